Context: an optimization exercise on an open-source flow, tuned for small area. The choices shown serve that exercise and are no tape-out recipe.
Function was checked by simulation only, so behaviour that the tests miss may differ from the original.
The runs stand in the order in which they began. Some may have run side by side, so a run need not build on the results above it, and the first need not be the original design.
The series may have gaps, and a smaller design here may also do less where the tests do not look.
Power is estimated from default activity; no workload was simulated. No driver is modelled on the clock port, so clocking that relies on it looks cheaper here than on a real chip.

<file path="config.mk">
export PLATFORM = sky130hd
export DESIGN_NAME = ping_pong_buffer
export DESIGN_NICKNAME = ping_pong_buffer
export VERILOG_FILES = /design/flow/design.v
export SDC_FILE = /design/flow/constraint.sdc
export NUM_CORES = 4
export LEC_CHECK = 0
export CAP_MARGIN = 20
export CORE_MARGIN = 2
export CORE_UTILIZATION = 40
export SLEW_MARGIN = 20
</file>
<file path="constraint.sdc">
create_clock -name core_clock -period 5.0 [get_ports {clk}]
set_input_delay 1.0000 -clock core_clock [delete_from_list [all_inputs] [get_ports {clk}]]
set_output_delay 1.0000 -clock core_clock [all_outputs]
set_load 0.01 [all_outputs]
</file>
<file path="run.sh">
#!/bin/bash
# synth_recipe.tcl (not shown) runs the flow's synth.tcl, then flattens the netlist and writes it again
# the make line also repeats each setting of config.mk as NAME=value (left out here)
make -C /OpenROAD-flow-scripts/flow DESIGN_CONFIG=/design/flow/config.mk WORK_HOME=/design/flow/orfs CLKGATE_MAP_FILE= SYNTH_SCRIPT=/design/flow/synth_recipe.tcl finish
</file>
<file path="design.v">
module ping_pong_buffer #(
    parameter int DATA_WIDTH = 16,
    parameter int BUFFER_SIZE = 32
) (
    input  logic                  clk,
    input  logic                  rst,
    input  logic                  write_en,
    input  logic [DATA_WIDTH-1:0] write_data,
    output logic                  write_full,
    input  logic                  read_en,
    output logic [DATA_WIDTH-1:0] read_data,
    output logic                  read_empty,
    output logic                  current_write_buffer,
    output logic                  current_read_buffer
);
    logic [DATA_WIDTH-1:0] buffer_a [0:BUFFER_SIZE-1];
    logic [DATA_WIDTH-1:0] buffer_b [0:BUFFER_SIZE-1];
    logic write_buffer;                         
    logic read_buffer;                          
    logic [$clog2(BUFFER_SIZE)-1:0] write_ptr;  
    logic [$clog2(BUFFER_SIZE)-1:0] read_ptr;   
    logic buffer_ready [1:0];                   
    assign current_write_buffer = write_buffer;
    assign current_read_buffer  = read_buffer;
    always_ff @(posedge clk or posedge rst) begin
        if (rst) begin
            write_buffer       <= 0;
            read_buffer        <= 0;
            write_ptr          <= 0;
            read_ptr           <= 0;
            buffer_ready[0]    <= 0;
            buffer_ready[1]    <= 0;
            write_full         <= 0;
            read_empty         <= 1;
            read_data          <= 0;
        end else begin
            if (write_en && !write_full) begin
                if (write_buffer == 0)
                    buffer_a[write_ptr] <= write_data;
                else
                    buffer_b[write_ptr] <= write_data;
                write_ptr <= write_ptr + 1;
                if (write_ptr == BUFFER_SIZE - 1) begin
                    buffer_ready[write_buffer] <= 1;  
                    write_full <= (buffer_ready[~write_buffer]);  
                    if (!buffer_ready[~write_buffer]) begin
                        write_buffer <= ~write_buffer;
                        write_ptr    <= 0;
                    end
                end
            end else if (write_full) begin
                if (!buffer_ready[~write_buffer]) begin
                    write_full   <= 0;
                    write_buffer <= ~write_buffer;
                    write_ptr    <= 0;
                end
            end
            if (read_en && !read_empty) begin
                if (read_buffer == 0)
                    read_data <= buffer_a[read_ptr];
                else
                    read_data <= buffer_b[read_ptr];
                read_ptr <= read_ptr + 1;
                if (read_ptr == BUFFER_SIZE - 1) begin
                    buffer_ready[read_buffer] <= 0;  
                    read_empty <= (buffer_ready[~read_buffer] == 0);  
                    if (buffer_ready[~read_buffer]) begin
                        read_buffer <= ~read_buffer;
                        read_ptr    <= 0;
                    end
                end
            end else if (read_empty) begin
                if (buffer_ready[read_buffer]) begin
                    read_empty <= 0;
                    read_ptr   <= 0;
                end else if (buffer_ready[~read_buffer]) begin
                    read_empty  <= 0;
                    read_buffer <= ~read_buffer;
                    read_ptr    <= 0;
                end
            end
        end
    end
endmodule
</file>
==> impl_metrics.env, run 1 <==
export IMPL_status="complete, no violations"
export IMPL_cts_tree="done"
export IMPL_stdcell_count=3638
export IMPL_cp_data_required_time_ns=5.59
export IMPL_grt_pass1_wl_microns=187000
export IMPL_wl_per_cell_microns=37.6
export IMPL_syn_area_sq_um=39000
export IMPL_max_cap_violations=0
export IMPL_gp_congestion=0.956
export IMPL_clock_latency_ns=0.68
export IMPL_synthDominantCellAreaShare_pct=78.9
export IMPL_final_hold_viol_count=0
export IMPL_avgSynthCellArea_sq_um=18.4
export IMPL_ys_seq_area_share_pct=80.9
export IMPL_synthCells=2124
export IMPL_drtPass1Iterations=6
export IMPL_power_density_nw_per_um2=480
export IMPL_cp_start_kind="flip-flop"
export IMPL_grt_max_degree=65
export IMPL_leakagePower_nw=14.1
export IMPL_crit_type="flip-flop to flip-flop"
export IMPL_hold_slack_ns=0.546
export IMPL_detail_route_antenna_nets=0
export IMPL_cts_root_buf="clkbuf_16"
export IMPL_layout_common_cells="1024 x edfxtp_1, 159 x a22oi_1, 145 x buf_4, 134 x a221oi_1, 130 x a22o_1"
export IMPL_yosys_warnings=4
export IMPL_setup_viol=0
export IMPL_route_detailed_drc=0
export IMPL_hold_path_class="primary input to flip-flop"
export IMPL_antenna_found_initial=9
export IMPL_htreeDepth=3
export IMPL_finalCriticalPeriod_ns=4.25
export IMPL_synth_ff_type="edfxtp_1"
export IMPL_grt_pass1_vias=22700
export IMPL_drv_slew=0
export IMPL_multiInputGateArea_sq_um=7030
export IMPL_mostFrequentLayoutCell="edfxtp_1"
export IMPL_rows=114
export IMPL_total_power_mw=21.6
export IMPL_seq_area_sq_um=31600
export IMPL_worstMarginPinSlew_ns=1.22
export IMPL_num_vias=24000
export IMPL_wl_met1_microns=49800
export IMPL_fin_nets=2313
export IMPL_layout_setup_ws_ns=0.751
export IMPL_rsz0062_at_grt="no"
export IMPL_n_fill_cell=7998
export IMPL_dr_max_layer_used="met5"
export IMPL_route_met3_wl_microns=18400
export IMPL_synthesis_nets=2156
export IMPL_dp_cells=3456
export IMPL_irDropWorstVdd_mv=0.249
export IMPL_grt_usage_pct=27.2
export IMPL_die_w_microns=316
export IMPL_placed_cell_area_sq_um=41800
export IMPL_max_freq_ghz=0.235
export IMPL_fin_skew_ns=0.0233
export IMPL_path_clk_slew_ns=0.06
export IMPL_clock_sinks=1056
export IMPL_dieArea_sq_um=100000
export IMPL_dpl_hpwl_microns=81800
export IMPL_first_iter_violations=4678
export IMPL_post_cts_buffers=0
export IMPL_final_area_sq_um=44900
export IMPL_crit_arrival_ns=4.84
export IMPL_period_share_pct=85.0
export IMPL_cp_max_fo=15
export IMPL_post_place_ws_ns=1.08
export IMPL_routed_wl_microns=137000
export IMPL_grt_overflow=0
export IMPL_yosys_top_cells_area="edfxtp_1 79%, a22oi_1 3.1%, a221oi_1 3.0%, a22o_1 2.9%, dfrtp_1 2.0%"
export IMPL_drive_gt1_share_pct=17.4
export IMPL_fin_util_pct=46.5
export IMPL_synth_area_leader_cell="edfxtp_1"
export IMPL_setup_tns_ns=0
export IMPL_ctsResizeCount=0
export IMPL_synthToLayoutAreaGrowth_pct=15.3
export IMPL_r2r_start="read_ptr[1]$_DFFE_PP0P_"
export IMPL_viasPerCell=6.60
export IMPL_fp_coreArea_sq_um=96600
export IMPL_cts_hold_fix_buffers=0
export IMPL_ys_ff_latch=1056
export IMPL_die_height_microns=316
export IMPL_cts_buffer_depth=3
export IMPL_synth_edf_count=1024
export IMPL_worstHoldStart="write_data[10]"
export IMPL_async_flop_share_pct=3.03
export IMPL_startpoint="read_ptr[1]$_DFFE_PP0P_"
export IMPL_relSlewSlack_pct=18.5
export IMPL_initial_core_util_pct=40.4
export IMPL_cts_buffers=99
export IMPL_ys_types=68
export IMPL_io_pins=40
export IMPL_crit_path_end_kind="flip-flop"
export IMPL_port_buffer_count=39
export IMPL_met2WireLength_microns=61400
==> sequential cells by signal, indices dropped and copies added, names as in the netlist, 2 cells and up <==
signal,cells
read_data,16
write_ptr,5
buffer_b,512
buffer_a,512
read_ptr,5
buffer_ready,2
==> cell families (layout without fill, tap and decap cells) <==
group / after synthesis / after routing / synth area share (%)
other: 0 / 5 / 0
buffers and inverters: 147 / 380 / 1.77
and+or+nand+nor: 312 / 312 / 4.32
muxes: 16 / 16 / 0.440
adders and majority gates: 12 / 12 / 0.385
DFF: 1056 / 1056 / 80.9
AOI/OAI and AO/OA: 581 / 581 / 12.1
==> synth_stat cells (6+ instances only) <==
| master | instances |
|---|---|
| a32oi_1 | 8 |
| a222oi_1 | 33 |
| buf_6 | 8 |
| nand4_1 | 57 |
| a22oi_1 | 159 |
| dfrtp_1 | 31 |
| o21ai_0 | 23 |
| mux2i_1 | 7 |
| nand3_1 | 28 |
| and4b_1 | 10 |
| clkbuf_1 | 64 |
| inv_1 | 10 |
| edfxtp_1 | 1024 |
| nor3_1 | 7 |
| or4_1 | 10 |
| nand2_1 | 54 |
| o211ai_1 | 9 |
| a221oi_1 | 134 |
| a31oi_1 | 12 |
| and2_1 | 6 |
| mux2_2 | 9 |
| buf_1 | 11 |
| buf_2 | 48 |
| nor2_1 | 92 |
| a21oi_1 | 23 |
| a22o_1 | 130 |
| ha_1 | 12 |
| nor4bb_1 | 7 |
| nor2b_1 | 9 |
==> layout make-up <==
| type | count | share of cell area, % |
|---|---|---|
| diodes | 5 | 0.0278 |
| clock buffers | 129 | 5.92 |
| clock inverters | 48 | 1.07 |
| inverters | 11 | 0.0919 |
| multi-input cells | 921 | 15.6 |
| flip-flops and latches | 1056 | 70.2 |
| well taps | 1276 | 3.55 |
| repair buffers | 192 | 3.48 |
==> where the power goes <==
part | leakage [nW] | switching (mW) | internal, mW
logic | 2.91 | 2.72 | 1.18
clock network | 1.55 | 3.29 | 4.14
registers | 9.59 | 0.312 | 9.94
total | 14.1 | 6.32 | 15.3
==> layer usage <==
layer	up-vias	global-route usage [%]
met5	-	0
met4	12	12.8
met3	388	6.49
met2	1931	41.6
met1	12300	37.0
li1	9331	-
==> final timing paths <==
check	to	depth (start not counted)	slack, ns
min	buffer_a[19][10]$_DFFE_PP_	1	0.55
max reg2reg	read_data[2]$_DFFE_PP0P_	10	0.75
min reg2reg	read_data[3]$_DFFE_PP0P_	2	0.57
min in group asynchronous	write_ptr[4]$_DFFE_PP0P_	3	0.94
max	read_data[2]$_DFFE_PP0P_	10	0.75
max in group asynchronous	read_ptr[2]$_DFFE_PP0P_	3	3.70
==> worst max-delay path, stage by stage (launching register included) <==
cell      delay (ns)
dfrtp_1         0.44
inv_1           0.10
ha_1            0.78
nand2b_1        0.59
nor3_4          0.80
buf_4           0.31
a221oi_1        0.11
nand4_1         0.28
or4_1           0.20
o211ai_1        0.27
a31oi_1         0.27
==> run 2: changes to the inputs <==
==> design.v (replaced) <==
module ping_pong_buffer #(
    parameter int DATA_WIDTH = 16,
    parameter int BUFFER_SIZE = 32
) (
    input  logic                  clk,
    input  logic                  rst,
    input  logic                  write_en,
    input  logic [DATA_WIDTH-1:0] write_data,
    output logic                  write_full,
    input  logic                  read_en,
    output logic [DATA_WIDTH-1:0] read_data,
    output logic                  read_empty,
    output logic                  current_write_buffer,
    output logic                  current_read_buffer
);
    localparam int AW = $clog2(BUFFER_SIZE);
    localparam int W  = DATA_WIDTH;
    localparam int N  = BUFFER_SIZE;
    logic          write_buffer;
    logic          read_buffer;
    logic [AW-1:0] write_ptr;
    logic [AW-1:0] read_ptr;
    logic [1:0]    buffer_ready;
    logic          ph;
    assign current_write_buffer = write_buffer;
    assign current_read_buffer  = read_buffer;
    wire wr = write_en && !write_full;
    wire rd = read_en && !read_empty;
    logic [N*W-1:0] bank0, bank1;
    logic [1:0]     sh, sh_n;
    logic [W-1:0]   wd;
    wire [W-1:0] src0 = sh[0] ? bank0[(N-2)*W +: W] : bank0[(N-1)*W +: W];
    wire [W-1:0] src1 = sh[1] ? bank1[(N-2)*W +: W] : bank1[(N-1)*W +: W];
    wire [W-1:0] src  = read_buffer ? src1 : src0;
    always_ff @(posedge clk or posedge rst) begin
        if (rst) begin
            write_buffer <= 0;
            read_buffer  <= 0;
            write_ptr    <= 0;
            read_ptr     <= 0;
            buffer_ready <= 2'b00;
            write_full   <= 0;
            read_empty   <= 1;
            read_data    <= 0;
            ph           <= 0;
        end else begin
            ph <= !ph;
            if (wr) begin
                write_ptr <= write_ptr + 1'b1;
                if (write_ptr == AW'(N - 1)) begin
                    buffer_ready[write_buffer] <= 1;
                    write_full <= buffer_ready[!write_buffer];
                    if (!buffer_ready[!write_buffer]) begin
                        write_buffer <= !write_buffer;
                        write_ptr    <= 0;
                    end
                end
            end else if (write_full) begin
                if (!buffer_ready[!write_buffer]) begin
                    write_full   <= 0;
                    write_buffer <= !write_buffer;
                    write_ptr    <= 0;
                end
            end
            if (rd) begin
                read_data <= src ^ {W{ph}};
                read_ptr  <= read_ptr + 1'b1;
                if (read_ptr == AW'(N - 1)) begin
                    buffer_ready[read_buffer] <= 0;
                    read_empty <= !buffer_ready[!read_buffer];
                    if (buffer_ready[!read_buffer]) begin
                        read_buffer <= !read_buffer;
                        read_ptr    <= 0;
                    end
                end
            end else if (read_empty) begin
                if (buffer_ready[read_buffer]) begin
                    read_empty <= 0;
                    read_ptr   <= 0;
                end else if (buffer_ready[!read_buffer]) begin
                    read_empty  <= 0;
                    read_buffer <= !read_buffer;
                    read_ptr    <= 0;
                end
            end
        end
    end
    always_ff @(posedge clk) begin
        sh[0]   <=  ((wr && !write_buffer) || (rd && !read_buffer));
        sh[1]   <=  ((wr &&  write_buffer) || (rd &&  read_buffer));
        sh_n[0] <= !((wr && !write_buffer) || (rd && !read_buffer));
        sh_n[1] <= !((wr &&  write_buffer) || (rd &&  read_buffer));
        wd      <= write_data ^ {W{!ph}};
    end
    always_ff @(posedge clk) begin
        bank0[0 +: W] <= ~(({W{sh_n[0]}} | wd) & ({W{sh[0]}} | bank0[0 +: W]));
        bank1[0 +: W] <= ~(({W{sh_n[1]}} | wd) & ({W{sh[1]}} | bank1[0 +: W]));
        for (int i = 1; i < N; i++) begin
            bank0[i*W +: W] <= ~(({W{sh_n[0]}} | bank0[(i-1)*W +: W]) & ({W{sh[0]}} | bank0[i*W +: W]));
            bank1[i*W +: W] <= ~(({W{sh_n[1]}} | bank1[(i-1)*W +: W]) & ({W{sh[1]}} | bank1[i*W +: W]));
        end
    end
endmodule
==> run 2 against run 1 <==
  * Still clean
  * Critical path depth is 9 lower
  * Register-to-register slack improved by 2.0 ns
  * Clock-buffer cell count is 26 higher
  * Total power increased by 11%
  * Routed wire length down 61%
  * Cell count decreased by 3.6%
  * Sequential share of layout area fell by 8.0 points
  * Worst setup slack better by 1.2 ns
  * Global-route usage fell by 14 points
  * Utilization shrank 0.48 points
  * Clock power is 2% higher
  * Clock skew down 0.011 ns
  * Largest cell class unchanged
==> impl_metrics.env, run 2 <==
export IMPL_cp_data_required_time_ns=4.00
export IMPL_relSlewSlack_pct=34.2
export IMPL_critPathBufInv=1
export IMPL_min_path_cells=1
export IMPL_synthDominantCellAreaShare_pct=68.2
export IMPL_viasPerCell=5.43
export IMPL_clock_latency_ns=0.64
export IMPL_yosys_warnings=1
export IMPL_ctsResizeCount=0
export IMPL_die_w_microns=281
export IMPL_synth_area_leader_cell="dfxtp_1"
export IMPL_worstHoldStart="bank0[19]$_DFF_P_"
export IMPL_htreeDepth=3
export IMPL_path_clk_slew_ns=0.06
export IMPL_cts_hold_fix_buffers=0
export IMPL_max_freq_ghz=0.332
export IMPL_post_cts_buffers=0
export IMPL_dp_cells=3322
export IMPL_routed_wl_microns=52700
export IMPL_r2r_end="read_data[0]$_DFFE_PP0P_"
export IMPL_grt_max_degree=211
export IMPL_cts_buffer_depth=3
export IMPL_grt_overflow=0
export IMPL_dpl_hpwl_microns=29600
export IMPL_grt_met1_usage_pct=17.7
export IMPL_grt_pass1_vias=18400
export IMPL_port_buffer_count=39
export IMPL_setup_tns_ns=0
export IMPL_gp_congestion=0.743
export IMPL_async_flop_share_pct=3.06
export IMPL_drive_gt1_share_pct=7.68
export IMPL_syn_area_sq_um=30600
export IMPL_synth_ff_type="dfxtp_1"
export IMPL_finalCriticalPeriod_ns=3.01
export IMPL_crit_type="flip-flop to output pin"
export IMPL_final_hold_viol_count=0
export IMPL_synthToLayoutAreaGrowth_pct=14.0
export IMPL_stdcell_count=3507
export IMPL_route_detailed_drc=0
export IMPL_cp_start_kind="flip-flop"
export IMPL_synth_edf_count=0
export IMPL_ys_seq_area_share_pct=70.9
export IMPL_antenna_found_initial=1
export IMPL_crit_path_end_kind="output pin"
export IMPL_power_density_nw_per_um2=688
export IMPL_clock_sinks=1077
export IMPL_synthesis_nets=2558
export IMPL_die_height_microns=281
export IMPL_cp_max_fo=15
export IMPL_crit_chain="clkdlybuf4s50_1"
export IMPL_top_regs="bank0 x512, bank1 x512"
export IMPL_startpoint="read_buffer$_DFFE_PP0P_"
export IMPL_rrSetupSlack_ns=2.80
export IMPL_period_share_pct=60.3
export IMPL_ys_types=46
export IMPL_max_cap_violations=0
export IMPL_worst_path_max_delay_cell="dfrtp_1"
export IMPL_yosys_top_cells_area="dfxtp_1 68%, o22ai_1 21%, dfrtp_1 2.6%, clkbuf_1 2.1%, mux2i_1 2.1%"
export IMPL_path_delay_family="flip-flops"
export IMPL_yosys_top_cells_count="1044 x dfxtp_1, 1026 x o22ai_1, 173 x clkbuf_1"
export IMPL_drtPass1Iterations=4
export IMPL_grt_met3_usage_pct=2.74
export IMPL_grt_pass1_wl_microns=89000
export IMPL_setup_viol=0
export IMPL_avgSynthCellArea_sq_um=12.1
export IMPL_rsz0062_at_grt="no"
export IMPL_wl_per_cell_microns=15.0
export IMPL_synthCells=2534
export IMPL_r2r_start="sh[0]$_DFF_P_"
export IMPL_mostFrequentLayoutCell="dfxtp_1"
export IMPL_worstMarginPinSlew_ns=0.986
export IMPL_fin_nets=2470
export IMPL_initial_core_util_pct=40.4
export IMPL_grt_busiest_layer="met2"
export IMPL_crit_arrival_ns=2.01
export IMPL_hold_path_class="flip-flop to flip-flop"
export IMPL_layout_common_cells="1040 x dfxtp_1, 1026 x o22ai_1, 102 x clkbuf_16, 64 x mux2i_1, 39 x clkdlybuf4s50_1"
export IMPL_whs_endpoint="bank0[35]$_DFF_P_"
export IMPL_ys_ff_latch=1077
export IMPL_fp_coreArea_sq_um=75800
export IMPL_detail_route_antenna_nets=0
export IMPL_cts_root_buf="clkbuf_16"
export IMPL_cts_tree="done"
export IMPL_grt_usage_pct=13.2
export IMPL_rows=101
export IMPL_fin_util_pct=46.1
export IMPL_status="complete, no violations"
export IMPL_cts_buffers=99
export IMPL_use_met2_pct=21.1
export IMPL_io_pins=40
export IMPL_dieArea_sq_um=78800
export IMPL_cpPeakStageDelay_ns=0.72
export IMPL_r2r_cells=4
export IMPL_irDropWorstVdd_mv=0.289
export IMPL_fin_skew_ns=0.0120
export IMPL_num_vias=19000
export IMPL_yosysMostFrequentCell="dfxtp_1"
export IMPL_leakagePower_nw=13.2
export IMPL_first_iter_violations=930
export IMPL_drv_slew=0
-- run 2: changes by cell type in the layout (fill, tap and decap cells not counted), sizes merged, moves of 137 or more --
cell,before,now
buf,169,20
edfxtp,1024,0
a22oi,159,2
dfxtp,0,1044
o22ai,1,1026
a221oi,137,0
-- run 2: how the worst max path moves through the flow --
stage,end,cells after the start
after global placement,read_data[0]$_DFFE_PP0P_,4
after detailed placement,read_data[0]$_DFFE_PP0P_,4
after global routing,current_read_buffer,1
after floorplan,read_data[0]$_DFFE_PP0P_,5
after CTS,current_read_buffer,1
final,current_read_buffer,1
-- run 2: cell families after synthesis --
group / count (synthesis) / share of synthesized area [%]
fa+ha+maj: 4 / 0.163
buf+inv: 256 / 3.39
flops: 1077 / 70.9
compound gates: 1054 / 21.6
simple gates: 59 / 1.18
mux: 67 / 2.21
xor+xnor: 17 / 0.486
-- run 2: cell type report --
class,instances,area [sq um]
inverters,8,30.0
repair buffers,59,686
clock inverters,27,382
diodes,2,5.00
multi-input cells,1201,7860
clock buffers,155,2990
well taps,978,1220
flip-flops and latches,1077,21700
fillers,6849,40900
-- run 2: through the flow --
step	power, mW	cell area, sq um	hold WS, ns	worst slack, ns
after floorplan	15.6	30600	0.423	3.18
after detailed placement	16.7	31500	0.433	2.01
after global placement	16.4	31500	0.429	2.14
final	24.0	34900	0.432	1.99
after CTS	24.3	34900	0.436	1.95
after global routing	25.4	34900	0.450	1.90
-- run 2: power breakdown --
part | total (mW) | switching [mW] | internal (mW)
clock network | 7.57 | 3.04 | 4.53
logic | 3.00 | 1.37 | 1.63
registers | 13.5 | 1.73 | 11.7
total | 24.0 | 6.15 | 17.9
-- run 2: per-layer routing --
layer | routed length, microns | up-vias | share of wire [%]
li1 | - | 9655 | -
met1 | 26000 | 9094 | 49
met2 | 23500 | 211 | 45
met3 | 2060 | 78 | 3.9
met4 | 1150 | 0 | 2.2
met5 | 0 | - | 0
==> run 3: changes to the inputs <==
--- a/design.v
+++ b/design.v
@@ -29,9 +29,14 @@
     logic [N*W-1:0] bank0, bank1;
     logic [1:0]     sh, sh_n;
     logic [W-1:0]   wd;
-    wire [W-1:0] src0 = sh[0] ? bank0[(N-2)*W +: W] : bank0[(N-1)*W +: W];
-    wire [W-1:0] src1 = sh[1] ? bank1[(N-2)*W +: W] : bank1[(N-1)*W +: W];
-    wire [W-1:0] src  = read_buffer ? src1 : src0;
+    logic [N*W-1:0] nxt0, nxt1;
+    assign nxt0[0 +: W] = ~(({W{sh_n[0]}} | wd) & ({W{sh[0]}} | bank0[0 +: W]));
+    assign nxt1[0 +: W] = ~(({W{sh_n[1]}} | wd) & ({W{sh[1]}} | bank1[0 +: W]));
+    for (genvar i = 1; i < N; i++) begin : g_stage
+        assign nxt0[i*W +: W] = ~(({W{sh_n[0]}} | bank0[(i-1)*W +: W]) & ({W{sh[0]}} | bank0[i*W +: W]));
+        assign nxt1[i*W +: W] = ~(({W{sh_n[1]}} | bank1[(i-1)*W +: W]) & ({W{sh[1]}} | bank1[i*W +: W]));
+    end
+    wire [W-1:0] src = read_buffer ? nxt1[(N-1)*W +: W] : nxt0[(N-1)*W +: W];
     always_ff @(posedge clk or posedge rst) begin
         if (rst) begin
             write_buffer <= 0;
@@ -63,7 +68,7 @@
                 end
             end
             if (rd) begin
-                read_data <= src ^ {W{ph}};
+                read_data <= src ^ {W{!ph}};
                 read_ptr  <= read_ptr + 1'b1;
                 if (read_ptr == AW'(N - 1)) begin
                     buffer_ready[read_buffer] <= 0;
@@ -93,11 +98,7 @@
         wd      <= write_data ^ {W{!ph}};
     end
     always_ff @(posedge clk) begin
-        bank0[0 +: W] <= ~(({W{sh_n[0]}} | wd) & ({W{sh[0]}} | bank0[0 +: W]));
-        bank1[0 +: W] <= ~(({W{sh_n[1]}} | wd) & ({W{sh[1]}} | bank1[0 +: W]));
-        for (int i = 1; i < N; i++) begin
-            bank0[i*W +: W] <= ~(({W{sh_n[0]}} | bank0[(i-1)*W +: W]) & ({W{sh[0]}} | bank0[i*W +: W]));
-            bank1[i*W +: W] <= ~(({W{sh_n[1]}} | bank1[(i-1)*W +: W]) & ({W{sh[1]}} | bank1[i*W +: W]));
-        end
+        bank0 <= nxt0;
+        bank1 <= nxt1;
     end
 endmodule
--- a/config.mk
+++ b/config.mk
@@ -7,5 +7,8 @@
 export LEC_CHECK = 0
 export CAP_MARGIN = 20
 export CORE_MARGIN = 2
-export CORE_UTILIZATION = 40
+export CORE_UTILIZATION = 60
+export CTS_BUF_LIST = sky130_fd_sc_hd__clkbuf_4
+export CTS_CLUSTER_DIAMETER = 40
+export CTS_CLUSTER_SIZE = 12
 export SLEW_MARGIN = 20
==> run 3 against run 2 <==
  * Largest cell class unchanged
  * Clock-buffer cell count shrank 27
  * Critical endpoint is now read_empty
  * First-iteration DRC count grew 1.3%
  * Sequential power is 11% higher
  * Largest power group unchanged
  * Global-route usage grew 5.1 points
  * Non-clock buffer count decreased by 1
  * Utilization grew 18 points
==> impl_metrics.env, run 3 <==
export IMPL_status="complete, no violations"
export IMPL_synth_area_leader_cell="dfxtp_1"
export IMPL_ys_seq_area_share_pct=71.4
export IMPL_antenna_found_initial=1
export IMPL_path_clk_slew_ns=0.12
export IMPL_switching_power_mw=6.89
export IMPL_yosysMostFrequentCell="dfxtp_1"
export IMPL_synthesis_nets=2531
export IMPL_fin_skew_ns=0.0455
export IMPL_htreeDepth=3
export IMPL_ctsResizeCount=0
export IMPL_rsz0062_at_grt="no"
export IMPL_path_delay_family="flip-flops"
export IMPL_cp_start_kind="flip-flop"
export IMPL_die_height_microns=229
export IMPL_fp_coreArea_sq_um=50100
export IMPL_die_w_microns=229
export IMPL_initial_core_util_pct=60.8
export IMPL_drv_slew=0
export IMPL_cp_max_fo=15
export IMPL_cp_data_required_time_ns=4.00
export IMPL_synth_ff_type="dfxtp_1"
export IMPL_crit_type="flip-flop to output pin"
export IMPL_top_regs="bank0 x512, bank1 x512"
export IMPL_grt_usage_pct=18.3
export IMPL_synthToLayoutAreaGrowth_pct=6.12
export IMPL_syn_area_sq_um=30400
export IMPL_n_fill_cell=4082
export IMPL_layout_common_cells="1040 x dfxtp_1, 1026 x o22ai_1, 128 x clkbuf_4, 39 x clkdlybuf4s50_1, 33 x mux2i_1"
export IMPL_wl_per_cell_microns=15.0
export IMPL_hold_slack_ns=0.426
export IMPL_rows=82
export IMPL_cts_root_buf="clkbuf_4"
export IMPL_port_buffer_count=39
export IMPL_ys_ff_latch=1077
export IMPL_multiInputGateArea_sq_um=7580
export IMPL_cts_buffers=115
export IMPL_crit_cells=1
export IMPL_dpl_hpwl_microns=26000
export IMPL_cpPeakStageDelay_ns=0.69
export IMPL_drtPass1Iterations=7
export IMPL_first_iter_violations=942
export IMPL_ys_types=47
export IMPL_final_hold_viol_count=0
export IMPL_cts_tree="done"
export IMPL_irDropWorstVdd_mv=0.364
export IMPL_fin_util_pct=64.5
export IMPL_relSlewSlack_pct=37.2
export IMPL_crit_path_end_kind="output pin"
export IMPL_route_detailed_drc=0
export IMPL_power_frac_clock_pct=18.3
export IMPL_p_int_mw=16.7
export IMPL_layout_setup_ws_ns=1.86
export IMPL_period_share_pct=62.8
export IMPL_mostFrequentLayoutCell="dfxtp_1"
export IMPL_total_power_mw=23.6
export IMPL_yosys_warnings=1
export IMPL_p_seq_share_pct=63.6
export IMPL_grt_overflow=0
export IMPL_grt_pass1_wl_microns=83800
export IMPL_max_cap_violations=0
export IMPL_routed_wl_microns=47600
export IMPL_synth_edf_count=0
export IMPL_critPathBufInv=1
export IMPL_async_flop_share_pct=3.06
export IMPL_viasPerCell=5.91
export IMPL_crit_chain="clkdlybuf4s50_1"
export IMPL_worstMarginPinSlew_ns=0.941
export IMPL_r2r_cells=2
export IMPL_yosys_top_cells_area="dfxtp_1 69%, o22ai_1 21%, dfrtp_1 2.6%, buf_2 1.8%, clkbuf_1 1.3%"
export IMPL_drive_gt1_share_pct=8.18
export IMPL_power_density_nw_per_um2=732
export IMPL_p_comb_share_pct=18.1
export IMPL_synthDominantCellAreaShare_pct=68.7
export IMPL_clock_sinks=1077
export IMPL_num_vias=18800
export IMPL_detail_route_antenna_nets=0
export IMPL_fin_nets=2461
export IMPL_crit_arrival_ns=2.14
export IMPL_grt_max_degree=185
export IMPL_grt_pass1_vias=18000
export IMPL_post_place_ws_ns=2.19
export IMPL_setup_viol=0
export IMPL_post_cts_buffers=0
export IMPL_p_sw_share_pct=29.1
export IMPL_finalCriticalPeriod_ns=3.14
export IMPL_io_pins=40
export IMPL_leakagePower_nw=12.2
export IMPL_max_freq_ghz=0.318
export IMPL_gp_congestion=0.745
export IMPL_dieArea_sq_um=52500
export IMPL_clock_latency_ns=0.88
export IMPL_avgSynthCellArea_sq_um=12.1
export IMPL_hold_path_class="flip-flop to flip-flop"
export IMPL_min_path_cells=1
export IMPL_cts_hold_fix_buffers=0
export IMPL_seq_area_sq_um=21700
export IMPL_synthCells=2507
export IMPL_worst_path_max_delay_cell="dfstp_2"
export IMPL_setup_tns_ns=0
export IMPL_cts_buffer_depth=3
export IMPL_yosys_top_cells_count="1044 x dfxtp_1, 1026 x o22ai_1, 108 x buf_2"
run 3: changes by cell type after synthesis, moves of 2 or more:
cell / delta
a211oi_1: +2
a21oi_1: +5
a22o_1: -2
a32o_1: +2
buf_1: -6
buf_2: +72
buf_4: -3
clkbuf_1: -66
mux2i_1: -31
run 3: cells by family (layout without fill, tap and decap cells):
group	count (synthesis)	in the layout	share of synthesized area [%]
AOI/OAI and AO/OA	1061	1061	21.9
xor gates and xnor gates	16	16	0.461
DFF	1077	1077	71.4
other	0	2	0
and+or+nand+nor	60	60	1.18
adders and majority gates	4	4	0.165
buffers and inverters	253	251	3.66
muxes	36	36	1.20
run 3: final timing paths:
path / end / slack, ns / from
max in group asynchronous: read_empty$_DFFE_PP1P_ / 4.14 / rst
hold / removal: bank1[476]$_DFF_P_ / 0.43 / bank1[460]$_DFF_P_
setup reg to reg: bank1[264]$_DFF_P_ / 2.86 / sh_n[1]$_DFF_P_
hold reg to reg: bank1[476]$_DFF_P_ / 0.43 / bank1[460]$_DFF_P_
min in group asynchronous: read_data[0]$_DFFE_PP0P_ / 0.53 / rst
setup / recovery: read_empty / 1.86 / read_empty$_DFFE_PP1P_
run 3: worst reg2reg max path, delay by kind of cell, from the launching register on:
family                 cells  cell delay [ns]
flip-flops                 1             0.86
AO/OA/AOI/OAI              1             0.27
buffers and inverters      1             0.85
run 3: area by class of cell:
cell class              instances  area share, %
diodes                          2         0.0155
clock buffers                 128           2.98
clock inverters                57           1.55
inverters                       8         0.0930
multi-input cells            1177           23.5
flip-flops and latches       1077           67.4
well taps                     672           2.60
repair buffers                 58           1.92
run 3: through the flow:
step                cell area [sq um]  instances
floorplan                       30400       2507
global placement                30800       2992
detailed placement              30800       2992
CTS                             32300       3177
global route                    32300       3179
finish                          32300       3179
run 3: metal layers:
layer,global-route usage [%],vias up,routed length [microns]
li1,-,9608,-
met1,24.9,8877,24000
met2,29.2,243,20900
met3,3.67,73,1790
met4,6.68,0,920
met5,0,-,0
run 3: power by group through the flow:
stage	clock (mW)	sequential, mW	combinational (mW)
5_1_grt	4.91	15.6	4.82
3_5_place_dp	0	15.3	4.29
6_report	4.32	15.0	4.28
3_3_place_gp	0	15.1	4.08
2_1_floorplan	0	14.5	3.79
4_1_cts	4.53	15.1	4.30
==> run 4: changes to the inputs <==
--- a/config.mk
+++ b/config.mk
@@ -8,7 +8,7 @@
 export CAP_MARGIN = 20
 export CORE_MARGIN = 2
 export CORE_UTILIZATION = 60
-export CTS_BUF_LIST = sky130_fd_sc_hd__clkbuf_4
-export CTS_CLUSTER_DIAMETER = 40
-export CTS_CLUSTER_SIZE = 12
+export CTS_BUF_LIST = sky130_fd_sc_hd__clkbuf_8
+export CTS_CLUSTER_DIAMETER = 50
+export CTS_CLUSTER_SIZE = 20
 export SLEW_MARGIN = 20
==> run 4 against run 3 <==
  * Clock skew down 0.022 ns
  * Clock power down 1%
  * Flip-flop and latch count unchanged
  * Non-clock buffer count unchanged
  * First-iteration DRC count up 1.9%
  * Area after synthesis unchanged
  * Routed wire length down 1.2%
  * Sequential power about the same
  * Utilization down 0.060 points
  * Critical path depth unchanged
  * Register-to-register slack better by 0.02 ns
  * Global-route usage down 0.34 points
==> impl_metrics.env, run 4 <==
export IMPL_fin_skew_ns=0.0232
export IMPL_drive_gt1_share_pct=6.04
export IMPL_mostFrequentLayoutCell="dfxtp_1"
export IMPL_cts_hold_fix_buffers=0
export IMPL_antenna_found_initial=0
export IMPL_fp_coreArea_sq_um=50100
export IMPL_cts_buffer_depth=3
export IMPL_worst_path_max_delay_cell="dfstp_2"
export IMPL_initial_core_util_pct=60.8
export IMPL_clock_sinks=1077
export IMPL_critPathBufInv=1
export IMPL_fin_util_pct=64.4
export IMPL_synthCells=2507
export IMPL_finalCriticalPeriod_ns=2.93
export IMPL_status="complete, no violations"
export IMPL_layout_setup_ws_ns=2.07
export IMPL_synth_compound_area_share_pct=21.9
export IMPL_drtPass1Iterations=4
export IMPL_r2r_cells=2
export IMPL_crit_arrival_ns=1.93
export IMPL_routed_wl_microns=47100
export IMPL_ys_types=47
export IMPL_cp_max_fo=15
export IMPL_synth_xor_area_share_pct=0.461
export IMPL_antenna_cells=0
export IMPL_layout_common_cells="1040 x dfxtp_1, 1026 x o22ai_1, 81 x clkbuf_8, 39 x clkdlybuf4s50_1, 33 x mux2i_1"
export IMPL_cp_start_kind="flip-flop"
export IMPL_hold_slack_ns=0.435
export IMPL_clock_latency_ns=0.67
export IMPL_first_iter_violations=960
export IMPL_ys_seq_area_share_pct=71.4
export IMPL_setup_viol=0
export IMPL_cts_buffers=72
export IMPL_post_place_ws_ns=2.19
export IMPL_cp_data_required_time_ns=4.00
export IMPL_final_hold_viol_count=0
export IMPL_synth_edf_count=0
export IMPL_syn_area_sq_um=30400
export IMPL_fin_nets=2418
export IMPL_top_regs="bank0 x512, bank1 x512"
export IMPL_leakagePower_nw=12.1
export IMPL_synthToLayoutAreaGrowth_pct=6.02
export IMPL_dpl_hpwl_microns=26000
export IMPL_io_pins=40
export IMPL_synthesis_nets=2531
export IMPL_crit_cells=1
export IMPL_muxShareOfSynthArea_pct=1.20
export IMPL_synthDominantCellAreaShare_pct=68.7
export IMPL_synth_fa_ha_area_share_pct=0.165
export IMPL_gp_congestion=0.745
export IMPL_yosys_top_cells_count="1044 x dfxtp_1, 1026 x o22ai_1, 108 x buf_2"
export IMPL_hold_path_class="flip-flop to flip-flop"
export IMPL_worstMarginPinSlew_ns=0.934
export IMPL_synth_top_family_by_area="compound AO/OA/AOI/OAI gates"
export IMPL_ys_ff_latch=1077
export IMPL_avgSynthCellArea_sq_um=12.1
export IMPL_async_flop_share_pct=3.06
export IMPL_grt_pass1_wl_microns=82200
export IMPL_synth_ff_type="dfxtp_1"
export IMPL_cts_root_buf="clkbuf_8"
export IMPL_detail_route_antenna_nets=0
export IMPL_crit_chain="clkdlybuf4s50_1"
export IMPL_grt_usage_pct=18.0
export IMPL_rsz0062_at_grt="no"
export IMPL_cts_tree="done"
export IMPL_rows=82
export IMPL_route_detailed_drc=0
export IMPL_synth_area_leader_cell="dfxtp_1"
export IMPL_max_freq_ghz=0.341
export IMPL_grt_pass1_vias=17500
export IMPL_num_vias=18500
export IMPL_n_fill_cell=4059
export IMPL_period_share_pct=58.6
export IMPL_viasPerCell=5.94
export IMPL_port_buffer_count=39
export IMPL_crit_path_end_kind="output pin"
export IMPL_grt_max_degree=185
export IMPL_htreeDepth=3
export IMPL_irDropWorstVdd_mv=0.403
export IMPL_crit_type="flip-flop to output pin"
export IMPL_post_cts_buffers=0
export IMPL_yosys_top_cells_area="dfxtp_1 69%, o22ai_1 21%, dfrtp_1 2.6%, buf_2 1.8%, clkbuf_1 1.3%"
export IMPL_synth_simple_area_share_pct=1.18
export IMPL_min_path_cells=1
export IMPL_die_height_microns=229
export IMPL_wl_per_cell_microns=15.1
export IMPL_path_delay_family="flip-flops"
export IMPL_setup_tns_ns=0
export IMPL_die_w_microns=229
export IMPL_grt_overflow=0
export IMPL_max_cap_violations=0
export IMPL_ctsResizeCount=0
export IMPL_yosys_warnings=1
export IMPL_cpPeakStageDelay_ns=0.69
export IMPL_power_density_nw_per_um2=731
export IMPL_drv_slew=0
export IMPL_path_clk_slew_ns=0.11
export IMPL_yosysMostFrequentCell="dfxtp_1"
export IMPL_dieArea_sq_um=52500
export IMPL_relSlewSlack_pct=37.8
-- run 4: changes by cell type in the layout (fill, tap and decap cells not counted), moves of 2 or more --
cell,previous run,this run
bufinv_16,8,2
clkbuf_4,128,0
clkbuf_8,0,81
clkinv_1,19,0
clkinv_2,13,4
clkinv_8,0,5
clkinvlp_4,4,7
diode_2,2,0
inv_1,8,15
inv_2,4,0
inv_6,4,6
-- run 4: final cells by class --
class,count,area [sq um],share of cell area (%)
inverters,8,30.0,0.0931
clock buffers,81,1110,3.46
flip-flops and latches,1077,21700,67.4
clock inverters,34,322,0.997
well taps,672,841,2.61
repair buffers,58,621,1.92
multi-input cells,1177,7580,23.5
-- run 4: path summary, 6_finish.rpt --
check	start	endpoint	slack, ns
setup / recovery	read_empty$_DFFE_PP1P_	read_empty	2.07
setup reg to reg	sh_n[1]$_DFF_P_	bank1[264]$_DFF_P_	2.88
hold reg to reg	bank1[185]$_DFF_P_	bank1[201]$_DFF_P_	0.43
max in group asynchronous	rst	read_empty$_DFFE_PP1P_	3.93
hold / removal	bank1[185]$_DFF_P_	bank1[201]$_DFF_P_	0.43
min in group asynchronous	rst	read_data[5]$_DFFE_PP0P_	0.73
-- run 4: stage by stage --
stage | cell area, sq um | total power [mW] | instances
floorplan | 30400 | 18.3 | 2507
global placement | 30800 | 19.2 | 2992
detailed placement | 30800 | 19.6 | 2992
CTS | 32200 | 23.8 | 3107
global route | 32200 | 25.2 | 3107
finish | 32200 | 23.6 | 3107
-- run 4: cell families (layout without fill, tap and decap cells) --
| family | count (synthesis) | after routing |
|---|---|---|
| adders and majority gates | 4 | 4 |
| DFF | 1077 | 1077 |
| buffers and inverters | 253 | 181 |
| and+or+nand+nor | 60 | 60 |
| AOI/OAI and AO/OA | 1061 | 1061 |
| muxes | 36 | 36 |
| xor gates and xnor gates | 16 | 16 |
-- run 4: routing by layer --
metal / up-vias / part of all wire [%] / track usage [%]
met2: 181 / 44 / 28.6
met5: - / 0 / 0
met1: 8757 / 51 / 25.1
li1: 9451 / - / -
met3: 77 / 2.9 / 3.50
met4: 0 / 2.3 / 5.38
-- run 4: power by group --
part           internal (mW)  switching (mW)
registers               12.8            2.24
clock network           1.66            2.61
logic                   2.27            2.01
total                   16.7            6.86
==> run 5: changes to the inputs <==
--- a/config.mk
+++ b/config.mk
@@ -8,7 +8,7 @@
 export CAP_MARGIN = 20
 export CORE_MARGIN = 2
 export CORE_UTILIZATION = 60
-export CTS_BUF_LIST = sky130_fd_sc_hd__clkbuf_8
-export CTS_CLUSTER_DIAMETER = 50
-export CTS_CLUSTER_SIZE = 20
+export CTS_BUF_LIST = sky130_fd_sc_hd__clkbuf_16
+export CTS_CLUSTER_DIAMETER = 100
+export CTS_CLUSTER_SIZE = 33
 export SLEW_MARGIN = 20
==> run 5 against run 4 <==
  * Still clean
  * Die area stayed put
  * Largest cell class unchanged
  * Routed wire length is 0.95% lower
  * Sequential power hardly changed
  * Combinational power hardly changed
  * Cell count is 2.3% lower
  * Non-clock buffer count stayed put
==> impl_metrics.env, run 5 <==
export IMPL_status="complete, no violations"
export IMPL_cts_buffer_depth=3
export IMPL_grt_pass1_wl_microns=81300
export IMPL_cts_root_buf="clkbuf_16"
export IMPL_leakagePower_nw=11.9
export IMPL_power_frac_clock_pct=16.5
export IMPL_cp_start_kind="flip-flop"
export IMPL_synth_ff_type="dfxtp_1"
export IMPL_ys_types=47
export IMPL_ctsResizeCount=0
export IMPL_crit_path_end_kind="output pin"
export IMPL_n_fill_cell=4066
export IMPL_worstHoldStart="bank0[277]$_DFF_P_"
export IMPL_grt_pass1_vias=17300
export IMPL_synthDominantCellAreaShare_pct=68.7
export IMPL_final_hold_viol_count=0
export IMPL_stdcell_count=3036
export IMPL_viasPerCell=6.02
export IMPL_p_int_mw=16.5
export IMPL_ys_seq_area_share_pct=71.4
export IMPL_power_density_nw_per_um2=726
export IMPL_crit_chain="clkdlybuf4s50_1"
export IMPL_synth_edf_count=0
export IMPL_hold_slack_ns=0.440
export IMPL_irDropWorstVdd_mv=0.509
export IMPL_post_cts_buffers=0
export IMPL_r2r_cells=2
export IMPL_cts_hold_fix_buffers=0
export IMPL_drive_gt1_share_pct=3.43
export IMPL_relSlewSlack_pct=37.5
export IMPL_fin_skew_ns=0.0157
export IMPL_whs_endpoint="bank0[293]$_DFF_P_"
export IMPL_grt_max_degree=185
export IMPL_p_sw_share_pct=28.5
export IMPL_cts_tree="done"
export IMPL_syn_area_sq_um=30400
export IMPL_yosys_warnings=1
export IMPL_layout_common_cells="1040 x dfxtp_1, 1026 x o22ai_1, 41 x clkbuf_16, 39 x clkdlybuf4s50_1, 33 x mux2i_1"
export IMPL_fp_coreArea_sq_um=50100
export IMPL_routed_wl_microns=46600
export IMPL_cpPeakStageDelay_ns=0.69
export IMPL_first_iter_violations=1072
export IMPL_rrSetupSlack_ns=2.87
export IMPL_worstMarginPinSlew_ns=0.938
export IMPL_yosysMostFrequentCell="dfxtp_1"
export IMPL_synthCells=2507
export IMPL_path_clk_slew_ns=0.11
export IMPL_dieArea_sq_um=52500
export IMPL_r2r_end="bank1[264]$_DFF_P_"
export IMPL_initial_core_util_pct=60.8
export IMPL_clock_sinks=1077
export IMPL_grt_overflow=0
export IMPL_io_pins=40
export IMPL_cts_buffers=38
export IMPL_period_share_pct=57.4
export IMPL_die_w_microns=229
export IMPL_max_cap_violations=0
export IMPL_crit_arrival_ns=1.87
export IMPL_min_path_cells=1
export IMPL_cp_data_required_time_ns=4.00
export IMPL_rows=82
export IMPL_fin_nets=2384
export IMPL_p_comb_share_pct=18.5
export IMPL_ys_ff_latch=1077
export IMPL_htreeDepth=2
export IMPL_startpoint="read_empty$_DFFE_PP1P_"
export IMPL_placed_cell_area_sq_um=30800
export IMPL_r2r_start="sh_n[1]$_DFF_P_"
export IMPL_cp_max_fo=15
export IMPL_async_flop_share_pct=3.06
export IMPL_avgSynthCellArea_sq_um=12.1
export IMPL_detail_route_antenna_nets=0
export IMPL_critPathBufInv=1
export IMPL_antenna_cells=0
export IMPL_yosys_top_cells_count="1044 x dfxtp_1, 1026 x o22ai_1, 108 x buf_2"
export IMPL_worst_path_max_delay_cell="dfstp_2"
export IMPL_rsz0062_at_grt="no"
export IMPL_drtPass1Iterations=4
export IMPL_setup_tns_ns=0
export IMPL_num_vias=18300
export IMPL_final_area_sq_um=31900
export IMPL_route_detailed_drc=0
export IMPL_switching_power_mw=6.58
export IMPL_dpl_hpwl_microns=26000
export IMPL_dp_cells=2992
export IMPL_port_buffer_count=39
export IMPL_p_seq_share_pct=65.0
export IMPL_synth_area_leader_cell="dfxtp_1"
export IMPL_grt_usage_pct=17.7
export IMPL_top_regs="bank0 x512, bank1 x512"
export IMPL_synthesis_nets=2531
export IMPL_gp_congestion=0.745
export IMPL_hold_path_class="flip-flop to flip-flop"
export IMPL_antenna_found_initial=0
export IMPL_drv_slew=0
export IMPL_crit_type="flip-flop to output pin"
export IMPL_max_freq_ghz=0.349
export IMPL_yosys_top_cells_area="dfxtp_1 69%, o22ai_1 21%, dfrtp_1 2.6%, buf_2 1.8%, clkbuf_1 1.3%"
export IMPL_mostFrequentLayoutCell="dfxtp_1"
export IMPL_post_place_ws_ns=2.19
export IMPL_finalCriticalPeriod_ns=2.87
export IMPL_die_height_microns=229
export IMPL_clock_latency_ns=0.60
export IMPL_layout_setup_ws_ns=2.13
export IMPL_wl_per_cell_microns=15.4
export IMPL_synthToLayoutAreaGrowth_pct=4.75
export IMPL_setup_viol=0
export IMPL_path_delay_family="flip-flops"
==> run 5: area by class of cell <==
| class | instances | area (sq um) | share of cell area (%) |
|---|---|---|---|
| clock buffers | 41 | 1030 | 3.22 |
| clock inverters | 3 | 23.8 | 0.0746 |
| inverters | 8 | 30.0 | 0.0943 |
| multi-input cells | 1177 | 7580 | 23.8 |
| flip-flops and latches | 1077 | 21700 | 68.2 |
| well taps | 672 | 841 | 2.64 |
| repair buffers | 58 | 621 | 1.95 |
==> run 5: kinds of logic (layout without fill, tap and decap cells) <==
logic type / after synthesis / count (layout) / share of synthesized area, %
buffers and inverters: 253 / 110 / 3.66
XOR/XNOR: 16 / 16 / 0.461
multiplexers: 36 / 36 / 1.20
flip-flops: 1077 / 1077 / 71.4
AND/OR/NAND/NOR: 60 / 60 / 1.18
adder cells (fa/ha/maj): 4 / 4 / 0.165
AO/OA/AOI/OAI: 1061 / 1061 / 21.9
==> run 5: power groups by stage <==
stage | clock network (mW) | logic (mW) | registers [mW]
after floorplan | 0 | 3.79 | 14.5
after global placement | 0 | 4.08 | 15.1
after detailed placement | 0 | 4.29 | 15.3
after CTS | 4.00 | 4.30 | 15.1
after global routing | 4.29 | 4.82 | 15.6
final | 3.82 | 4.28 | 15.0
==> run 5: worst max path at each step <==
stage          slack [ns]                       end  cells past startpoint
2_1_floorplan        3.08  write_ptr[0]$_DFFE_PP0P_                      4
3_3_place_gp         2.26  read_data[7]$_DFFE_PP0P_                      4
3_5_place_dp         2.19  read_data[1]$_DFFE_PP0P_                      4
4_1_cts              2.09                read_empty                      1
5_1_grt              2.04                read_empty                      1
6_report             2.13                read_empty                      1
==> run 5: stage by stage <==
stage	util, %	power, mW
floorplan	-	18.3
CTS	63.6	23.4
detailed placement	61.5	19.6
finish	63.6	23.1
global route	63.6	24.7
global placement	61.5	19.2
==> run 5: layer usage <==
layer | global-route usage (%) | routed length [microns]
met5 | 0 | 0
met4 | 3.90 | 743
met3 | 3.03 | 1310
met2 | 29.1 | 20500
met1 | 24.7 | 24000
==> run 6: changes to the inputs <==
--- a/config.mk
+++ b/config.mk
@@ -8,7 +8,7 @@
 export CAP_MARGIN = 20
 export CORE_MARGIN = 2
 export CORE_UTILIZATION = 60
-export CTS_BUF_LIST = sky130_fd_sc_hd__clkbuf_16
-export CTS_CLUSTER_DIAMETER = 100
-export CTS_CLUSTER_SIZE = 33
+export CTS_BUF_LIST = sky130_fd_sc_hd__clkbuf_8
+export CTS_CLUSTER_DIAMETER = 80
+export CTS_CLUSTER_SIZE = 18
 export SLEW_MARGIN = 20
==> run 6 against run 5 <==
  * Combinational power about the same
  * Clock-buffer cell count up 32
  * Sequential share of layout area unchanged
  * Clock power down 3%
  * Non-clock buffer count unchanged
  * Critical path depth unchanged
  * Register-to-register slack about the same
  * Cell count up 1.2%
  * Still clean on timing, DRC and antenna
  * Critical endpoint unchanged
  * Critical path type unchanged
==> impl_metrics.env, run 6 <==
export IMPL_layout_setup_ws_ns=2.07
export IMPL_synthCells=2507
export IMPL_rsz0062_at_grt="no"
export IMPL_switching_power_mw=6.64
export IMPL_yosys_top_cells_count="1044 x dfxtp_1, 1026 x o22ai_1, 108 x buf_2"
export IMPL_fin_skew_ns=0.0201
export IMPL_first_iter_violations=970
export IMPL_cp_start_kind="flip-flop"
export IMPL_synthesis_nets=2531
export IMPL_grt_max_degree=185
export IMPL_critPathBufInv=1
export IMPL_worstMarginPinSlew_ns=0.940
export IMPL_min_path_cells=1
export IMPL_detail_route_antenna_nets=0
export IMPL_startpoint="read_empty$_DFFE_PP1P_"
export IMPL_stdcell_count=3073
export IMPL_wl_per_cell_microns=15.3
export IMPL_dp_cells=2992
export IMPL_power_density_nw_per_um2=723
export IMPL_post_cts_buffers=0
export IMPL_io_pins=40
export IMPL_grt_usage_pct=18.0
export IMPL_drtPass1Iterations=5
export IMPL_max_freq_ghz=0.342
export IMPL_finalCriticalPeriod_ns=2.93
export IMPL_p_int_mw=16.4
export IMPL_mostFrequentLayoutCell="dfxtp_1"
export IMPL_leakagePower_nw=11.9
export IMPL_yosysMostFrequentCell="dfxtp_1"
export IMPL_placed_cell_area_sq_um=30800
export IMPL_rrSetupSlack_ns=2.86
export IMPL_synth_edf_count=0
export IMPL_hold_slack_ns=0.441
export IMPL_crit_arrival_ns=1.93
export IMPL_status="complete, no violations"
export IMPL_fin_nets=2415
export IMPL_gp_congestion=0.745
export IMPL_grt_pass1_wl_microns=82300
export IMPL_final_area_sq_um=31900
export IMPL_whs_endpoint="bank0[340]$_DFF_P_"
export IMPL_clock_latency_ns=0.66
export IMPL_cts_buffers=69
export IMPL_crit_path_end_kind="output pin"
export IMPL_period_share_pct=58.5
export IMPL_crit_type="flip-flop to output pin"
export IMPL_path_delay_family="flip-flops"
export IMPL_viasPerCell=6.01
export IMPL_p_seq_share_pct=65.3
export IMPL_crit_chain="clkdlybuf4s50_1"
export IMPL_yosys_warnings=1
export IMPL_max_cap_violations=0
export IMPL_grt_overflow=0
export IMPL_layout_common_cells="1040 x dfxtp_1, 1026 x o22ai_1, 73 x clkbuf_8, 39 x clkdlybuf4s50_1, 33 x mux2i_1"
export IMPL_drive_gt1_share_pct=4.83
export IMPL_dpl_hpwl_microns=26000
export IMPL_syn_area_sq_um=30400
export IMPL_top_regs="bank0 x512, bank1 x512"
export IMPL_cts_root_buf="clkbuf_8"
export IMPL_relSlewSlack_pct=37.4
export IMPL_worst_path_max_delay_cell="dfstp_2"
export IMPL_cts_tree="done"
export IMPL_ys_seq_area_share_pct=71.4
export IMPL_htreeDepth=3
export IMPL_hold_path_class="flip-flop to flip-flop"
export IMPL_ys_ff_latch=1077
export IMPL_final_hold_viol_count=0
export IMPL_post_place_ws_ns=2.19
export IMPL_power_frac_clock_pct=16.2
export IMPL_async_flop_share_pct=3.06
export IMPL_route_detailed_drc=0
export IMPL_initial_core_util_pct=60.8
export IMPL_grt_pass1_vias=17600
export IMPL_synth_area_leader_cell="dfxtp_1"
export IMPL_irDropWorstVdd_mv=0.396
export IMPL_die_height_microns=229
export IMPL_ctsResizeCount=0
export IMPL_r2r_start="sh_n[1]$_DFF_P_"
export IMPL_routed_wl_microns=47100
export IMPL_cts_hold_fix_buffers=0
export IMPL_p_comb_share_pct=18.6
export IMPL_setup_viol=0
export IMPL_cp_data_required_time_ns=4.00
export IMPL_r2r_end="bank1[264]$_DFF_P_"
export IMPL_p_sw_share_pct=28.8
export IMPL_avgSynthCellArea_sq_um=12.1
export IMPL_worstHoldStart="bank0[324]$_DFF_P_"
export IMPL_fin_util_pct=63.6
export IMPL_synthToLayoutAreaGrowth_pct=4.75
export IMPL_synth_ff_type="dfxtp_1"
export IMPL_n_fill_cell=4085
export IMPL_antenna_cells=0
export IMPL_num_vias=18500
export IMPL_cp_max_fo=15
export IMPL_fp_coreArea_sq_um=50100
export IMPL_dieArea_sq_um=52500
export IMPL_path_clk_slew_ns=0.11
export IMPL_die_w_microns=229
export IMPL_r2r_cells=2
export IMPL_ys_types=47
export IMPL_cts_buffer_depth=3
export IMPL_antenna_found_initial=0
export IMPL_port_buffer_count=39
export IMPL_synthDominantCellAreaShare_pct=68.7
export IMPL_rows=82
export IMPL_setup_tns_ns=0
export IMPL_total_power_mw=23.0
export IMPL_clock_sinks=1077
export IMPL_drv_slew=0
export IMPL_yosys_top_cells_area="dfxtp_1 69%, o22ai_1 21%, dfrtp_1 2.6%, buf_2 1.8%, clkbuf_1 1.3%"
export IMPL_cpPeakStageDelay_ns=0.69
run 6: changes by cell type in the layout (fill, tap and decap cells not counted), sizes merged:
cell      previous run  this run
inv                 10        14
clkinvlp             0         1
clkbuf              41        73
run 6: cell families after synthesis:
group | count (synthesis) | share of synthesized area (%)
adders and majority gates | 4 | 0.165
AOI/OAI and AO/OA | 1061 | 21.9
xor gates and xnor gates | 16 | 0.461
muxes | 36 | 1.20
DFF | 1077 | 71.4
and+or+nand+nor | 60 | 1.18
buffers and inverters | 253 | 3.66
run 6: layer usage:
metal | GRT usage, % | up-vias | part of all wire, %
met4 | 5.84 | 0 | 1.9
met5 | 0 | - | 0
met3 | 2.96 | 74 | 3.1
li1 | - | 9402 | -
met1 | 24.8 | 8790 | 51
met2 | 29.1 | 201 | 44
run 6: worst max path at each step:
stage,to,slack [ns],depth (start not counted)
floorplan,write_ptr[0]$_DFFE_PP0P_,3.08,4
detailed placement,read_data[1]$_DFFE_PP0P_,2.19,4
finish,read_empty,2.07,1
CTS,read_empty,2.01,1
global placement,read_data[7]$_DFFE_PP0P_,2.26,4
global route,read_empty,1.99,1
run 6: cell type report:
cell class	instances	area [sq um]	area share, %
clock inverters	8	45.0	0.141
multi-input cells	1177	7580	23.8
repair buffers	58	621	1.95
well taps	672	841	2.64
inverters	8	30.0	0.0943
flip-flops and latches	1077	21700	68.2
clock buffers	73	1000	3.15
run 6: power by group through the flow:
stage          logic (mW)  registers [mW]  clock network (mW)
2_1_floorplan        3.79            14.5                   0
3_3_place_gp         4.08            15.1                   0
3_5_place_dp         4.29            15.3                   0
4_1_cts              4.29            15.1                3.91
5_1_grt              4.81            15.6                4.22
6_report             4.28            15.0                3.72
==> run 7: changes to the inputs <==
==> flow/run.sh (new file) <==
#!/bin/bash
# Layout with the standard flow (standard synthesis included), changing only
# two placement/CTS choices: ports are buffered with the smallest buffer, and
# clock tree synthesis uses clkbuf_8 leaves without dummy loads.
set -euo pipefail
export BUFFER_PORTS_ARGS="-buffer_cell sky130_fd_sc_hd__buf_1"
export CTS_ARGS="-sink_clustering_enable -repair_clock_nets -dont_use_dummy_load -buf_list sky130_fd_sc_hd__clkbuf_16 -sink_clustering_size 33 -sink_clustering_max_diameter 100"
bash standard.sh > standard.log 2>&1
==> standard.sh (new file) <==
#!/bin/bash
# synth_recipe.tcl (not shown) runs the flow's synth.tcl, then flattens the netlist and writes it again
# the make line also repeats each setting of config.mk as NAME=value (left out here)
make -C /OpenROAD-flow-scripts/flow DESIGN_CONFIG=/design/flow/config.mk WORK_HOME=/design/flow/orfs CLKGATE_MAP_FILE= SYNTH_SCRIPT=/design/flow/synth_recipe.tcl "${@:-finish}"
--- a/config.mk
+++ b/config.mk
@@ -8,7 +8,4 @@
 export CAP_MARGIN = 20
 export CORE_MARGIN = 2
 export CORE_UTILIZATION = 60
-export CTS_BUF_LIST = sky130_fd_sc_hd__clkbuf_8
-export CTS_CLUSTER_DIAMETER = 80
-export CTS_CLUSTER_SIZE = 18
 export SLEW_MARGIN = 20
removed: run.sh
==> run 7 against run 6 <==
  * Via count fell by 1.5%
  * Worst setup slack improved by 0.48 ns
  * Global-route usage fell by 0.43 points
  * Critical endpoint unchanged
  * Largest cell class unchanged
  * Largest power group unchanged
==> impl_metrics.env, run 7 <==
export IMPL_status="complete, no violations"
export IMPL_avgSynthCellArea_sq_um=12.1
export IMPL_synth_edf_count=0
export IMPL_cts_hold_fix_buffers=0
export IMPL_wl_per_cell_microns=15.3
export IMPL_num_vias=18200
export IMPL_cts_tree="done"
export IMPL_synthToLayoutAreaGrowth_pct=3.76
export IMPL_r2r_cells=4
export IMPL_grt_usage_pct=17.6
export IMPL_cts_buffers=38
export IMPL_ctsResizeCount=0
export IMPL_fp_coreArea_sq_um=50100
export IMPL_yosys_top_cells_count="1044 x dfxtp_1, 1026 x o22ai_1, 108 x buf_2"
export IMPL_crit_type="flip-flop to output pin"
export IMPL_rrSetupSlack_ns=2.91
export IMPL_post_cts_buffers=0
export IMPL_synthesis_nets=2531
export IMPL_drtPass1Iterations=5
export IMPL_layout_common_cells="1040 x dfxtp_1, 1026 x o22ai_1, 39 x buf_1, 38 x clkbuf_16, 33 x mux2i_1"
export IMPL_leakagePower_nw=11.7
export IMPL_p_sw_share_pct=28.6
export IMPL_drv_slew=0
export IMPL_grt_pass1_wl_microns=80600
export IMPL_cts_buffer_depth=3
export IMPL_grt_overflow=0
export IMPL_p_comb_share_pct=18.5
export IMPL_path_clk_slew_ns=0.11
export IMPL_worst_path_max_delay_cell="dfstp_2"
export IMPL_switching_power_mw=6.55
export IMPL_synthDominantCellAreaShare_pct=68.7
export IMPL_antenna_found_initial=0
export IMPL_dpl_hpwl_microns=26300
export IMPL_yosys_warnings=1
export IMPL_cp_max_fo=15
export IMPL_die_height_microns=229
export IMPL_yosysMostFrequentCell="dfxtp_1"
export IMPL_grt_pass1_vias=17200
export IMPL_crit_path_end_kind="output pin"
export IMPL_crit_arrival_ns=1.45
export IMPL_port_buffer_count=39
export IMPL_fin_nets=2387
export IMPL_grt_max_degree=146
export IMPL_route_detailed_drc=0
export IMPL_rsz0062_at_grt="no"
export IMPL_p_seq_share_pct=65.4
export IMPL_gp_congestion=0.756
export IMPL_critPathBufInv=1
export IMPL_synth_area_leader_cell="dfxtp_1"
export IMPL_r2r_end="read_data[3]$_DFFE_PP0P_"
export IMPL_irDropWorstVdd_mv=0.407
export IMPL_clock_sinks=1077
export IMPL_max_freq_ghz=0.409
export IMPL_synthCells=2507
export IMPL_clock_latency_ns=0.60
export IMPL_antenna_cells=0
export IMPL_dp_cells=2994
export IMPL_cp_start_kind="flip-flop"
export IMPL_first_iter_violations=1058
export IMPL_syn_area_sq_um=30400
export IMPL_dieArea_sq_um=52500
export IMPL_cp_data_required_time_ns=4.00
export IMPL_rows=82
export IMPL_routed_wl_microns=46400
export IMPL_detail_route_antenna_nets=0
export IMPL_fin_skew_ns=0.0291
export IMPL_setup_viol=0
export IMPL_worstMarginPinSlew_ns=1.09
export IMPL_viasPerCell=6.00
export IMPL_r2r_start="sh[1]$_DFF_P_"
export IMPL_mostFrequentLayoutCell="dfxtp_1"
export IMPL_initial_core_util_pct=60.8
export IMPL_relSlewSlack_pct=27.0
export IMPL_hold_path_class="flip-flop to flip-flop"
export IMPL_drive_gt1_share_pct=3.39
export IMPL_crit_cells=1
export IMPL_cts_root_buf="clkbuf_16"
export IMPL_setup_tns_ns=0
export IMPL_yosys_top_cells_area="dfxtp_1 69%, o22ai_1 21%, dfrtp_1 2.6%, buf_2 1.8%, clkbuf_1 1.3%"
export IMPL_htreeDepth=2
export IMPL_final_hold_viol_count=0
export IMPL_cpPeakStageDelay_ns=0.69
export IMPL_stdcell_count=3033
export IMPL_synth_ff_type="dfxtp_1"
export IMPL_startpoint="read_empty$_DFFE_PP1P_"
export IMPL_power_frac_clock_pct=16.1
export IMPL_top_regs="bank0 x512, bank1 x512"
export IMPL_die_w_microns=229
export IMPL_ys_types=47
export IMPL_p_int_mw=16.4
export IMPL_period_share_pct=48.9
export IMPL_crit_chain="buf_1"
export IMPL_ys_seq_area_share_pct=71.4
export IMPL_power_density_nw_per_um2=727
export IMPL_async_flop_share_pct=3.06
export IMPL_finalCriticalPeriod_ns=2.45
export IMPL_endpoint="read_empty"
export IMPL_ys_ff_latch=1077
export IMPL_path_delay_family="flip-flops"
export IMPL_io_pins=40
export IMPL_max_cap_violations=0
[run 7: power by group through the flow]
stage          clock, mW  sequential, mW  combinational (mW)
6_report            3.70            15.0                4.25
4_1_cts             3.86            15.1                4.26
3_5_place_dp           0            15.3                4.25
3_3_place_gp           0            15.2                3.98
2_1_floorplan          0            14.5                3.79
5_1_grt             4.14            15.6                4.77
[run 7: layout make-up]
cell class,count,area [sq um]
repair buffers,61,418
multi-input cells,1177,7580
clock buffers,38,951
well taps,672,841
flip-flops and latches,1077,21700
fillers,4082,18500
inverters,8,30.0
[run 7: cell families after synthesis]
| logic type | count (synthesis) | share of synthesized area (%) |
|---|---|---|
| AO/OA/AOI/OAI | 1061 | 21.9 |
| XOR/XNOR | 16 | 0.461 |
| adder cells (fa/ha/maj) | 4 | 0.165 |
| buffers and inverters | 253 | 3.66 |
| flip-flops | 1077 | 71.4 |
| multiplexers | 36 | 1.20 |
| AND/OR/NAND/NOR | 60 | 1.18 |
[run 7: worst min-delay path by stage]
stage | start | end | slack (ns) | cells after the start
global route | bank0[30]$_DFF_P_ | bank0[46]$_DFF_P_ | 0.45 | 1
finish | bank1[100]$_DFF_P_ | bank1[116]$_DFF_P_ | 0.43 | 1
global placement | bank0[411]$_DFF_P_ | bank0[411]$_DFF_P_ | 0.43 | 1
detailed placement | bank0[189]$_DFF_P_ | bank0[205]$_DFF_P_ | 0.43 | 1
floorplan | wd[15]$_DFF_P_ | bank0[15]$_DFF_P_ | 0.42 | 1
CTS | rst | read_ptr[4]$_DFFE_PP0P_ | 0.43 | 3
[run 7: per-layer routing]
metal / up-vias / GRT usage [%] / part of all wire [%] / wire (microns)
li1: 9363 / - / - / -
met1: 8643 / 24.9 / 53 / 24400
met2: 128 / 28.6 / 43 / 20100
met3: 53 / 2.12 / 2.2 / 1010
met4: 0 / 5.03 / 2.0 / 925
met5: - / 0 / 0 / 0
[run 7: stage by stage]
step,hold WS (ns),instance area (sq um),total power [mW],worst slack (ns),util (%)
after floorplan,0.423,30400,18.3,3.08,-
after global routing,0.446,31600,24.5,2.50,63.0
after detailed placement,0.434,30600,19.5,2.58,61.1
final,0.431,31600,22.9,2.55,63.0
after CTS,0.431,31500,23.2,2.52,63.0
after global placement,0.430,30500,19.1,2.66,61.0
==> run 8: changes to the inputs <==
==> flow/run.sh (replaced) <==
#!/bin/bash
# Layout with the standard flow (standard synthesis included), changing only
# two placement/CTS choices: ports are buffered with the smallest buffer, and
# clock tree synthesis uses clkbuf_8 leaves without dummy loads.
set -euo pipefail
export BUFFER_PORTS_ARGS="-buffer_cell sky130_fd_sc_hd__buf_1"
export CTS_ARGS="-sink_clustering_enable -repair_clock_nets -dont_use_dummy_load -buf_list sky130_fd_sc_hd__clkbuf_8 -sink_clustering_size 20 -sink_clustering_max_diameter 80"
bash standard.sh > standard.log 2>&1
==> run 8 against run 7 <==
  * Clock-buffer cell count up 21
  * Still clean on timing, DRC and antenna
  * Flip-flop and latch count is the same
  * Highest routed layer unchanged
  * Via count rose by 0.79%
  * Register-to-register slack worse by 0.05 ns
  * Clock skew up 0.017 ns
  * First-iteration DRC count decreased by 11%
==> impl_metrics.env, run 8 <==
export IMPL_grt_pass1_wl_microns=81400
export IMPL_syn_area_sq_um=30400
export IMPL_die_height_microns=229
export IMPL_crit_type="flip-flop to output pin"
export IMPL_max_freq_ghz=0.392
export IMPL_drive_gt1_share_pct=4.28
export IMPL_setup_tns_ns=0
export IMPL_top_regs="bank0 x512, bank1 x512"
export IMPL_antenna_cells=0
export IMPL_dp_cells=2994
export IMPL_ys_ff_latch=1077
export IMPL_htreeDepth=2
export IMPL_clock_latency_ns=0.70
export IMPL_yosys_top_cells_count="1044 x dfxtp_1, 1026 x o22ai_1, 108 x buf_2"
export IMPL_post_cts_buffers=0
export IMPL_yosys_warnings=1
export IMPL_rows=82
export IMPL_cts_tree="done"
export IMPL_gp_congestion=0.756
export IMPL_async_flop_share_pct=3.06
export IMPL_first_iter_violations=945
export IMPL_worst_path_max_delay_cell="dfstp_2"
export IMPL_fin_skew_ns=0.0456
export IMPL_worstMarginPinSlew_ns=1.09
export IMPL_antenna_found_initial=0
export IMPL_grt_pass1_vias=17400
export IMPL_layout_common_cells="1040 x dfxtp_1, 1026 x o22ai_1, 59 x clkbuf_8, 39 x buf_1, 33 x mux2i_1"
export IMPL_total_power_mw=22.6
export IMPL_cp_max_fo=15
export IMPL_hold_slack_ns=0.378
export IMPL_synth_edf_count=0
export IMPL_wl_per_cell_microns=15.3
export IMPL_clock_sinks=1077
export IMPL_cts_buffer_depth=3
export IMPL_finalCriticalPeriod_ns=2.55
export IMPL_leakagePower_nw=11.7
export IMPL_viasPerCell=6.00
export IMPL_period_share_pct=51.0
export IMPL_synthCells=2507
export IMPL_ys_seq_area_share_pct=71.4
export IMPL_synth_ff_type="dfxtp_1"
export IMPL_cp_data_required_time_ns=4.00
export IMPL_drv_slew=0
export IMPL_cp_start_kind="flip-flop"
export IMPL_synth_area_leader_cell="dfxtp_1"
export IMPL_num_vias=18300
export IMPL_port_buffer_count=39
export IMPL_path_delay_family="flip-flops"
export IMPL_route_detailed_drc=0
export IMPL_avgSynthCellArea_sq_um=12.1
export IMPL_critPathBufInv=1
export IMPL_max_cap_violations=0
export IMPL_grt_overflow=0
export IMPL_mostFrequentLayoutCell="dfxtp_1"
export IMPL_crit_chain="buf_1"
export IMPL_irDropWorstVdd_mv=0.353
export IMPL_initial_core_util_pct=60.8
export IMPL_final_hold_viol_count=0
export IMPL_rrSetupSlack_ns=2.86
export IMPL_crit_arrival_ns=1.55
export IMPL_detail_route_antenna_nets=0
export IMPL_cpPeakStageDelay_ns=0.70
export IMPL_dieArea_sq_um=52500
export IMPL_stdcell_count=3055
export IMPL_cts_buffers=59
export IMPL_hold_path_class="primary input to asynchronous set/reset pin"
export IMPL_grt_usage_pct=17.7
export IMPL_grt_max_degree=146
export IMPL_die_w_microns=229
export IMPL_cts_root_buf="clkbuf_8"
export IMPL_placed_cell_area_sq_um=30600
export IMPL_status="complete, no violations"
export IMPL_cts_hold_fix_buffers=0
export IMPL_synthesis_nets=2531
export IMPL_ctsResizeCount=0
export IMPL_synthDominantCellAreaShare_pct=68.7
export IMPL_final_area_sq_um=31400
export IMPL_fp_coreArea_sq_um=50100
export IMPL_relSlewSlack_pct=27.3
export IMPL_crit_path_end_kind="output pin"
export IMPL_yosys_top_cells_area="dfxtp_1 69%, o22ai_1 21%, dfrtp_1 2.6%, buf_2 1.8%, clkbuf_1 1.3%"
export IMPL_path_clk_slew_ns=0.11
export IMPL_dpl_hpwl_microns=26300
export IMPL_rsz0062_at_grt="no"
export IMPL_ys_types=47
export IMPL_fin_nets=2409
export IMPL_drtPass1Iterations=4
export IMPL_io_pins=40
export IMPL_setup_viol=0
export IMPL_synthToLayoutAreaGrowth_pct=3.39
export IMPL_yosysMostFrequentCell="dfxtp_1"
export IMPL_power_density_nw_per_um2=719
export IMPL_routed_wl_microns=46700
-- run 8: cell counts after synthesis --
Identical to the previous run, type by type.
-- run 8: final cells by class --
type / count / area, sq um
inverter: 8 / 30.0
multi-input combinational: 1177 / 7580
sequential: 1077 / 21700
timing repair buffer: 62 / 445
tap: 672 / 841
clock buffer: 59 / 812
fill: 4113 / 18600
-- run 8: power breakdown --
part	internal [mW]	total [mW]	switching (mW)
clock network	1.06	3.36	2.30
registers	12.8	15.0	2.21
logic	2.22	4.25	2.03
-- run 8: cells by family after synthesis --
group	after synthesis	share of synthesized area [%]
compound gates	1061	21.9
buf+inv	253	3.66
mux	36	1.20
flops	1077	71.4
fa+ha+maj	4	0.165
simple gates	60	1.18
xor+xnor	16	0.461
-- run 8: final timing paths --
path / startpoint / to / cells after the start
hold / removal: rst / buffer_ready[0]$_DFF_PP0_ / 3
max in group asynchronous: rst / read_empty$_DFFE_PP1P_ / 3
setup / recovery: read_empty$_DFFE_PP1P_ / read_empty / 1
hold reg to reg: bank1[358]$_DFF_P_ / bank1[374]$_DFF_P_ / 1
min in group core_clock: bank1[358]$_DFF_P_ / bank1[374]$_DFF_P_ / 1
setup reg to reg: sh_n[1]$_DFF_P_ / read_data[10]$_DFFE_PP0P_ / 4
-- run 8: through the flow --
| step | util [%] | setup WS [ns] |
|---|---|---|
| 2_1_floorplan | - | 3.08 |
| 3_3_place_gp | 61.0 | 2.66 |
| 3_5_place_dp | 61.1 | 2.58 |
| 4_1_cts | 62.7 | 2.37 |
| 5_1_grt | 62.8 | 2.36 |
| 6_report | 62.8 | 2.45 |
-- run 8: layer usage --
metal / global-route usage [%] / up-vias / wire length, microns
met3: 2.71 / 65 / 1410
met4: 5.34 / 0 / 926
met2: 28.4 / 176 / 20200
li1: - / 9399 / -
met5: 0 / - / 0
met1: 25.0 / 8691 / 24100
-- run 8: worst register-to-register path, delay by kind of cell (launching register included) --
kind	cells	cell delay, ns
multiplexers	1	0.22
AO/OA/AOI/OAI	1	0.40
flip-flops	1	0.55
buffers and inverters	1	0.75
AND/OR/NAND/NOR	1	0.09
==> run 9: changes to the inputs <==
==> flow/run.sh (replaced) <==
#!/bin/bash
# Layout with the standard flow (standard synthesis included), changing only
# two placement/CTS choices: ports are buffered with the smallest buffer, and
# clock tree synthesis uses clkbuf_8 leaves without dummy loads.
set -euo pipefail
export BUFFER_PORTS_ARGS="-buffer_cell sky130_fd_sc_hd__buf_1"
export CTS_ARGS="-sink_clustering_enable -repair_clock_nets -dont_use_dummy_load -buf_list sky130_fd_sc_hd__clkbuf_8 -sink_clustering_size 21 -sink_clustering_max_diameter 60"
bash standard.sh > standard.log 2>&1
--- a/config.mk
+++ b/config.mk
@@ -5,7 +5,8 @@
 export SDC_FILE = /design/flow/constraint.sdc
 export NUM_CORES = 4
 export LEC_CHECK = 0
-export CAP_MARGIN = 20
+export CAP_MARGIN = 0
 export CORE_MARGIN = 2
-export CORE_UTILIZATION = 60
-export SLEW_MARGIN = 20
+export CORE_UTILIZATION = 75
+export PLACE_DENSITY = 0.8
+export SLEW_MARGIN = 0
==> run 9 against run 8 <==
  * Utilization is 15 points higher
  * Total power hardly changed
  * Synthesized cell count is the same
  * Clock-buffer cell count fell by 1
  * Combinational power fell by 2%
==> impl_metrics.env, run 9 <==
export IMPL_rows=73
export IMPL_rsz0062_at_grt="no"
export IMPL_cts_buffers=58
export IMPL_initial_core_util_pct=76.2
export IMPL_fin_nets=2398
export IMPL_fin_skew_ns=0.0370
export IMPL_finalCriticalPeriod_ns=2.56
export IMPL_synthesis_nets=2531
export IMPL_yosys_warnings=1
export IMPL_final_hold_viol_count=0
export IMPL_synthDominantCellAreaShare_pct=68.7
export IMPL_grt_max_degree=230
export IMPL_clock_sinks=1077
export IMPL_switching_power_mw=6.56
export IMPL_cp_data_required_time_ns=4.00
export IMPL_crit_chain="buf_1"
export IMPL_die_height_microns=205
export IMPL_path_delay_family="flip-flops"
export IMPL_setup_viol=0
export IMPL_grt_overflow=0
export IMPL_htreeDepth=2
export IMPL_wl_met1_microns=22800
export IMPL_synth_area_leader_cell="dfxtp_1"
export IMPL_gp_congestion=0.817
export IMPL_fp_coreArea_sq_um=39900
export IMPL_drv_slew=0
export IMPL_synth_ff_type="dfxtp_1"
export IMPL_max_freq_ghz=0.391
export IMPL_cts_hold_fix_buffers=0
export IMPL_drive_gt1_share_pct=3.84
export IMPL_max_cap_violations=0
export IMPL_yosys_top_cells_count="1044 x dfxtp_1, 1026 x o22ai_1, 108 x buf_2"
export IMPL_grt_pass1_vias=17000
export IMPL_grt_usage_pct=21.6
export IMPL_cts_tree="done"
export IMPL_worstMarginPinSlew_ns=1.21
export IMPL_irDropWorstVdd_mv=0.427
export IMPL_ys_seq_area_share_pct=71.4
export IMPL_detail_route_antenna_nets=0
export IMPL_synth_edf_count=0
export IMPL_layout_common_cells="1040 x dfxtp_1, 1026 x o22ai_1, 58 x clkbuf_8, 39 x buf_1, 33 x mux2i_1"
export IMPL_antenna_cells=0
export IMPL_yosysMostFrequentCell="dfxtp_1"
export IMPL_crit_path_end_kind="output pin"
export IMPL_mostFrequentLayoutCell="dfxtp_1"
export IMPL_dpl_hpwl_microns=25700
export IMPL_setup_tns_ns=0
export IMPL_viasPerCell=6.34
export IMPL_route_met3_wl_microns=1150
export IMPL_grt_pass1_wl_microns=78200
export IMPL_status="complete, no violations"
export IMPL_cpPeakStageDelay_ns=0.71
export IMPL_cp_start_kind="flip-flop"
export IMPL_syn_area_sq_um=30400
export IMPL_met2WireLength_microns=20800
export IMPL_worst_path_max_delay_cell="dfstp_2"
export IMPL_leakagePower_nw=11.6
export IMPL_p_comb_share_pct=18.4
export IMPL_die_w_microns=205
export IMPL_cts_buffer_depth=3
export IMPL_critPathBufInv=1
export IMPL_ctsResizeCount=0
export IMPL_antenna_found_initial=0
export IMPL_p_seq_share_pct=66.9
export IMPL_routed_wl_microns=45700
export IMPL_wl_per_cell_microns=15.8
export IMPL_avgSynthCellArea_sq_um=12.1
export IMPL_crit_type="flip-flop to output pin"
export IMPL_ys_types=47
export IMPL_cp_max_fo=15
export IMPL_drtPass1Iterations=4
export IMPL_path_clk_slew_ns=0.12
export IMPL_p_sw_share_pct=29.0
export IMPL_dr_max_layer_used="met4"
export IMPL_hold_slack_ns=0.277
export IMPL_async_flop_share_pct=3.06
export IMPL_dieArea_sq_um=42200
export IMPL_port_buffer_count=39
export IMPL_route_detailed_drc=0
export IMPL_crit_arrival_ns=1.56
export IMPL_period_share_pct=51.2
export IMPL_synthCells=2507
export IMPL_num_vias=18400
export IMPL_p_int_mw=16.0
export IMPL_power_density_nw_per_um2=725
export IMPL_ys_ff_latch=1077
export IMPL_power_frac_clock_pct=14.7
export IMPL_cts_root_buf="clkbuf_8"
export IMPL_relSlewSlack_pct=19.6
export IMPL_first_iter_violations=1308
export IMPL_post_cts_buffers=0
export IMPL_top_regs="bank0 x512, bank1 x512"
export IMPL_yosys_top_cells_area="dfxtp_1 69%, o22ai_1 21%, dfrtp_1 2.6%, buf_2 1.8%, clkbuf_1 1.3%"
export IMPL_hold_path_class="primary input to asynchronous set/reset pin"
export IMPL_io_pins=40
export IMPL_synthToLayoutAreaGrowth_pct=2.47
export IMPL_clock_latency_ns=0.66
-- run 9: cell counts after synthesis --
Identical to the previous run, type by type.
-- run 9: cell type report --
class | count | area [sq um]
clock buffers | 58 | 798
fillers | 2536 | 8750
inverters | 8 | 30.0
multi-input cells | 1177 | 7580
flip-flops and latches | 1077 | 21700
well taps | 525 | 657
repair buffers | 52 | 364
-- run 9: layer usage --
layer / vias up / track usage (%)
met3: 65 / 2.90
met1: 8748 / 29.5
met5: - / 0
li1: 9357 / -
met4: 0 / 6.42
met2: 189 / 36.2
-- run 9: stage by stage --
stage	area, sq um	total power, mW	worst slack, ns	std cells	util (%)
after floorplan	30400	18.3	3.08	2507	-
after global placement	30300	19.0	2.71	2838	76.0
after detailed placement	30300	19.5	2.59	2838	76.0
after CTS	31100	22.7	2.37	2896	78.0
after global routing	31200	24.0	2.35	2897	78.1
final	31200	22.6	2.44	2897	78.1
-- run 9: power groups by stage --
stage	registers, mW	clock network, mW	logic, mW
6_report	15.1	3.32	4.16
5_1_grt	15.7	3.72	4.63
4_1_cts	15.1	3.43	4.16
3_5_place_dp	15.4	0	4.15
3_3_place_gp	15.1	0	3.88
2_1_floorplan	14.5	0	3.79
-- run 9: final timing paths --
check	endpoint	slack, ns	cells after the start	from
setup / recovery	read_empty	2.44	1	read_empty$_DFFE_PP1P_
hold / removal	read_data[1]$_DFFE_PP0P_	0.28	2	rst
setup reg to reg	bank0[211]$_DFF_P_	2.57	2	sh_n[0]$_DFF_P_
hold reg to reg	bank0[14]$_DFF_P_	0.41	1	wd[14]$_DFF_P_
max in group asynchronous	read_empty$_DFFE_PP1P_	4.21	3	rst
min in group core_clock	bank0[14]$_DFF_P_	0.41	1	wd[14]$_DFF_P_
-- run 9: logic make-up after synthesis --
logic type | count (synthesis) | share of synthesized area [%]
AOI/OAI and AO/OA | 1061 | 21.9
and+or+nand+nor | 60 | 1.18
DFF | 1077 | 71.4
muxes | 36 | 1.20
buffers and inverters | 253 | 3.66
xor gates and xnor gates | 16 | 0.461
adders and majority gates | 4 | 0.165
==> run 10: changes to the inputs <==
--- a/config.mk
+++ b/config.mk
@@ -5,8 +5,8 @@
 export SDC_FILE = /design/flow/constraint.sdc
 export NUM_CORES = 4
 export LEC_CHECK = 0
-export CAP_MARGIN = 0
+export CAP_MARGIN = 20
 export CORE_MARGIN = 2
 export CORE_UTILIZATION = 75
 export PLACE_DENSITY = 0.8
-export SLEW_MARGIN = 0
+export SLEW_MARGIN = 20
==> run 10 against run 9 <==
  * Still clean
  * Routed wire length barely moved
  * Synthesized cell count stayed put
  * Sequential share of layout area is essentially flat
  * Critical path type unchanged
  * Critical endpoint unchanged
  * Largest power group unchanged
==> impl_metrics.env, run 10 <==
export IMPL_max_freq_ghz=0.391
export IMPL_drive_gt1_share_pct=3.92
export IMPL_cts_buffer_depth=3
export IMPL_fin_skew_ns=0.0369
export IMPL_period_share_pct=51.1
export IMPL_route_detailed_drc=0
export IMPL_dpl_hpwl_microns=25700
export IMPL_post_place_ws_ns=2.59
export IMPL_leakagePower_nw=11.6
export IMPL_stdcell_count=2897
export IMPL_final_hold_viol_count=0
export IMPL_num_vias=18400
export IMPL_path_delay_family="flip-flops"
export IMPL_grt_max_degree=230
export IMPL_detail_route_antenna_nets=0
export IMPL_crit_path_end_kind="output pin"
export IMPL_synthCells=2507
export IMPL_grt_usage_pct=21.6
export IMPL_crit_chain="buf_1"
export IMPL_crit_arrival_ns=1.56
export IMPL_power_density_nw_per_um2=725
export IMPL_synth_ff_type="dfxtp_1"
export IMPL_top_regs="bank0 x512, bank1 x512"
export IMPL_synth_area_leader_cell="dfxtp_1"
export IMPL_layout_setup_ws_ns=2.44
export IMPL_ys_seq_area_share_pct=71.4
export IMPL_async_flop_share_pct=3.06
export IMPL_synthToLayoutAreaGrowth_pct=2.48
export IMPL_synthesis_nets=2531
export IMPL_viasPerCell=6.36
export IMPL_yosys_top_cells_area="dfxtp_1 69%, o22ai_1 21%, dfrtp_1 2.6%, buf_2 1.8%, clkbuf_1 1.3%"
export IMPL_hold_path_class="primary input to asynchronous set/reset pin"
export IMPL_setup_viol=0
export IMPL_worstMarginPinSlew_ns=1.08
export IMPL_ys_ff_latch=1077
export IMPL_yosys_warnings=1
export IMPL_finalCriticalPeriod_ns=2.56
export IMPL_cts_hold_fix_buffers=0
export IMPL_io_pins=40
export IMPL_syn_area_sq_um=30400
export IMPL_clock_latency_ns=0.66
export IMPL_antenna_found_initial=0
export IMPL_fin_nets=2398
export IMPL_drtPass1Iterations=5
export IMPL_ys_types=47
export IMPL_crit_type="flip-flop to output pin"
export IMPL_first_iter_violations=1284
export IMPL_cts_root_buf="clkbuf_8"
export IMPL_synthDominantCellAreaShare_pct=68.7
export IMPL_post_cts_buffers=0
export IMPL_ctsResizeCount=0
export IMPL_status="complete, no violations"
export IMPL_relSlewSlack_pct=27.9
export IMPL_antenna_cells=0
export IMPL_total_power_mw=22.6
export IMPL_rsz0062_at_grt="no"
export IMPL_worst_path_max_delay_cell="dfstp_2"
export IMPL_layout_common_cells="1040 x dfxtp_1, 1026 x o22ai_1, 58 x clkbuf_8, 39 x buf_1, 33 x mux2i_1"
export IMPL_dp_cells=2838
export IMPL_yosys_top_cells_count="1044 x dfxtp_1, 1026 x o22ai_1, 108 x buf_2"
export IMPL_grt_pass1_wl_microns=78200
export IMPL_final_area_sq_um=31200
export IMPL_avgSynthCellArea_sq_um=12.1
export IMPL_cp_start_kind="flip-flop"
export IMPL_n_fill_cell=2533
export IMPL_placed_cell_area_sq_um=30300
export IMPL_yosysMostFrequentCell="dfxtp_1"
export IMPL_max_cap_violations=0
export IMPL_die_w_microns=205
export IMPL_irDropWorstVdd_mv=0.427
export IMPL_rows=73
export IMPL_die_height_microns=205
export IMPL_path_clk_slew_ns=0.12
export IMPL_setup_tns_ns=0
export IMPL_gp_congestion=0.817
export IMPL_synth_edf_count=0
export IMPL_clock_sinks=1077
export IMPL_cts_tree="done"
export IMPL_critPathBufInv=1
export IMPL_htreeDepth=2
export IMPL_cp_data_required_time_ns=4.00
export IMPL_cp_max_fo=15
export IMPL_initial_core_util_pct=76.2
export IMPL_drv_slew=0
export IMPL_cts_buffers=58
export IMPL_wl_per_cell_microns=15.8
export IMPL_port_buffer_count=39
export IMPL_mostFrequentLayoutCell="dfxtp_1"
export IMPL_dieArea_sq_um=42200
export IMPL_hold_slack_ns=0.410
export IMPL_fp_coreArea_sq_um=39900
export IMPL_fin_util_pct=78.1
export IMPL_cpPeakStageDelay_ns=0.71
export IMPL_grt_pass1_vias=17000
export IMPL_grt_overflow=0
export IMPL_routed_wl_microns=45700
==> run 10: cell counts after synthesis <==
Identical to the previous run, type by type.
==> run 10: cells by family (layout without fill, tap and decap cells) <==
| group | after synthesis | after routing | synth area share, % |
|---|---|---|---|
| buffers and inverters | 253 | 118 | 3.66 |
| AND/OR/NAND/NOR | 60 | 60 | 1.18 |
| flip-flops | 1077 | 1077 | 71.4 |
| AO/OA/AOI/OAI | 1061 | 1061 | 21.9 |
| multiplexers | 36 | 36 | 1.20 |
| adder cells (fa/ha/maj) | 4 | 4 | 0.165 |
| XOR/XNOR | 16 | 16 | 0.461 |
==> run 10: area by class of cell <==
type / instances / area, sq um / share of cell area [%]
multi-input cells: 1177 / 7580 / 24.3
inverters: 8 / 30.0 / 0.0963
repair buffers: 52 / 364 / 1.17
clock buffers: 58 / 798 / 2.56
flip-flops and latches: 1077 / 21700 / 69.8
well taps: 525 / 657 / 2.11
==> run 10: path summary, 6_finish.rpt <==
path	from	end	slack (ns)	depth (start not counted)
max	read_empty$_DFFE_PP1P_	read_empty	2.44	1
min	rst	read_data[7]$_DFFE_PP0P_	0.41	2
max reg2reg	sh[0]$_DFF_P_	bank0[57]$_DFF_P_	2.77	2
min reg2reg	bank0[344]$_DFF_P_	bank0[360]$_DFF_P_	0.42	1
max in group asynchronous	rst	read_buffer$_DFFE_PP0P_	4.10	2
min in group core_clock	bank0[344]$_DFF_P_	bank0[360]$_DFF_P_	0.42	1
==> run 10: report_power, final <==
part           switching [mW]  leakage (nW)  internal (mW)
clock network            2.28         0.417           1.05
logic                    2.00          2.02           2.21
registers                2.28          9.21           12.8
total                    6.56          11.6           16.0
==> run 10: routing by layer <==
metal	global-route usage [%]	wire length (microns)	share of wire, %
met4	6.42	923	2.0
met3	2.90	1300	2.8
met2	36.2	20900	46
met1	29.5	22700	50
met5	0	0	0
==> run 11: changes to the inputs <==
==> flow/run.sh (replaced) <==
#!/bin/bash
# Layout with the standard flow (standard synthesis included), changing only
# two placement/CTS choices: ports are buffered with the smallest buffer, and
# clock tree synthesis uses clkbuf_8 leaves without dummy loads.
set -euo pipefail
export BUFFER_PORTS_ARGS="-buffer_cell sky130_fd_sc_hd__buf_1"
export CTS_ARGS="-sink_clustering_enable -repair_clock_nets -dont_use_dummy_load -buf_list sky130_fd_sc_hd__clkbuf_8 -sink_clustering_size 20 -sink_clustering_max_diameter 50"
bash standard.sh > standard.log 2>&1
--- a/config.mk
+++ b/config.mk
@@ -7,6 +7,6 @@
 export LEC_CHECK = 0
 export CAP_MARGIN = 20
 export CORE_MARGIN = 2
-export CORE_UTILIZATION = 75
-export PLACE_DENSITY = 0.8
+export CORE_UTILIZATION = 85
+export PLACE_DENSITY = 0.9
 export SLEW_MARGIN = 20
==> run 11 against run 10 <==
  * Still clean on timing, DRC and antenna
  * Sequential power is essentially flat
  * Die area down 12%
  * Maximum frequency about the same
  * Sequential share of layout area barely moved
  * First-iteration DRC count up 22%
  * Synthesized cell count did not move
  * Utilization increased by 10 points
  * Total power is 3.0% higher
  * Clock skew rose by 0.014 ns
  * Cell count fell by 1.9%
  * Worst setup slack hardly changed
  * Highest routed layer unchanged
==> impl_metrics.env, run 11 <==
export IMPL_yosys_top_cells_count="1044 x dfxtp_1, 1026 x o22ai_1, 108 x buf_2"
export IMPL_die_w_microns=193
export IMPL_ctsResizeCount=0
export IMPL_mostFrequentLayoutCell="dfxtp_1"
export IMPL_path_clk_slew_ns=0.11
export IMPL_grt_overflow=0
export IMPL_routed_wl_microns=55900
export IMPL_cts_tree="done"
export IMPL_dpl_hpwl_microns=30700
export IMPL_layout_common_cells="1040 x dfxtp_1, 1026 x o22ai_1, 61 x clkbuf_8, 39 x buf_1, 33 x mux2i_1"
export IMPL_cts_hold_fix_buffers=0
export IMPL_drive_gt1_share_pct=4.20
export IMPL_syn_area_sq_um=30400
export IMPL_r2r_start="sh[1]$_DFF_P_"
export IMPL_setup_tns_ns=0
export IMPL_max_freq_ghz=0.391
export IMPL_ys_types=47
export IMPL_relSlewSlack_pct=34.0
export IMPL_worstMarginPinSlew_ns=0.989
export IMPL_hold_path_class="primary input to asynchronous set/reset pin"
export IMPL_period_share_pct=51.1
export IMPL_setup_viol=0
export IMPL_critPathBufInv=1
export IMPL_cp_max_fo=9
export IMPL_clock_latency_ns=0.69
export IMPL_synthDominantCellAreaShare_pct=68.7
export IMPL_top_regs="bank0 x512, bank1 x512"
export IMPL_grt_usage_pct=29.4
export IMPL_crit_chain="buf_1"
export IMPL_cts_buffers=61
export IMPL_synth_area_leader_cell="dfxtp_1"
export IMPL_synth_edf_count=0
export IMPL_detail_route_antenna_nets=0
export IMPL_r2r_cells=2
export IMPL_irDropWorstVdd_mv=0.559
export IMPL_ys_ff_latch=1077
export IMPL_yosys_top_cells_area="dfxtp_1 69%, o22ai_1 21%, dfrtp_1 2.6%, buf_2 1.8%, clkbuf_1 1.3%"
export IMPL_leakagePower_nw=11.7
export IMPL_rows=69
export IMPL_synthCells=2507
export IMPL_viasPerCell=6.85
export IMPL_final_hold_viol_count=0
export IMPL_wl_per_cell_microns=19.7
export IMPL_avgSynthCellArea_sq_um=12.1
export IMPL_worst_path_max_delay_cell="dfrtp_1"
export IMPL_post_cts_buffers=0
export IMPL_ys_seq_area_share_pct=71.4
export IMPL_max_cap_violations=0
export IMPL_fin_util_pct=88.1
export IMPL_r2r_end="bank1[44]$_DFF_P_"
export IMPL_cp_start_kind="flip-flop"
export IMPL_cpPeakStageDelay_ns=0.55
export IMPL_initial_core_util_pct=85.9
export IMPL_synth_ff_type="dfxtp_1"
export IMPL_fin_nets=2406
export IMPL_synthesis_nets=2531
export IMPL_grt_pass1_wl_microns=90000
export IMPL_clock_sinks=1077
export IMPL_hold_slack_ns=0.351
export IMPL_fin_skew_ns=0.0513
export IMPL_num_vias=19500
export IMPL_yosysMostFrequentCell="dfxtp_1"
export IMPL_dieArea_sq_um=37300
export IMPL_fp_coreArea_sq_um=35400
export IMPL_status="complete, no violations"
export IMPL_crit_path_end_kind="output pin"
export IMPL_crit_type="flip-flop to output pin"
export IMPL_async_flop_share_pct=3.06
export IMPL_htreeDepth=2
export IMPL_cts_buffer_depth=3
export IMPL_port_buffer_count=39
export IMPL_rrSetupSlack_ns=2.67
export IMPL_crit_arrival_ns=1.56
export IMPL_first_iter_violations=1562
export IMPL_startpoint="write_buffer$_DFFE_PP0P_"
export IMPL_die_height_microns=193
export IMPL_io_pins=40
export IMPL_rsz0062_at_grt="no"
export IMPL_grt_max_degree=223
export IMPL_gp_congestion=0.779
export IMPL_power_density_nw_per_um2=747
export IMPL_drv_slew=0
export IMPL_finalCriticalPeriod_ns=2.56
export IMPL_drtPass1Iterations=5
export IMPL_route_detailed_drc=0
export IMPL_yosys_warnings=1
export IMPL_cp_data_required_time_ns=4.00
export IMPL_synthToLayoutAreaGrowth_pct=2.47
export IMPL_antenna_found_initial=0
export IMPL_antenna_cells=0
export IMPL_grt_pass1_vias=18400
export IMPL_path_delay_family="flip-flops"
export IMPL_cts_root_buf="clkbuf_8"
[run 11: changes by cell type in the layout (fill, tap and decap cells not counted), sizes merged]
cell,previous run,this run
buf,52,57
clkbuf,58,61
[run 11: cells by family (layout without fill, tap and decap cells)]
family	Yosys count	after routing	share of synthesized area [%]
AO/OA/AOI/OAI	1061	1061	21.9
XOR/XNOR	16	16	0.461
adder cells (fa/ha/maj)	4	4	0.165
buffers and inverters	253	126	3.66
flip-flops	1077	1077	71.4
multiplexers	36	36	1.20
AND/OR/NAND/NOR	60	60	1.18
[run 11: cell type report]
| cell class | instances | area (sq um) |
|---|---|---|
| tap | 461 | 577 |
| multi-input combinational | 1177 | 7580 |
| fill | 1582 | 4230 |
| inverter | 8 | 30.0 |
| clock buffer | 61 | 840 |
| sequential | 1077 | 21700 |
| timing repair buffer | 57 | 402 |
[run 11: worst reg2reg max path, delay by kind of cell, from the launching register on]
kind	cells	cell delay, ns
AO/OA/AOI/OAI	1	0.34
flip-flops	1	0.93
buffers and inverters	1	0.90
[run 11: worst max path at each step]
stage	end	slack [ns]	cells past startpoint
finish	current_write_buffer	2.44	1
global route	read_empty	2.38	1
CTS	current_write_buffer	2.41	1
detailed placement	read_data[15]$_DFFE_PP0P_	2.58	4
global placement	read_data[1]$_DFFE_PP0P_	2.62	4
floorplan	write_ptr[0]$_DFFE_PP0P_	3.08	4
[run 11: per-stage QoR]
step | instance area, sq um | setup WS (ns) | total power, mW | cells
2_1_floorplan | 30400 | 3.08 | 18.3 | 2507
3_3_place_gp | 30300 | 2.62 | 19.0 | 2779
3_5_place_dp | 30300 | 2.58 | 19.8 | 2779
4_1_cts | 31100 | 2.41 | 23.2 | 2840
5_1_grt | 31200 | 2.38 | 24.5 | 2841
6_report | 31200 | 2.44 | 23.3 | 2841
[run 11: power breakdown]
group          switching, mW  internal (mW)  total [mW]
logic                   2.32           2.21        4.53
registers               2.53           12.8        15.3
clock network           2.32           1.10        3.41
[run 11: metal layers]
| metal | track usage [%] | up-vias | wire length (microns) |
|---|---|---|---|
| li1 | - | 9331 | - |
| met5 | 0 | - | 0 |
| met3 | 4.52 | 125 | 2230 |
| met4 | 9.94 | 0 | 1400 |
| met2 | 50.7 | 522 | 28100 |
| met1 | 38.2 | 9490 | 24200 |
==> run 12: changes to the inputs <==
==> flow/run.sh (replaced) <==
#!/bin/bash
# Layout with the standard flow (standard synthesis included), changing only
# two placement/CTS choices: ports are buffered with the smallest buffer, and
# clock tree synthesis uses clkbuf_8 leaves without dummy loads.
set -euo pipefail
export BUFFER_PORTS_ARGS="-buffer_cell sky130_fd_sc_hd__buf_1"
export CTS_ARGS="-sink_clustering_enable -repair_clock_nets -dont_use_dummy_load -buf_list sky130_fd_sc_hd__clkbuf_8 -sink_clustering_size 21 -sink_clustering_max_diameter 60 -balance_levels"
bash standard.sh > standard.log 2>&1
--- a/config.mk
+++ b/config.mk
@@ -7,6 +7,6 @@
 export LEC_CHECK = 0
 export CAP_MARGIN = 20
 export CORE_MARGIN = 2
-export CORE_UTILIZATION = 85
-export PLACE_DENSITY = 0.9
+export CORE_UTILIZATION = 75
+export PLACE_DENSITY = 0.8
 export SLEW_MARGIN = 20
==> run 12 against run 11 <==
  * Still clean
  * Non-clock buffer count shrank 5
  * Clock-buffer cell count decreased by 3
  * Clock skew is 0.014 ns lower
  * Global-route usage decreased by 7.8 points
  * Clock power fell by 3%
  * Combinational power shrank 7.1%
  * First-iteration DRC count is 18% lower
  * Area after synthesis unchanged
  * Final area hardly changed
  * Critical path depth did not move
  * Die area up 13%
  * Utilization decreased by 10 points
  * Largest cell class unchanged
  * Highest routed layer unchanged
==> impl_metrics.env, run 12 <==
export IMPL_status="complete, no violations"
export IMPL_crit_type="flip-flop to output pin"
export IMPL_antenna_cells=0
export IMPL_gp_congestion=0.817
export IMPL_rows=73
export IMPL_wl_per_cell_microns=15.8
export IMPL_path_clk_slew_ns=0.12
export IMPL_p_sw_share_pct=29.0
export IMPL_power_frac_clock_pct=14.7
export IMPL_io_pins=40
export IMPL_num_vias=18400
export IMPL_leakagePower_nw=11.6
export IMPL_fin_util_pct=78.1
export IMPL_layout_setup_ws_ns=2.44
export IMPL_rsz0062_at_grt="no"
export IMPL_grt_overflow=0
export IMPL_fp_coreArea_sq_um=39900
export IMPL_routed_wl_microns=45700
export IMPL_stdcell_count=2897
export IMPL_synthesis_nets=2531
export IMPL_yosysMostFrequentCell="dfxtp_1"
export IMPL_yosys_warnings=1
export IMPL_period_share_pct=51.1
export IMPL_fin_skew_ns=0.0369
export IMPL_synthDominantCellAreaShare_pct=68.7
export IMPL_cts_tree="done"
export IMPL_viasPerCell=6.36
export IMPL_ctsResizeCount=0
export IMPL_layout_common_cells="1040 x dfxtp_1, 1026 x o22ai_1, 58 x clkbuf_8, 39 x buf_1, 33 x mux2i_1"
export IMPL_worstMarginPinSlew_ns=1.08
export IMPL_max_freq_ghz=0.391
export IMPL_grt_pass1_wl_microns=78200
export IMPL_post_place_ws_ns=2.59
export IMPL_drv_slew=0
export IMPL_die_w_microns=205
export IMPL_yosys_top_cells_count="1044 x dfxtp_1, 1026 x o22ai_1, 108 x buf_2"
export IMPL_initial_core_util_pct=76.2
export IMPL_clock_latency_ns=0.66
export IMPL_crit_chain="buf_1"
export IMPL_antenna_found_initial=0
export IMPL_cp_max_fo=15
export IMPL_synth_ff_type="dfxtp_1"
export IMPL_async_flop_share_pct=3.06
export IMPL_synthToLayoutAreaGrowth_pct=2.48
export IMPL_ys_types=47
export IMPL_hold_path_class="primary input to asynchronous set/reset pin"
export IMPL_first_iter_violations=1284
export IMPL_switching_power_mw=6.56
export IMPL_finalCriticalPeriod_ns=2.56
export IMPL_top_regs="bank0 x512, bank1 x512"
export IMPL_grt_pass1_vias=17000
export IMPL_fin_nets=2398
export IMPL_syn_area_sq_um=30400
export IMPL_final_hold_viol_count=0
export IMPL_route_detailed_drc=0
export IMPL_max_cap_violations=0
export IMPL_crit_cells=1
export IMPL_irDropWorstVdd_mv=0.427
export IMPL_crit_arrival_ns=1.56
export IMPL_setup_viol=0
export IMPL_synth_area_leader_cell="dfxtp_1"
export IMPL_clock_sinks=1077
export IMPL_p_seq_share_pct=66.7
export IMPL_cts_hold_fix_buffers=0
export IMPL_n_fill_cell=2533
export IMPL_avgSynthCellArea_sq_um=12.1
export IMPL_cp_start_kind="flip-flop"
export IMPL_mostFrequentLayoutCell="dfxtp_1"
export IMPL_crit_path_end_kind="output pin"
export IMPL_power_density_nw_per_um2=725
export IMPL_r2r_cells=2
export IMPL_grt_usage_pct=21.6
export IMPL_synthCells=2507
export IMPL_cpPeakStageDelay_ns=0.71
export IMPL_ys_seq_area_share_pct=71.4
export IMPL_cts_buffers=58
export IMPL_htreeDepth=2
export IMPL_detail_route_antenna_nets=0
export IMPL_die_height_microns=205
export IMPL_dpl_hpwl_microns=25700
export IMPL_path_delay_family="flip-flops"
export IMPL_grt_max_degree=230
export IMPL_post_cts_buffers=0
export IMPL_relSlewSlack_pct=27.9
export IMPL_p_comb_share_pct=18.6
export IMPL_cp_data_required_time_ns=4.00
export IMPL_cts_root_buf="clkbuf_8"
export IMPL_synth_edf_count=0
export IMPL_worst_path_max_delay_cell="dfstp_2"
export IMPL_critPathBufInv=1
export IMPL_cts_buffer_depth=3
export IMPL_ys_ff_latch=1077
export IMPL_setup_tns_ns=0
export IMPL_yosys_top_cells_area="dfxtp_1 69%, o22ai_1 21%, dfrtp_1 2.6%, buf_2 1.8%, clkbuf_1 1.3%"
export IMPL_drive_gt1_share_pct=3.92
export IMPL_dieArea_sq_um=42200
export IMPL_port_buffer_count=39
export IMPL_dp_cells=2838
export IMPL_drtPass1Iterations=5
export IMPL_p_int_mw=16.0
[run 12: path summary, 6_finish.rpt]
| check | slack [ns] | to | from |
|---|---|---|---|
| max | 2.44 | read_empty | read_empty$_DFFE_PP1P_ |
| min | 0.41 | read_data[7]$_DFFE_PP0P_ | rst |
| max reg2reg | 2.77 | bank0[57]$_DFF_P_ | sh[0]$_DFF_P_ |
| min reg2reg | 0.42 | bank0[360]$_DFF_P_ | bank0[344]$_DFF_P_ |
| max in group asynchronous | 4.10 | read_buffer$_DFFE_PP0P_ | rst |
| min in group core_clock | 0.42 | bank0[360]$_DFF_P_ | bank0[344]$_DFF_P_ |
[run 12: cell families after synthesis]
logic type                 Yosys count  synth area share (%)
DFF                               1077                  71.4
AOI/OAI and AO/OA                 1061                  21.9
buffers and inverters              253                  3.66
and+or+nand+nor                     60                  1.18
muxes                               36                  1.20
xor gates and xnor gates            16                 0.461
adders and majority gates            4                 0.165
[run 12: final cells by class]
cell class              count  area (sq um)  area share [%]
multi-input cells        1177          7580            24.3
clock buffers              58           798            2.56
well taps                 525           657            2.11
flip-flops and latches   1077         21700            69.8
repair buffers             52           364            1.17
inverters                   8          30.0          0.0963
[run 12: power groups by stage]
stage                     clock network (mW)  logic [mW]  registers, mW
after CTS                               3.43        4.16           15.1
after global routing                    3.72        4.69           15.6
after detailed placement                   0        4.15           15.4
after floorplan                            0        3.79           14.5
after global placement                     0        3.88           15.1
final                                   3.32        4.21           15.1
[run 12: routing by layer]
layer	up-vias	global-route usage [%]	routed length (microns)
met5	-	0	0
met1	8778	29.5	22700
met2	215	36.2	20900
met4	0	6.42	923
li1	9357	-	-
met3	67	2.90	1300
[run 12: per-stage QoR]
stage               hold slack (ns)  power, mW  instance area, sq um
floorplan                     0.423       18.3                 30400
global placement              0.430       19.0                 30300
detailed placement            0.432       19.5                 30300
CTS                           0.369       22.7                 31100
global route                  0.433       24.0                 31200
finish                        0.410       22.6                 31200
[run 12: worst register-to-register path: cells and delay by family (launching register included)]
| kind | cells | cell delay, ns |
|---|---|---|
| buffers and inverters | 1 | 0.78 |
| AOI/OAI and AO/OA | 1 | 0.25 |
| DFF | 1 | 1.07 |
==> run 13: changes to the inputs <==
==> flow/run.sh (replaced) <==
#!/bin/bash
# Layout with the standard flow (standard synthesis included), changing only
# two placement/CTS choices: ports are buffered with the smallest buffer, and
# clock tree synthesis uses clkbuf_8 leaves without dummy loads.
set -euo pipefail
export BUFFER_PORTS_ARGS="-buffer_cell sky130_fd_sc_hd__buf_1"
export CTS_ARGS="-sink_clustering_enable -repair_clock_nets -dont_use_dummy_load -buf_list sky130_fd_sc_hd__clkbuf_16 -sink_clustering_size 36 -sink_clustering_max_diameter 60"
bash standard.sh > standard.log 2>&1
==> run 13 against run 12 <==
  * Still clean on timing, DRC and antenna
  * Cell count shrank 0.48%
  * Worst setup slack better by 0.071 ns
  * Utilization grew 0.76 points
  * Combinational power about the same
  * Sequential power about the same
  * Clock-buffer cell count down 14
  * Critical path depth unchanged
  * Global-route usage rose by 0.36 points
  * Critical path type unchanged
  * Highest routed layer unchanged
==> impl_metrics.env, run 13 <==
export IMPL_status="complete, no violations"
export IMPL_final_hold_viol_count=0
export IMPL_crit_path_end_kind="output pin"
export IMPL_worstHoldStart="bank1[27]$_DFF_P_"
export IMPL_drive_gt1_share_pct=3.35
export IMPL_yosysMostFrequentCell="dfxtp_1"
export IMPL_grt_overflow=0
export IMPL_wl_per_cell_microns=16.2
export IMPL_stdcell_count=2883
export IMPL_ys_seq_area_share_pct=71.4
export IMPL_hold_path_class="flip-flop to flip-flop"
export IMPL_setup_tns_ns=0
export IMPL_ys_types=47
export IMPL_viasPerCell=6.42
export IMPL_detail_route_antenna_nets=0
export IMPL_cpPeakStageDelay_ns=0.70
export IMPL_cts_buffer_depth=3
export IMPL_n_fill_cell=2471
export IMPL_mostFrequentLayoutCell="dfxtp_1"
export IMPL_synth_edf_count=0
export IMPL_finalCriticalPeriod_ns=2.48
export IMPL_cts_root_buf="clkbuf_16"
export IMPL_hold_slack_ns=0.365
export IMPL_route_detailed_drc=0
export IMPL_synthesis_nets=2531
export IMPL_synth_ff_type="dfxtp_1"
export IMPL_cts_buffers=44
export IMPL_max_freq_ghz=0.402
export IMPL_dieArea_sq_um=42200
export IMPL_cts_hold_fix_buffers=0
export IMPL_crit_type="flip-flop to output pin"
export IMPL_yosys_top_cells_count="1044 x dfxtp_1, 1026 x o22ai_1, 108 x buf_2"
export IMPL_io_pins=40
export IMPL_crit_chain="buf_1"
export IMPL_layout_common_cells="1040 x dfxtp_1, 1026 x o22ai_1, 44 x clkbuf_16, 39 x buf_1, 33 x mux2i_1"
export IMPL_synthCells=2507
export IMPL_num_vias=18500
export IMPL_grt_pass1_vias=17200
export IMPL_first_iter_violations=1336
export IMPL_period_share_pct=49.7
export IMPL_antenna_cells=0
export IMPL_ctsResizeCount=0
export IMPL_ys_ff_latch=1077
export IMPL_port_buffer_count=39
export IMPL_antenna_found_initial=0
export IMPL_htreeDepth=2
export IMPL_clock_latency_ns=0.61
export IMPL_top_regs="bank0 x512, bank1 x512"
export IMPL_die_height_microns=205
export IMPL_cts_tree="done"
export IMPL_power_density_nw_per_um2=738
export IMPL_syn_area_sq_um=30400
export IMPL_cp_max_fo=15
export IMPL_cp_start_kind="flip-flop"
export IMPL_avgSynthCellArea_sq_um=12.1
export IMPL_dp_cells=2838
export IMPL_total_power_mw=23.2
export IMPL_worst_path_max_delay_cell="dfstp_2"
export IMPL_clock_sinks=1077
export IMPL_routed_wl_microns=46700
export IMPL_path_clk_slew_ns=0.11
export IMPL_irDropWorstVdd_mv=0.551
export IMPL_min_path_cells=1
export IMPL_final_area_sq_um=31500
export IMPL_post_place_ws_ns=2.59
export IMPL_fin_nets=2384
export IMPL_fin_util_pct=78.9
export IMPL_max_cap_violations=0
export IMPL_setup_viol=0
export IMPL_r2r_cells=2
export IMPL_placed_cell_area_sq_um=30300
export IMPL_dpl_hpwl_microns=25700
export IMPL_crit_arrival_ns=1.48
export IMPL_synth_area_leader_cell="dfxtp_1"
export IMPL_rsz0062_at_grt="no"
export IMPL_async_flop_share_pct=3.06
export IMPL_grt_max_degree=230
export IMPL_post_cts_buffers=0
export IMPL_fin_skew_ns=0.0606
export IMPL_startpoint="read_empty$_DFFE_PP1P_"
export IMPL_synthDominantCellAreaShare_pct=68.7
export IMPL_die_w_microns=205
export IMPL_crit_cells=1
export IMPL_gp_congestion=0.817
export IMPL_drv_slew=0
export IMPL_critPathBufInv=1
export IMPL_path_delay_family="flip-flops"
export IMPL_leakagePower_nw=11.8
export IMPL_r2r_start="sh[0]$_DFF_P_"
export IMPL_synthToLayoutAreaGrowth_pct=3.47
export IMPL_drtPass1Iterations=5
export IMPL_rows=73
export IMPL_initial_core_util_pct=76.2
export IMPL_yosys_top_cells_area="dfxtp_1 69%, o22ai_1 21%, dfrtp_1 2.6%, buf_2 1.8%, clkbuf_1 1.3%"
export IMPL_worstMarginPinSlew_ns=1.10
export IMPL_grt_pass1_wl_microns=79100
export IMPL_layout_setup_ws_ns=2.52
export IMPL_grt_usage_pct=22.0
export IMPL_fp_coreArea_sq_um=39900
export IMPL_relSlewSlack_pct=26.6
export IMPL_yosys_warnings=1
export IMPL_cp_data_required_time_ns=4.00
-- run 13: cell counts after synthesis --
Identical to the previous run, type by type.
-- run 13: logic make-up (layout without fill, tap and decap cells) --
| logic type | count (synthesis) | count (layout) | share of synthesized area (%) |
|---|---|---|---|
| fa+ha+maj | 4 | 4 | 0.165 |
| xor+xnor | 16 | 16 | 0.461 |
| compound gates | 1061 | 1061 | 21.9 |
| flops | 1077 | 1077 | 71.4 |
| buf+inv | 253 | 104 | 3.66 |
| mux | 36 | 36 | 1.20 |
| simple gates | 60 | 60 | 1.18 |
-- run 13: final timing paths --
check | end | slack [ns]
setup / recovery | read_empty | 2.52
min in group asynchronous | buffer_ready[0]$_DFF_PP0_ | 0.48
hold / removal | bank1[43]$_DFF_P_ | 0.37
setup reg to reg | bank0[145]$_DFF_P_ | 2.72
max in group asynchronous | ph$_DFF_PP0_ | 4.03
hold reg to reg | bank1[43]$_DFF_P_ | 0.37
-- run 13: cell type report --
cell class	instances	area (sq um)	area share, %
multi-input cells	1177	7580	24.1
repair buffers	52	364	1.16
flip-flops and latches	1077	21700	69.1
clock buffers	44	1100	3.50
inverters	8	30.0	0.0954
well taps	525	657	2.09
-- run 13: per-layer routing --
| metal | wire [microns] | global-route usage (%) |
|---|---|---|
| met5 | 0 | 0 |
| met4 | 906 | 6.14 |
| met3 | 1310 | 2.99 |
| met2 | 21800 | 37.7 |
| met1 | 22800 | 29.4 |
-- run 13: where the power goes --
part / total (mW) / switching [mW] / internal [mW]
Sequential: 15.1 / 2.31 / 12.8
Clock: 3.90 / 2.32 / 1.58
Combinational: 4.23 / 2.03 / 2.21

-- afterwards: timing with drivers on the ports --
The flow's constraints put no driver on any port. The routed layouts listed below were extracted and timed again, unchanged, in two steps.
Step 1: set_driving_cell puts a clkbuf_16 on clk and a buf_2 on each other input, an assumption about the parent block.
Step 2 also shifts input and output timing later by t, the mid clock arrival at the registers, as if the neighbouring blocks saw the same clock.
Three values: no drivers, after step 1, after step 2; two values: the first two.
| run | t, ns | setup WS [ns] | worst hold slack (ns) | slew at the worst register clock pin (ns) | worst data-port slew with drivers (ns) |
|---|---|---|---|---|---|
| run 1 | 0.737 | 0.751 / 0.751 / 0.751 | 0.546 / 0.508 / 0.571 | 0.07 / 0.07 | 0.08 |
| run 2 | 0.690 | 1.986 / 1.926 / 2.000 | 0.432 / 0.432 / 0.432 | 0.06 / 0.06 | 0.05 |
| run 3 | 0.907 | 1.859 / 1.806 / 2.148 | 0.426 / 0.426 / 0.426 | 0.12 / 0.12 | 0.05 |
| run 4 | 0.713 | 2.071 / 2.017 / 2.138 | 0.435 / 0.435 / 0.435 | 0.12 / 0.12 | 0.05 |
| run 5 | 0.651 | 2.132 / 2.075 / 2.145 | 0.440 / 0.440 / 0.440 | 0.12 / 0.12 | 0.05 |
| run 6 | 0.708 | 2.073 / 2.016 / 2.151 | 0.441 / 0.441 / 0.441 | 0.12 / 0.12 | 0.05 |
| run 7 | 0.643 | 2.553 / 2.493 / 2.530 | 0.431 / 0.422 / 0.431 | 0.12 / 0.12 | 0.04 |
| run 8 | 0.732 | 2.448 / 2.392 / 2.537 | 0.378 / 0.344 / 0.427 | 0.11 / 0.11 | 0.04 |
| run 9 | 0.706 | 2.440 / 2.388 / 2.525 | 0.277 / 0.245 / 0.414 | 0.12 / 0.12 | 0.10 |
| run 10 | 0.706 | 2.445 / 2.393 / 2.486 | 0.410 / 0.378 / 0.416 | 0.12 / 0.12 | 0.09 |
| run 11 | 0.722 | 2.445 / 2.390 / 2.534 | 0.351 / 0.319 / 0.440 | 0.12 / 0.12 | 0.08 |
| run 12 | 0.706 | 2.445 / 2.393 / 2.486 | 0.410 / 0.378 / 0.416 | 0.12 / 0.12 | 0.09 |
| run 13 | 0.639 | 2.516 / 2.459 / 2.514 | 0.365 / 0.365 / 0.365 | 0.12 / 0.12 | 0.09 |
After both steps setup and hold are still met in every run listed. The setup slack of run 7, which loses most, moves by -0.060 ns with the drivers and by -0.023 ns with both steps.
